Background: an optimization exercise with open tools, aiming at small area and a short achievable clock period. Do not read the settings as production practice. RTL that was checked went through simulation tests only; none was proved equivalent to the original. Runs are listed by start time; runs that overlapped did not see each other's results, and the first one shown may already differ from the original design. Not every run is shown, and edits may drop behaviour that the tests do not exercise. Only the layout flow was run in runs 1 and 2; the RTL was not checked for function there. Power and IR drop assume default switching activity.

$ cat config.mk
export PLATFORM = sky130hd
export DESIGN_NAME = QRCODE_FINDER
export DESIGN_NICKNAME = QRCODE_FINDER
export VERILOG_FILES = /design/flow/design.v
export SDC_FILE = /design/flow/constraint.sdc
export NUM_CORES = 4
export LEC_CHECK = 0
export CAP_MARGIN = 20
export CORE_MARGIN = 2
export CORE_UTILIZATION = 45
export SLEW_MARGIN = 20
$ cat constraint.sdc
create_clock -name core_clock -period 9.0 [get_ports {iCLOCK}]
set_input_delay 1.8000 -clock core_clock [delete_from_list [all_inputs] [get_ports {iCLOCK}]]
set_output_delay 1.8000 -clock core_clock [all_outputs]
set_load 0.01 [all_outputs]
$ cat design.v
module QRCODE_FINDER (
input             iCLOCK,
input             iRESET,
input [23:0]      iVID_DATA,
input             iVID_START,
input             iVID_DATA_VALID,
input [10:0]      iADDRESS,
input [31:0]      iWRITE_DATA,
input             iWRITE,
input             iREAD,
output  [31:0]    oREAD_DATA,
output reg [23:0] oVID_DATA,
output            oVID_START,
output            oVID_DATA_VALID
);
parameter pHRES=128;
parameter pVRES=480;
parameter pTHRESHOLD=60;
parameter pRESULTS=32;
localparam cPIPE_DEPTH=4;
localparam cHBITS=$clog2(pHRES);
localparam cRBITS=$clog2(pRESULTS);
reg [9:0] rHCNT;
reg [9:0] rVCNT ;
reg [cPIPE_DEPTH-1:0] rVALID_PIPE;
reg [cPIPE_DEPTH-1:0] rSTART_PIPE;
reg [cPIPE_DEPTH-1:0] rDSTART_PIPE;
reg [cPIPE_DEPTH-1:0][23:0] rDATA_PIPE;
reg [cPIPE_DEPTH-1:0][9:0] rHCNT_PIPE;
reg rDSTART;
reg [9:0] rLUM;
wire [9:0] wLUM;
wire [9:0] wLUM_NORM;
reg [cPIPE_DEPTH-1:0][9:0] rLUM_HIST;
reg [1:0] rSTATE;
reg [9:0] rPREV_CHANGE;
reg [1:0] rPREV_STATE;
reg [9:0] rPREV_HSTART;
reg [9:0] rPREV_CENT_HSTART;
reg [9:0] rPREV_CENT_HEND;
reg [9:0] rPREV_DUR;
reg [3:0] rDECODE_STATE;
reg [9:0] rREFBIT_DUR_MAX;
reg [9:0] rREFBIT_DUR_MIN;
reg [9:0] rREFBIT_3DUR_MAX;
reg [9:0] rREFBIT_3DUR_MIN;
reg [9:0] rREFBIT_HSTART;
reg rFOUND;
reg rCHANGE;
reg [9:0] rHSTART;
reg rUPDATE, rREFRESH;
wire signed [11:0] wLUM_DIFF;
reg signed [10:0] rLUM_DIFF;
reg signed [12:0] rTHRESHOLD;
wire [19:0] wLB_RAM_DATA;
reg [10:0] rAVL_ADDRESS;
reg [31:0] rREAD_DATA;
localparam stNONE  = 2'd0;
localparam stWHITE = 2'd1;
localparam stBLACK = 2'd2;
localparam dsIDLE   = 4'd0;
localparam dsFIRST  = 4'd1;
localparam dsSECOND = 4'd2;
localparam dsCENTER = 4'd3;
localparam dsTHIRD  = 4'd4;
localparam dsFOURTH = 4'd5;
assign wLUM = {2'b0,iVID_DATA[7:0]}+
              {2'b0,iVID_DATA[15:8]}+
              {2'b0,iVID_DATA[23:16]};
assign wLUM_NORM = rLUM+rLUM[9:2]+rLUM[9:4]+rLUM[9:6]+rLUM[9:8];
assign oVID_START=rSTART_PIPE[2];
assign oVID_DATA_VALID=rVALID_PIPE[2];
reg [19:0] rLINE_BUF [0:pHRES-1];
always @(posedge iCLOCK)
begin
  if (rVALID_PIPE[1])
    rLINE_BUF[rHCNT_PIPE[1][cHBITS-1:0]] <= {wLB_RAM_DATA[9:0],rLUM_DIFF[10:1]};
end
assign wLB_RAM_DATA = rLINE_BUF[rHCNT_PIPE[1][cHBITS-1:0]];
reg [1:0] rOUTMODE;
reg [cRBITS-1:0] rDETECT_ADDR;
wire [31:0] wDETECT_DATA;
reg         rDETECT_WRITE;
reg [31:0] rRESULTS [0:pRESULTS-1];
reg [cRBITS-1:0] rRESULTS_RADDR;
always @(posedge iCLOCK)
begin
  if (rDETECT_WRITE)
    rRESULTS[rDETECT_ADDR] <= rUPDATE? {32{1'b1}} : {2'b0,rVCNT,rPREV_CENT_HSTART,rPREV_CENT_HEND};
  rRESULTS_RADDR <= iADDRESS[cRBITS-1:0];
end
assign wDETECT_DATA = rRESULTS[rRESULTS_RADDR];
always @(posedge iCLOCK)
begin
  if (iRESET) begin
    rTHRESHOLD<= pTHRESHOLD;
    rOUTMODE <= 0;
    rREFRESH <= 0;
  end
  if (iWRITE) begin
    case (iADDRESS)
      0: {rOUTMODE,rREFRESH}<= iWRITE_DATA;
      1: rTHRESHOLD <= iWRITE_DATA;
    endcase
  end
  rAVL_ADDRESS <= iADDRESS;
  if (iREAD) begin
    case (iADDRESS)
      0 : rREAD_DATA<= {rOUTMODE,rUPDATE};  
      default: rREAD_DATA<=0;
    endcase
  end
  if (rREFRESH&!rUPDATE)
    rREFRESH<=0;
end
assign oREAD_DATA = rAVL_ADDRESS[10] ? wDETECT_DATA : rREAD_DATA;
assign wLUM_DIFF = { {2{rLUM_DIFF[10]}},rLUM_DIFF[10:1]} + { {1{wLB_RAM_DATA[9]}},wLB_RAM_DATA[9:0],1'b0} + {{2{wLB_RAM_DATA[19]}},wLB_RAM_DATA[19:10]};
always @(posedge iCLOCK)
begin
  rDETECT_WRITE<=0;
  if (rDETECT_WRITE)
    rDETECT_ADDR<=rDETECT_ADDR+1;
  rDATA_PIPE  <= {rDATA_PIPE,iVID_DATA};
  rVALID_PIPE <= {rVALID_PIPE,iVID_DATA_VALID};
  rSTART_PIPE <= {rSTART_PIPE,iVID_START};
  rDSTART_PIPE <= {rDSTART_PIPE,rDSTART};
  rHCNT_PIPE <= {rHCNT_PIPE,rHCNT};
  if (iVID_DATA_VALID) begin
    rDSTART <= iVID_START;
    rLUM    <= wLUM;
    rHCNT   <= rHCNT+1;
    if (rHCNT==pHRES-1) begin
      rHCNT<=0;
      rSTATE<=stNONE;
      rVCNT<=rVCNT+1;
      rDSTART_PIPE[0]<=1;
    end
    if (rDSTART) begin
      rHCNT<=0;
      rVCNT<=0;
      if (rUPDATE&&rREFRESH) begin
        rUPDATE<=0;
        rDETECT_ADDR<=0;
      end
      if (!rUPDATE) begin
        rUPDATE <=1;
        rDETECT_WRITE<=1;
      end
      rSTATE<=stNONE;
    end
  end
  if (rVALID_PIPE[0]) begin
    rLUM_DIFF <= {1'b0,rLUM_HIST[0]}-{1'b0,rLUM_HIST[2]};
    rLUM_HIST <= {rLUM_HIST,wLUM_NORM};
    if (rDSTART_PIPE[0]) begin
      rLUM_HIST<={cPIPE_DEPTH-1{wLUM_NORM}};
      rLUM_DIFF<=0;
    end
  end
  if (rVALID_PIPE[1]) begin
    rCHANGE<=0;
    oVID_DATA<= rOUTMODE==0 ? rDATA_PIPE[1] :
                rOUTMODE==1 ? {3{rLUM_HIST[0][9:2]}} :
                rOUTMODE==2 ? (rSTATE==stNONE) ? {3{8'h80}} :
                              (rSTATE==stBLACK) ? {3{8'h0}} : {3{8'hFF}}  :
                              0;
    if ((wLUM_DIFF>0) && (wLUM_DIFF > rTHRESHOLD ) ) begin
      if ((rSTATE==stWHITE && rPREV_CHANGE<wLUM_DIFF) ||
          (rSTATE!=stWHITE) ) begin
        rHSTART<= rHCNT_PIPE[1];
        rPREV_CHANGE<= wLUM_DIFF;
        if (rSTATE!=stWHITE) begin
          rSTATE <= stWHITE;
          rPREV_STATE <= rSTATE;
          rPREV_HSTART <= rHSTART;
          rCHANGE<=1;
          if (rOUTMODE!=0) oVID_DATA<= 24'hff0000;
          rPREV_DUR<=rHCNT_PIPE[0]-rHSTART;
        end
      end
    end
    if ((wLUM_DIFF<0) && ((-wLUM_DIFF) > rTHRESHOLD ) ) begin
      if ((rSTATE==stBLACK && rPREV_CHANGE<(-wLUM_DIFF)) ||
          (rSTATE!=stBLACK) ) begin
        rHSTART<= rHCNT_PIPE[1];
        rPREV_CHANGE<= -wLUM_DIFF;
        if (rSTATE!=stBLACK) begin
          rSTATE <= stBLACK;
          rPREV_STATE <= rSTATE;
          rPREV_HSTART <= rHSTART;
          rCHANGE<=1;
          if (rOUTMODE!=0) oVID_DATA<= 24'h0000ff;
          rPREV_DUR<=rHCNT_PIPE[0]-rHSTART;
        end
      end
    end
    if (rDSTART_PIPE[1]) begin
      rPREV_STATE<=stNONE;
      rHSTART <=0;
      rCHANGE<=0;
    end
    rFOUND<=0;
    if (rFOUND && rOUTMODE!=0)
      oVID_DATA<= 24'h00FF00;
  end
  if (rVALID_PIPE[2]) begin
    if (rDSTART_PIPE[2])
      rDECODE_STATE<=dsIDLE;
    else if (rCHANGE) begin
      case (rDECODE_STATE)
        dsIDLE: begin
          if (rPREV_STATE==stBLACK) begin
            rREFBIT_DUR_MAX <=rPREV_DUR+(rPREV_DUR>>3)+1;
            rREFBIT_DUR_MIN <=rPREV_DUR-(rPREV_DUR>>3)-1;
            rREFBIT_3DUR_MAX <=(rPREV_DUR<<1)+rPREV_DUR+(rPREV_DUR>>2)+(rPREV_DUR>>3)+3;
            rREFBIT_3DUR_MIN <=(rPREV_DUR<<1)+rPREV_DUR-(rPREV_DUR>>2)-(rPREV_DUR>>3)-3;
            rDECODE_STATE<=dsFIRST;
            rREFBIT_HSTART<= rPREV_HSTART;
          end
        end
        dsFIRST: begin
          if ((rREFBIT_DUR_MAX>=rPREV_DUR) &&
              (rREFBIT_DUR_MIN<=rPREV_DUR)  ) begin
            rDECODE_STATE<= dsCENTER;
          end
          else
            rDECODE_STATE<= dsIDLE;
        end
        dsCENTER: begin
          if ((rREFBIT_3DUR_MAX>=rPREV_DUR) &&
              (rREFBIT_3DUR_MIN<=rPREV_DUR)  ) begin
            rDECODE_STATE<= dsTHIRD;
            rPREV_CENT_HSTART<= rPREV_HSTART;
          end
          else begin
            rREFBIT_DUR_MAX <=rPREV_DUR+(rPREV_DUR>>3)+1;
            rREFBIT_DUR_MIN <=rPREV_DUR-(rPREV_DUR>>3)-1;
            rREFBIT_3DUR_MAX <=(rPREV_DUR<<1)+rPREV_DUR+(rPREV_DUR>>2)+(rPREV_DUR>>3)+3;
            rREFBIT_3DUR_MIN <=(rPREV_DUR<<1)+rPREV_DUR-(rPREV_DUR>>2)-(rPREV_DUR>>3)-3;
            rDECODE_STATE<=dsFIRST;
            rREFBIT_HSTART<= rPREV_HSTART;
          end
        end
        dsTHIRD: begin
          if ((rREFBIT_DUR_MAX>=rPREV_DUR) &&
              (rREFBIT_DUR_MIN<=rPREV_DUR)  ) begin
            rDECODE_STATE<= dsFOURTH;
            rPREV_CENT_HEND<= rPREV_HSTART;
          end
          else
            rDECODE_STATE<= dsIDLE;
        end
        dsFOURTH: begin
          if ((rREFBIT_DUR_MAX>=rPREV_DUR) &&
              (rREFBIT_DUR_MIN<=rPREV_DUR)  ) begin
            rDECODE_STATE<= dsIDLE;
            rFOUND<=1;
            rDETECT_WRITE<=!rUPDATE;
          end
          else begin
            rREFBIT_DUR_MAX <=rPREV_DUR+(rPREV_DUR>>3)+1;
            rREFBIT_DUR_MIN <=rPREV_DUR-(rPREV_DUR>>3)-1;
            rREFBIT_3DUR_MAX <=(rPREV_DUR<<1)+rPREV_DUR+(rPREV_DUR>>2)+(rPREV_DUR>>3)+3;
            rREFBIT_3DUR_MIN <=(rPREV_DUR<<1)+rPREV_DUR-(rPREV_DUR>>2)-(rPREV_DUR>>3)-3;
            rDECODE_STATE<=dsFIRST;
            rREFBIT_HSTART<= rPREV_HSTART;
          end
        end
      endcase
    end
  end
  if (iRESET) begin
    rHCNT <= 0;
    rVCNT <= 0;
    rVALID_PIPE <= 0;
    rSTART_PIPE <= 0;
    rDSTART_PIPE <= 0;
    rHCNT_PIPE <= 0;
    rDSTART <= 0;
    rLUM <= 0;
    rLUM_HIST <= 0;
    rLUM_DIFF <= 0;
    rSTATE <= stNONE;
    rPREV_CHANGE <= 0;
    rPREV_STATE <= stNONE;
    rPREV_HSTART <= 0;
    rPREV_DUR <= 0;
    rHSTART <= 0;
    rCHANGE <= 0;
    rFOUND <= 0;
    rDECODE_STATE <= dsIDLE;
    rREFBIT_DUR_MAX <= 0;
    rREFBIT_DUR_MIN <= 0;
    rREFBIT_3DUR_MAX <= 0;
    rREFBIT_3DUR_MIN <= 0;
    rPREV_CENT_HSTART <= 0;
    rPREV_CENT_HEND <= 0;
    rUPDATE <= 0;
    rDETECT_ADDR <= 0;
    rDETECT_WRITE <= 0;
    oVID_DATA <= 0;
  end
end
endmodule
$ cat run.sh
#!/bin/bash
# synth_recipe.tcl (not shown) runs the flow's synth.tcl, then flattens the netlist and writes it again
# the make line also repeats each setting of config.mk as NAME=value (left out here)
make -C /OpenROAD-flow-scripts/flow DESIGN_CONFIG=/design/flow/config.mk WORK_HOME=/design/flow/orfs CLKGATE_MAP_FILE= SYNTH_SCRIPT=/design/flow/synth_recipe.tcl finish
==> reports/results.ini, run 1 <==
[run_status]
outcome = complete, no violations

[clocking]
clkSinkCount = 3864
clock_latency_ps = 970
cts-resized-gates = 0
cts_tree = done
root_buffer = clkbuf_16
path_clk_slew_ps = 60
cts.path.max_buffers = 4
cts_buffers = 386
h-tree-depth = 5
hold_buffers = 0
postCtsSetupBuffers = 0

[sta]
fin_setup_tns_ps = 0
min_period_over_period_pct = 96.2
fin_skew_ps = 106
setup_violations = 0
max_freq_ghz = 0.116
hold-worst-slack_ps = 309
slew_violations = 0
worst_slew_pin_slew_ps = 1330
rsz0062_at_grt = false
hold_viol = 0
period_needed_ps = 8650
max_slew_margin_pct = 10.9

[setup_path]
worstSetupEndpointType = flop
critPathSlowestCell = nor2_1
worstPathRequired_ps = 9840
reg2regPathDepth = 26
cp_slowest_stage_delay_ps = 1030
r2r-end = rPREV_DUR[4]$_SDFFE_PP0P_
critPathLaunchType = flop
path_class = reg2reg
startpoint = rHCNT_PIPE[13]$_SDFF_PP0_
r2r_slack_ps = 350
crit_fanout = 16
cp.arrival_ps = 9490
r2r-start = rHCNT_PIPE[13]$_SDFF_PP0_

[finish]
stdcell_area_sq_um = 171000
final_layout_size_suffix_gt1_share_pct = 18.2
final_common_cell = edfxtp_1
nNetsFinal = 9247
mostFrequentLayoutCells = 3555 x edfxtp_1, 999 x a22oi_1, 466 x buf_4, 400 x clkbuf_16, 311 x mux4_2
final_cells = 13600
area_growth_pct = 15.1
fillers = 26200

[pwr]
p_int_mw = 30.1
leakagePower_nw = 55.2
p_total_mw = 39.0
seq_power_share_pct = 51.8
ir_worst_vdd_v = 0.000170
switching_share_pct = 22.7
power_density_nw_per_um2 = 227
clock_power_share_pct = 40.6
power_switching_mw = 8.86
pwr-share-comb_pct = 7.6

[grt]
grt_pass1_wl_mm = 605
overflow = 0
grt_pass1_vias = 83300
antenna_found_initial = 20
grt_usage_pct = 24.9
grt_max_degree = 141

[worst_hold_path]
min_from = rDATA_PIPE[1]$_DFF_P_
min_path_type = reg2reg
whs_path_depth = 0
hold_path_end = rDATA_PIPE[25]$_DFF_P_

[synth]
ys_ff_latch = 3864
yosysWarnings = 1
synth_cell_type_count = 95
syn_nets = 8746
avgSynthCellArea_sq_um = 17.7
synth.yosys.seq_area_share_pct = 75.8
async_reset_ff_share_pct = 0
synth_edf_count = 3555
syn_area_sq_um = 149000
synthCells = 8424
yosys_most_used_dff = edfxtp_1

[floorplanning]
initial_core_util_pct = 45.1
die_y_um = 579
dieArea_sq_um = 336000
boundaryPins = 131
std_cell_rows = 211
die_w_um = 579
core_area_sq_um = 330000

[placed_design]
port_buffers = 111
dp_cells = 12900
place.detailed.hpwl_mm = 252
dpl_cell_area_sq_um = 159000
gp_congestion = 0.870

[drt]
drt-total-wl_mm = 425
vias_per_cell = 6.24
drt_first_iter_violations = 10300
vias = 85000
drtPass1Iterations = 7
drc_errors = 0
postRouteAntennaNets = 0
wl_per_cell_um = 31.2

[flow_run]
cap_violations = 0

## flip-flops by register name, indices dropped and copies added (netlist names), 6 cells and up
signal and count:
rRESULTS 992, rLUM_HIST 30, rREFBIT_DUR_MIN 9, rLUM 10, rPREV_HSTART 10, rHCNT 10
rHSTART 10, rREFBIT_3DUR_MIN 10, rLINE_BUF 2560, rAVL_ADDRESS 6, rVCNT 10, rREFBIT_3DUR_MAX 10
rPREV_CENT_HSTART 10, rREFBIT_DUR_MAX 10, oVID_DATA 24, rPREV_CENT_HEND 10, rTHRESHOLD 13, rHCNT_PIPE 20
rPREV_DUR 10, rPREV_CHANGE 10, rDATA_PIPE 48, rLUM_DIFF 10
## worst max-delay path by stage
| stage | slack [ps] | endpoint | cells past startpoint |
|---|---|---|---|
| 3_5_place_dp | 490 | rPREV_DUR[1]$_SDFFE_PP0P_ | 30 |
| 5_1_grt | 80 | rPREV_DUR[1]$_SDFFE_PP0P_ | 28 |
| 2_1_floorplan | -350 | rPREV_CHANGE[0]$_SDFFE_PP0P_ | 30 |
| 3_3_place_gp | 300 | rPREV_DUR[4]$_SDFFE_PP0P_ | 28 |
| 6_report | 350 | rPREV_DUR[4]$_SDFFE_PP0P_ | 26 |
| 4_1_cts | 450 | rPREV_DUR[1]$_SDFFE_PP0P_ | 30 |
## cell usage after synthesis (16+ instances only)
library cell / count / area, sq um
edfxtp_1: 3555 / 107000
a22oi_1: 1003 / 7530
nor2_1: 325 / 1220
mux4_2: 311 / 7000
dfxtp_1: 309 / 6190
clkbuf_1: 263 / 987
ha_1: 196 / 2450
inv_1: 174 / 653
a21oi_1: 167 / 836
nand4_1: 166 / 1040
a22o_1: 153 / 1340
a221oi_1: 147 / 1290
nand2_1: 143 / 537
buf_2: 138 / 691
buf_1: 122 / 458
a41oi_1: 115 / 1010
o21ai_0: 108 / 541
a31oi_1: 77 / 482
mux2i_1: 74 / 741
nand3_1: 74 / 370
nor2b_1: 74 / 463
xnor2_1: 66 / 578
nor3_1: 54 / 270
fa_1: 53 / 1060
o31ai_1: 49 / 368
o211ai_1: 48 / 360
nand2b_1: 32 / 200
nor4_1: 32 / 200
or2_2: 31 / 194
a211oi_1: 29 / 218
a21o_1: 24 / 180
xor2_1: 21 / 184
and3_1: 20 / 125
o2111ai_1: 17 / 149
or4_1: 17 / 128
o21bai_1: 16 / 120
## critical path, delay by kind of cell, from the launching register on
family / cells / cell delay, ps
simple gates: 10 / 3670
compound gates: 8 / 2400
fa+ha+maj: 4 / 1600
flops: 1 / 430
buf+inv: 4 / 400
## final cells by class
cell class / count / area (sq um) / share of cell area [%]
Sequential cell: 3864 / 113000 / 65.9
Multi-Input combinational cell: 3853 / 34000 / 19.8
Clock buffer: 491 / 10400 / 6.07
Timing Repair Buffer: 642 / 5870 / 3.43
Tap cell: 4366 / 5460 / 3.19
Clock inverter: 217 / 2000 / 1.17
Inverter: 178 / 671 / 0.391
Antenna cell: 13 / 32.5 / 0.0190
## metrics by stage
step                setup slack (ps)  util [%]
global placement                 298      48.2
finish                           346      52.0
floorplan                       -350         -
global route                    76.1      52.0
CTS                              447      51.9
detailed placement               490      48.2
## kinds of logic (layout without fill, tap and decap cells)
| logic type | after synthesis | in the layout | share of synthesized area [%] |
|---|---|---|---|
| flip-flops | 3864 | 3864 | 75.8 |
| AO/OA/AOI/OAI | 2113 | 2113 | 10.7 |
| AND/OR/NAND/NOR | 1012 | 1012 | 3.45 |
| buffers and inverters | 707 | 1528 | 1.92 |
| multiplexers | 389 | 389 | 5.23 |
| adder cells (fa/ha/maj) | 250 | 250 | 2.37 |
| XOR/XNOR | 89 | 89 | 0.537 |
| other | 0 | 13 | 0 |
## routing by layer
metal | vias up | global-route usage (%) | part of all wire [%]
met5 | - | 0 | 0.013
met4 | 10 | 9.32 | 4.0
met3 | 717 | 3.53 | 8.0
met2 | 4038 | 40.8 | 48
met1 | 44300 | 33.9 | 40
li1 | 35900 | - | -
## power groups by stage
stage | Combinational, mW | Clock (mW) | Sequential, mW
4_1_cts | 2.95 | 16.0 | 20.2
6_report | 2.94 | 15.8 | 20.2
3_3_place_gp | 2.88 | 0 | 20.6
2_1_floorplan | 1.77 | 0 | 20.6
3_5_place_dp | 2.93 | 0 | 20.6
5_1_grt | 3.21 | 16.7 | 20.2
==> run 2: changes to the inputs <==
==> design.v (replaced) <==
module QRCODE_FINDER (
input             iCLOCK,
input             iRESET,
input [23:0]      iVID_DATA,
input             iVID_START,
input             iVID_DATA_VALID,
input [10:0]      iADDRESS,
input [31:0]      iWRITE_DATA,
input             iWRITE,
input             iREAD,
output reg [31:0] oREAD_DATA,
output reg [23:0] oVID_DATA,
output            oVID_START,
output            oVID_DATA_VALID
);
localparam pTHRESHOLD = 60;
localparam stNONE  = 2'd0;
localparam stWHITE = 2'd1;
localparam stBLACK = 2'd2;
localparam dsIDLE   = 3'd0;
localparam dsFIRST  = 3'd1;
localparam dsCENTER = 3'd3;
localparam dsTHIRD  = 3'd4;
localparam dsFOURTH = 3'd5;
reg [6:0]  rHCNT;
reg [9:0]  rVCNT;
reg        rDSTART;
reg [2:0]  rVALID_PIPE;
reg [2:0]  rSTART_PIPE;
reg [2:0]  rDSTART_PIPE;
reg [23:0] rDATA0, rDATA1;
reg [6:0]  rHCNT_P0, rHCNT_P1;
reg [9:0]  rLUM;
reg [9:0]  rH0, rH1, rH2;
reg [19:0] rLBQ;
reg [11:0] rMAG;
reg        rPOS, rNEG;
reg [1:0]  rSTATE;
reg [9:0]  rPREV_CHANGE;
reg [1:0]  rPREV_STATE;
reg [6:0]  rHSTART;
reg [6:0]  rPREV_HSTART;
reg [7:0]  rPREV_DUR;
reg        rCHANGE;
reg        rFOUND;
reg [2:0]  rDECODE_STATE;
reg [9:0]  rREFBIT_DUR_MAX;
reg [9:0]  rREFBIT_DUR_MIN;
reg [9:0]  rREFBIT_3DUR_MAX;
reg [9:0]  rREFBIT_3DUR_MIN;
reg [6:0]  rPREV_CENT_HSTART;
reg [6:0]  rPREV_CENT_HEND;
reg        rUPDATE, rREFRESH;
reg signed [12:0] rTHRESHOLD;
reg [1:0]  rOUTMODE;
reg [4:0]  rDETECT_ADDR;
reg        rDETECT_WRITE;
reg [4:0]  rEND_ADDR;
assign oVID_START      = rSTART_PIPE[2];
assign oVID_DATA_VALID = rVALID_PIPE[2];
wire [9:0] wLUM      = {2'b0,iVID_DATA[7:0]} + {2'b0,iVID_DATA[15:8]} + {2'b0,iVID_DATA[23:16]};
wire [9:0] wLUM_NORM = rLUM + rLUM[9:2] + rLUM[9:4] + rLUM[9:6] + rLUM[9:8];
wire        wFLAG1   = rDSTART_PIPE[0];
wire [10:0] wLUM_DIFF = wFLAG1 ? 11'd0 : {1'b0,rH0} - {1'b0,rH2};
reg [19:0] rLINE_BUF [0:127];
wire [19:0] wLB_WDATA = {rLBQ[9:0], wLUM_DIFF[10:1]};
always @(posedge iCLOCK) begin
  if (rVALID_PIPE[0])
    rLINE_BUF[rHCNT_P0] <= wLB_WDATA;
  rLBQ <= (rVALID_PIPE[0] && rHCNT_P0 == rHCNT) ? wLB_WDATA : rLINE_BUF[rHCNT];
end
wire [13:0] wA  = wFLAG1 ? 14'd0 : {4'b0, rH0};
wire [13:0] wB  = wFLAG1 ? 14'd0 : {4'b0, rH2};
wire [13:0] wL1 = {{2{rLBQ[9]}},  rLBQ[9:0],   2'b0};
wire [13:0] wL2 = {{3{rLBQ[19]}}, rLBQ[19:10], 1'b0};
wire [13:0] wS  = wA - wB + wL1 + wL2;
wire [13:0] wSN = wB - wA - wL1 - wL2 + 14'd1;
always @(posedge iCLOCK) begin
  rMAG <= wS[13] ? wSN[12:1] : wS[12:1];
  rPOS <= !wS[13] && (wS[12:1] != 0);
  rNEG <= wS[13];
end
wire wGT_TH = $signed({1'b0, rMAG}) > rTHRESHOLD;
wire wRISE  = rPOS && wGT_TH;
wire wFALL  = rNEG && wGT_TH;
wire wPC_LT = {2'b0, rPREV_CHANGE} < rMAG;
wire [9:0] wDUR = {{2{rPREV_DUR[7]}}, rPREV_DUR};
wire [9:0] wDUR_MAX  = wDUR + (wDUR>>3) + 10'd1;
wire [9:0] wDUR_MIN  = wDUR - (wDUR>>3) - 10'd1;
wire [9:0] w3DUR_MAX = (wDUR<<1) + wDUR + (wDUR>>2) + (wDUR>>3) + 10'd3;
wire [9:0] w3DUR_MIN = (wDUR<<1) + wDUR - (wDUR>>2) - (wDUR>>3) - 10'd3;
wire wIN1 = (rREFBIT_DUR_MAX  >= wDUR) && (rREFBIT_DUR_MIN  <= wDUR);
wire wIN3 = (rREFBIT_3DUR_MAX >= wDUR) && (rREFBIT_3DUR_MIN <= wDUR);
reg [23:0] rRESULTS [0:31];
always @(posedge iCLOCK) begin
  if (rDETECT_WRITE) begin
    if (rUPDATE)
      rEND_ADDR <= rDETECT_ADDR;
    else
      rRESULTS[rDETECT_ADDR] <= {rVCNT, rPREV_CENT_HSTART, rPREV_CENT_HEND};
  end
end
wire [23:0] wRES = rRESULTS[iADDRESS[4:0]];
wire [2:0]  wCTRL = (iADDRESS == 11'd0) ? {rOUTMODE, rUPDATE} : 3'd0;
reg  [2:0]  rCTRL;
always @(posedge iCLOCK) begin
  if (iADDRESS[10])
    oREAD_DATA <= (iADDRESS[4:0] == rEND_ADDR) ? 32'hFFFFFFFF :
                  {2'b0, wRES[23:14], 3'b0, wRES[13:7], 3'b0, wRES[6:0]};
  else
    oREAD_DATA <= iREAD ? {29'b0, wCTRL} : {29'b0, rCTRL};
  if (iREAD)
    rCTRL <= wCTRL;
end
always @(posedge iCLOCK) begin
  if (iRESET) begin
    rTHRESHOLD <= pTHRESHOLD;
    rOUTMODE <= 0;
    rREFRESH <= 0;
  end
  if (iWRITE) begin
    case (iADDRESS)
      0: {rOUTMODE,rREFRESH} <= iWRITE_DATA[2:0];
      1: rTHRESHOLD <= iWRITE_DATA[12:0];
    endcase
  end
  if (rREFRESH & !rUPDATE)
    rREFRESH <= 0;
end
always @(posedge iCLOCK) begin
  rDETECT_WRITE <= 0;
  if (rDETECT_WRITE)
    rDETECT_ADDR <= rDETECT_ADDR + 1'b1;
  rDATA0 <= iVID_DATA;
  rDATA1 <= rDATA0;
  rVALID_PIPE  <= {rVALID_PIPE[1:0], iVID_DATA_VALID};
  rSTART_PIPE  <= {rSTART_PIPE[1:0], iVID_START};
  rDSTART_PIPE <= {rDSTART_PIPE[1:0], rDSTART};
  rHCNT_P0 <= rHCNT;
  rHCNT_P1 <= rHCNT_P0;
  rLUM <= wLUM;
  if (iVID_DATA_VALID) begin
    rDSTART <= iVID_START;
    rHCNT   <= rHCNT + 1'b1;
    if (rHCNT == 7'd127) begin
      rSTATE <= stNONE;
      rVCNT <= rVCNT + 1'b1;
      rDSTART_PIPE[0] <= 1'b1;
    end
    if (rDSTART) begin
      rHCNT <= 0;
      rVCNT <= 0;
      if (rUPDATE && rREFRESH) begin
        rUPDATE <= 0;
        rDETECT_ADDR <= 0;
      end
      if (!rUPDATE) begin
        rUPDATE <= 1;
        rDETECT_WRITE <= 1;
      end
      rSTATE <= stNONE;
    end
  end
  if (rVALID_PIPE[0]) begin
    if (wFLAG1) begin
      rH0 <= wLUM_NORM;
      rH1 <= wLUM_NORM;
      rH2 <= wLUM_NORM;
    end else begin
      rH0 <= wLUM_NORM;
      rH1 <= rH0;
      rH2 <= rH1;
    end
  end
  if (rVALID_PIPE[1]) begin
    rCHANGE <= 0;
    oVID_DATA <= rOUTMODE == 0 ? rDATA1 :
                 rOUTMODE == 1 ? {3{rH0[9:2]}} :
                 rOUTMODE == 2 ? ((rSTATE == stNONE)  ? {3{8'h80}} :
                                  (rSTATE == stBLACK) ? {3{8'h00}} : {3{8'hFF}}) :
                 24'd0;
    if (wRISE && (rSTATE != stWHITE || wPC_LT)) begin
      rHSTART <= rHCNT_P1;
      rPREV_CHANGE <= rMAG[9:0];
      if (rSTATE != stWHITE) begin
        rSTATE <= stWHITE;
        rPREV_STATE <= rSTATE;
        rPREV_HSTART <= rHSTART;
        rCHANGE <= 1;
        if (rOUTMODE != 0) oVID_DATA <= 24'hff0000;
        rPREV_DUR <= rHCNT_P0 - rHSTART;
      end
    end
    if (wFALL && (rSTATE != stBLACK || wPC_LT)) begin
      rHSTART <= rHCNT_P1;
      rPREV_CHANGE <= rMAG[9:0];
      if (rSTATE != stBLACK) begin
        rSTATE <= stBLACK;
        rPREV_STATE <= rSTATE;
        rPREV_HSTART <= rHSTART;
        rCHANGE <= 1;
        if (rOUTMODE != 0) oVID_DATA <= 24'h0000ff;
        rPREV_DUR <= rHCNT_P0 - rHSTART;
      end
    end
    if (rDSTART_PIPE[1]) begin
      rPREV_STATE <= stNONE;
      rHSTART <= 0;
      rCHANGE <= 0;
    end
    rFOUND <= 0;
    if (rFOUND && rOUTMODE != 0)
      oVID_DATA <= 24'h00FF00;
  end
  if (rVALID_PIPE[2]) begin
    if (rDSTART_PIPE[2])
      rDECODE_STATE <= dsIDLE;
    else if (rCHANGE) begin
      case (rDECODE_STATE)
        dsIDLE: begin
          if (rPREV_STATE == stBLACK) begin
            rREFBIT_DUR_MAX  <= wDUR_MAX;
            rREFBIT_DUR_MIN  <= wDUR_MIN;
            rREFBIT_3DUR_MAX <= w3DUR_MAX;
            rREFBIT_3DUR_MIN <= w3DUR_MIN;
            rDECODE_STATE <= dsFIRST;
          end
        end
        dsFIRST: begin
          if (wIN1)
            rDECODE_STATE <= dsCENTER;
          else
            rDECODE_STATE <= dsIDLE;
        end
        dsCENTER: begin
          if (wIN3) begin
            rDECODE_STATE <= dsTHIRD;
            rPREV_CENT_HSTART <= rPREV_HSTART;
          end else begin
            rREFBIT_DUR_MAX  <= wDUR_MAX;
            rREFBIT_DUR_MIN  <= wDUR_MIN;
            rREFBIT_3DUR_MAX <= w3DUR_MAX;
            rREFBIT_3DUR_MIN <= w3DUR_MIN;
            rDECODE_STATE <= dsFIRST;
          end
        end
        dsTHIRD: begin
          if (wIN1) begin
            rDECODE_STATE <= dsFOURTH;
            rPREV_CENT_HEND <= rPREV_HSTART;
          end else
            rDECODE_STATE <= dsIDLE;
        end
        dsFOURTH: begin
          if (wIN1) begin
            rDECODE_STATE <= dsIDLE;
            rFOUND <= 1;
            rDETECT_WRITE <= !rUPDATE;
          end else begin
            rREFBIT_DUR_MAX  <= wDUR_MAX;
            rREFBIT_DUR_MIN  <= wDUR_MIN;
            rREFBIT_3DUR_MAX <= w3DUR_MAX;
            rREFBIT_3DUR_MIN <= w3DUR_MIN;
            rDECODE_STATE <= dsFIRST;
          end
        end
        default: ;
      endcase
    end
  end
  if (iRESET) begin
    rHCNT <= 0;
    rVCNT <= 0;
    rVALID_PIPE <= 0;
    rSTART_PIPE <= 0;
    rDSTART_PIPE <= 0;
    rDSTART <= 0;
    rH0 <= 0;
    rH1 <= 0;
    rH2 <= 0;
    rSTATE <= stNONE;
    rPREV_STATE <= stNONE;
    rHSTART <= 0;
    rCHANGE <= 0;
    rFOUND <= 0;
    rDECODE_STATE <= dsIDLE;
    rUPDATE <= 0;
    rDETECT_ADDR <= 0;
    rDETECT_WRITE <= 0;
  end
end
endmodule
==> reports/results.ini, run 2 <==
[synth]
netlist.area_leader.share_pct = 73.3
async_reset_ff_share_pct = 0
avgSynthCellArea_sq_um = 18.0
yosysWarnings = 1
syn_area_sq_um = 141000
netlist_top_cells_area = edfxtp_1 73%, a22oi_1 4.1%, mux4_2 4.0%, dfxtp_1 2.9%, ha_1 1.9%
ys_ff_latch = 3645
synthCells = 7837
syn_nets = 8182
synth_cell_type_count = 88
synth.yosys.seq_area_share_pct = 76.3
yosys_most_used_dff = edfxtp_1
yosysTopAreaCell = edfxtp_1
yosys.cell_count.top_type = edfxtp_1
synth_edf_count = 3438
yosys-top-cells-count = 3438 x edfxtp_1, 773 x a22oi_1, 318 x nor2_1

[clocking]
cts_buffers = 376
path_clk_slew_ps = 60
clock_latency_ps = 970
cts_tree = done
root_buffer = clkbuf_16
clkSinkCount = 3645
cts.path.max_buffers = 4
h-tree-depth = 5
cts-resized-gates = 0
postCtsSetupBuffers = 0
hold_buffers = 0

[finish]
final_cells = 12700
mostFrequentLayoutCells = 3438 x edfxtp_1, 773 x a22oi_1, 381 x clkbuf_16, 314 x buf_4, 252 x mux4_2
area_growth_pct = 14.4
finish.utilization_pct = 51.7
final_layout_size_suffix_gt1_share_pct = 16.8
final_common_cell = edfxtp_1
nNetsFinal = 8538
largest_reg_flops = 2560
stdcell_area_sq_um = 161000
fillers = 24800

[sta]
min_period_over_period_pct = 82.7
period_needed_ps = 7440
max_slew_margin_pct = 11.7
rsz0062_at_grt = false
fin_setup_tns_ps = 0
setup_violations = 0
worst_slew_pin_slew_ps = 1290
hold_viol = 0
hold-worst-slack_ps = 298
fin_skew_ps = 88.8
max_freq_ghz = 0.134
slew_violations = 0
setup_ws_ps = 1560

[setup_path]
path_class = reg2reg
worstPathRequired_ps = 9770
worstSetupEndpointType = flop
critPathLaunchType = flop
critPathSlowestCell = and3b_4
cp.arrival_ps = 8210
worstPathCellList = buf_4 > and3b_4 > buf_4 > a22oi_1 > nand4_1 > mux4_2 > nand2_1 > nand4_1 > a31o_4 > fa_1 > ha_1 > o21ai_0 > nor2_1 > o31a_1 > o22ai_1 > o21ai_0 > o221a_2 > inv_1 > mux2_2
cp_top_family = compound AO/OA/AOI/OAI gates
cp_slowest_stage_delay_ps = 900
crit_buf_inv = 3
crit_fanout = 44

[floorplanning]
initial_core_util_pct = 45.2
std_cell_rows = 205
dieArea_sq_um = 317000
die_y_um = 563
die_w_um = 563
core_area_sq_um = 312000
boundaryPins = 131

[pwr]
ir_worst_vdd_v = 0.000341
leakagePower_nw = 50.8
power_density_nw_per_um2 = 272
p_total_mw = 43.8

[placed_design]
dp_cells = 12000
place.detailed.hpwl_mm = 242
dp_slack_ps = 1710
port_buffers = 111
dpl_cell_area_sq_um = 149000
gp_congestion = 0.929

[drt]
vias = 79400
postRouteAntennaNets = 0
drc_errors = 0
wl_per_cell_um = 32.5
drt_first_iter_violations = 11200
vias_per_cell = 6.28
drtPass1Iterations = 6
drt-total-wl_mm = 411

[grt]
grt_usage_pct = 25.3
grt_pass1_wl_mm = 576
grt_pass1_vias = 77100
antenna_found_initial = 25
grt_max_degree = 107
overflow = 0

[flow_run]
cap_violations = 0

[run_status]
outcome = complete, no violations

[worst_hold_path]
min_path_type = reg2reg

[run 2: cell count changes after synthesis, moves of 59 or more]
cell / delta
a221oi_1: +88
dfxtp_1: -102
edfxtp_1: -117
mux4_2: -59
a22oi_1: -230
clkbuf_1: -71
a41oi_1: -94
a31oi_1: +82
[run 2: metal layers]
metal / wire (um) / track usage [%]
met1: 159000 / 34.3
met5: 97 / 0
met2: 196000 / 41.2
met4: 16600 / 9.38
met3: 39000 / 4.48
[run 2: final timing paths]
kind                                           from            endpoint  slack, ps  depth (start not counted)
worst max-delay path            rHCNT_P0[1]$_DFF_P_     rMAG[6]$_DFF_P_       1560                         19
worst min-delay path             rDATA0[19]$_DFF_P_  rDATA1[19]$_DFF_P_        300                          0
worst max register to register  rHCNT_P0[1]$_DFF_P_     rMAG[6]$_DFF_P_       1560                         19
worst min register to register   rDATA0[19]$_DFF_P_  rDATA1[19]$_DFF_P_        300                          0
[run 2: logic make-up (layout without fill, tap and decap cells)]
| group | Yosys count | count (layout) | synth area share [%] |
|---|---|---|---|
| adders and majority gates | 272 | 272 | 2.74 |
| AOI/OAI and AO/OA | 1948 | 1948 | 10.4 |
| DFF | 3645 | 3645 | 76.3 |
| other | 0 | 16 | 0 |
| xor gates and xnor gates | 110 | 110 | 0.684 |
| and+or+nand+nor | 842 | 842 | 2.96 |
| muxes | 378 | 378 | 4.97 |
| buffers and inverters | 642 | 1305 | 1.95 |
[run 2: worst reg2reg max path, stage by stage (launching register included)]
cell,delay [ps]
dfxtp_4,760
buf_4,420
and3b_4,900
buf_4,620
a22oi_1,140
nand4_1,240
mux4_2,360
nand2_1,240
nand4_1,200
a31o_4,620
fa_1,540
ha_1,340
o21ai_0,90
nor2_1,70
o31a_1,260
o22ai_1,250
o21ai_0,160
o221a_2,330
inv_1,380
mux2_2,400
[run 2: cell type report]
| type | count | area, sq um | area share, % |
|---|---|---|---|
| Antenna cell | 16 | 40.0 | 0.0249 |
| Clock inverter | 222 | 2320 | 1.44 |
| Sequential cell | 3645 | 107000 | 66.7 |
| Timing Repair Buffer | 450 | 3960 | 2.46 |
| Inverter | 170 | 643 | 0.399 |
| Multi-Input combinational cell | 3550 | 31600 | 19.6 |
| Clock buffer | 463 | 9920 | 6.16 |
| Tap cell | 4140 | 5180 | 3.22 |
[run 2: where the power goes]
part | leakage [nW] | internal, mW | total [mW] | switching (mW)
combinational | 12.3 | 2.39 | 7.56 | 5.17
sequential | 32.6 | 20.6 | 20.7 | 0.149
clock | 5.92 | 8.86 | 15.4 | 6.59
total | 50.8 | 31.8 | 43.8 | 11.9
==> run 3: changes to the inputs <==
--- a/design.v
+++ b/design.v
@@ -31,7 +31,7 @@
 reg [23:0] rDATA0, rDATA1;
 reg [6:0]  rHCNT_P0, rHCNT_P1;
 reg [9:0]  rLUM;
-reg [9:0]  rH0, rH1, rH2;
+reg [9:0]  rH0, rH1;
 reg [19:0] rLBQ;
 reg [11:0] rMAG;
 reg        rPOS, rNEG;
@@ -40,14 +40,14 @@
 reg [1:0]  rPREV_STATE;
 reg [6:0]  rHSTART;
 reg [6:0]  rPREV_HSTART;
-reg [7:0]  rPREV_DUR;
+reg [6:0]  rPREV_DUR;
 reg        rCHANGE;
 reg        rFOUND;
 reg [2:0]  rDECODE_STATE;
-reg [9:0]  rREFBIT_DUR_MAX;
-reg [9:0]  rREFBIT_DUR_MIN;
-reg [9:0]  rREFBIT_3DUR_MAX;
-reg [9:0]  rREFBIT_3DUR_MIN;
+reg [7:0]  rREFBIT_DUR_MAX;
+reg [6:0]  rREFBIT_DUR_MIN;
+reg [8:0]  rREFBIT_3DUR_MAX;
+reg [8:0]  rREFBIT_3DUR_MIN;
 reg [6:0]  rPREV_CENT_HSTART;
 reg [6:0]  rPREV_CENT_HEND;
 reg        rUPDATE, rREFRESH;
@@ -61,46 +61,80 @@
 wire [9:0] wLUM      = {2'b0,iVID_DATA[7:0]} + {2'b0,iVID_DATA[15:8]} + {2'b0,iVID_DATA[23:16]};
 wire [9:0] wLUM_NORM = rLUM + rLUM[9:2] + rLUM[9:4] + rLUM[9:6] + rLUM[9:8];
 wire        wFLAG1   = rDSTART_PIPE[0];
-wire [10:0] wLUM_DIFF = wFLAG1 ? 11'd0 : {1'b0,rH0} - {1'b0,rH2};
-reg [19:0] rLINE_BUF [0:127];
+reg  [10:0] rHDIFF;
+wire [10:0] wLUM_DIFF = wFLAG1 ? 11'd0 : rHDIFF;
+reg  [20*128-1:0] rLINE_BUF;
+reg  [7:0]  rCOL_HI, rCOLW_HI;
+reg  [15:0] rCOL_LO, rCOLW_LO;
+wire [6:0]  wHCNT_NEXT = iRESET ? 7'd0 :
+                         !iVID_DATA_VALID ? rHCNT :
+                         rDSTART ? 7'd0 : rHCNT + 1'b1;
 wire [19:0] wLB_WDATA = {rLBQ[9:0], wLUM_DIFF[10:1]};
+integer k;
 always @(posedge iCLOCK) begin
-  if (rVALID_PIPE[0])
-    rLINE_BUF[rHCNT_P0] <= wLB_WDATA;
-  rLBQ <= (rVALID_PIPE[0] && rHCNT_P0 == rHCNT) ? wLB_WDATA : rLINE_BUF[rHCNT];
+  rCOL_HI  <= 8'd1 << wHCNT_NEXT[6:4];
+  rCOL_LO  <= 16'd1 << wHCNT_NEXT[3:0];
+  rCOLW_HI <= rCOL_HI;
+  rCOLW_LO <= rCOL_LO;
+  for (k = 1; k < 127; k = k + 1)
+    if (rVALID_PIPE[0] && rCOLW_HI[k/16] && rCOLW_LO[k%16])
+      rLINE_BUF[k*20 +: 20] <= wLB_WDATA;
+  rLBQ <= wLB_RD;
 end
-wire [13:0] wA  = wFLAG1 ? 14'd0 : {4'b0, rH0};
-wire [13:0] wB  = wFLAG1 ? 14'd0 : {4'b0, rH2};
+reg [19:0] wLB_RD;
+reg [19:0] wLB_GRP;
+integer g;
+always @* begin
+  wLB_RD = 20'd0;
+  for (g = 0; g < 8; g = g + 1) begin
+    wLB_GRP = 20'd0;
+    for (k = 16*g; k < 16*g + 16; k = k + 1)
+      if (k != 0 && k != 127)
+        wLB_GRP = wLB_GRP | ({20{rCOL_LO[k%16]}} & rLINE_BUF[k*20 +: 20]);
+    wLB_RD = wLB_RD | ({20{rCOL_HI[g]}} & wLB_GRP);
+  end
+end
+wire [13:0] wD  = {{3{wLUM_DIFF[10]}}, wLUM_DIFF};
 wire [13:0] wL1 = {{2{rLBQ[9]}},  rLBQ[9:0],   2'b0};
 wire [13:0] wL2 = {{3{rLBQ[19]}}, rLBQ[19:10], 1'b0};
-wire [13:0] wS  = wA - wB + wL1 + wL2;
-wire [13:0] wSN = wB - wA - wL1 - wL2 + 14'd1;
+wire [13:0] wS  = wD + wL1 + wL2;
+wire [13:0] wSN = 14'd1 - wD - wL1 - wL2;
 always @(posedge iCLOCK) begin
   rMAG <= wS[13] ? wSN[12:1] : wS[12:1];
   rPOS <= !wS[13] && (wS[12:1] != 0);
   rNEG <= wS[13];
 end
-wire wGT_TH = $signed({1'b0, rMAG}) > rTHRESHOLD;
+wire wGT_TH = rTHRESHOLD[12] | (rMAG > rTHRESHOLD[11:0]);
 wire wRISE  = rPOS && wGT_TH;
 wire wFALL  = rNEG && wGT_TH;
 wire wPC_LT = {2'b0, rPREV_CHANGE} < rMAG;
-wire [9:0] wDUR = {{2{rPREV_DUR[7]}}, rPREV_DUR};
-wire [9:0] wDUR_MAX  = wDUR + (wDUR>>3) + 10'd1;
-wire [9:0] wDUR_MIN  = wDUR - (wDUR>>3) - 10'd1;
-wire [9:0] w3DUR_MAX = (wDUR<<1) + wDUR + (wDUR>>2) + (wDUR>>3) + 10'd3;
-wire [9:0] w3DUR_MIN = (wDUR<<1) + wDUR - (wDUR>>2) - (wDUR>>3) - 10'd3;
-wire wIN1 = (rREFBIT_DUR_MAX  >= wDUR) && (rREFBIT_DUR_MIN  <= wDUR);
-wire wIN3 = (rREFBIT_3DUR_MAX >= wDUR) && (rREFBIT_3DUR_MIN <= wDUR);
-reg [23:0] rRESULTS [0:31];
+wire [6:0] wDUR      = rPREV_DUR;
+wire [4:0] wDUR_T1   = {1'b0, wDUR[6:3]} + 5'd1;
+wire [5:0] wDUR_T3   = {1'b0, wDUR[6:2]} + {2'b0, wDUR[6:3]} + 6'd3;
+wire [8:0] wDUR_X3   = {1'b0, wDUR, 1'b0} + {2'b0, wDUR};
+wire [7:0] wDUR_MAX  = {1'b0, wDUR} + {3'b0, wDUR_T1};
+wire [6:0] wDUR_MIN  = wDUR - wDUR_T1[4:0];
+wire [8:0] w3DUR_MAX = wDUR_X3 + {3'b0, wDUR_T3};
+wire [8:0] w3DUR_MIN = wDUR_X3 - {3'b0, wDUR_T3};
+wire wIN1 = (rREFBIT_DUR_MAX  >= {1'b0, wDUR}) && (rREFBIT_DUR_MIN  <= wDUR);
+wire wIN3 = (rREFBIT_3DUR_MAX >= {2'b0, wDUR}) && (rREFBIT_3DUR_MIN <= {2'b0, wDUR});
+reg [24*32-1:0] rRESULTS;
+integer j;
 always @(posedge iCLOCK) begin
   if (rDETECT_WRITE) begin
     if (rUPDATE)
       rEND_ADDR <= rDETECT_ADDR;
-    else
-      rRESULTS[rDETECT_ADDR] <= {rVCNT, rPREV_CENT_HSTART, rPREV_CENT_HEND};
+    for (j = 0; j < 32; j = j + 1)
+      if (!rUPDATE && rDETECT_ADDR == j)
+        rRESULTS[j*24 +: 24] <= {rVCNT, rPREV_CENT_HSTART, rPREV_CENT_HEND};
   end
 end
-wire [23:0] wRES = rRESULTS[iADDRESS[4:0]];
+reg [23:0] wRES;
+always @* begin
+  wRES = 24'd0;
+  for (j = 0; j < 32; j = j + 1)
+    wRES = wRES | ({24{iADDRESS[4:0] == j}} & rRESULTS[j*24 +: 24]);
+end
 wire [2:0]  wCTRL = (iADDRESS == 11'd0) ? {rOUTMODE, rUPDATE} : 3'd0;
 reg  [2:0]  rCTRL;
 always @(posedge iCLOCK) begin
@@ -165,20 +199,29 @@
     if (wFLAG1) begin
       rH0 <= wLUM_NORM;
       rH1 <= wLUM_NORM;
-      rH2 <= wLUM_NORM;
+      rHDIFF <= 0;
     end else begin
       rH0 <= wLUM_NORM;
       rH1 <= rH0;
-      rH2 <= rH1;
+      rHDIFF <= {1'b0,rLUM} + {3'b0,rLUM[9:2]} + {5'b0,rLUM[9:4]} +
+                {7'b0,rLUM[9:6]} + {9'b0,rLUM[9:8]} - {1'b0,rH1};
     end
   end
-  if (rVALID_PIPE[1]) begin
-    rCHANGE <= 0;
-    oVID_DATA <= rOUTMODE == 0 ? rDATA1 :
+  oVID_DATA <= rOUTMODE == 0 ? rDATA1 :
                  rOUTMODE == 1 ? {3{rH0[9:2]}} :
                  rOUTMODE == 2 ? ((rSTATE == stNONE)  ? {3{8'h80}} :
                                   (rSTATE == stBLACK) ? {3{8'h00}} : {3{8'hFF}}) :
                  24'd0;
+  if (rVALID_PIPE[1] && rOUTMODE != 0) begin
+    if (rFOUND)
+      oVID_DATA <= 24'h00FF00;
+    else if (wRISE && rSTATE != stWHITE)
+      oVID_DATA <= 24'hff0000;
+    else if (wFALL && rSTATE != stBLACK)
+      oVID_DATA <= 24'h0000ff;
+  end
+  if (rVALID_PIPE[1]) begin
+    rCHANGE <= 0;
     if (wRISE && (rSTATE != stWHITE || wPC_LT)) begin
       rHSTART <= rHCNT_P1;
       rPREV_CHANGE <= rMAG[9:0];
@@ -187,7 +230,6 @@
         rPREV_STATE <= rSTATE;
         rPREV_HSTART <= rHSTART;
         rCHANGE <= 1;
-        if (rOUTMODE != 0) oVID_DATA <= 24'hff0000;
         rPREV_DUR <= rHCNT_P0 - rHSTART;
       end
     end
@@ -199,7 +241,6 @@
         rPREV_STATE <= rSTATE;
         rPREV_HSTART <= rHSTART;
         rCHANGE <= 1;
-        if (rOUTMODE != 0) oVID_DATA <= 24'h0000ff;
         rPREV_DUR <= rHCNT_P0 - rHSTART;
       end
     end
@@ -209,8 +250,6 @@
       rCHANGE <= 0;
     end
     rFOUND <= 0;
-    if (rFOUND && rOUTMODE != 0)
-      oVID_DATA <= 24'h00FF00;
   end
   if (rVALID_PIPE[2]) begin
     if (rDSTART_PIPE[2])
@@ -270,19 +309,14 @@
   end
   if (iRESET) begin
     rHCNT <= 0;
-    rVCNT <= 0;
     rVALID_PIPE <= 0;
     rSTART_PIPE <= 0;
-    rDSTART_PIPE <= 0;
     rDSTART <= 0;
     rH0 <= 0;
     rH1 <= 0;
-    rH2 <= 0;
+    rHDIFF <= 0;
     rSTATE <= stNONE;
-    rPREV_STATE <= stNONE;
     rHSTART <= 0;
-    rCHANGE <= 0;
-    rFOUND <= 0;
     rDECODE_STATE <= dsIDLE;
     rUPDATE <= 0;
     rDETECT_ADDR <= 0;
--- a/config.mk
+++ b/config.mk
@@ -8,4 +8,7 @@
 export CAP_MARGIN = 20
 export CORE_MARGIN = 2
 export CORE_UTILIZATION = 45
+export CTS_CLUSTER_DIAMETER = 100
+export CTS_CLUSTER_SIZE = 30
+export SETUP_SLACK_MARGIN = 5
 export SLEW_MARGIN = 20
==> reports/results.ini, run 3 <==
[drt]
wl_per_cell_um = 35.1
vias_per_cell = 6.59
drt-total-wl_mm = 421
vias = 78900
drtPass1Iterations = 8
drt_first_iter_violations = 12400
postRouteAntennaNets = 0
drc_errors = 0

[worst_hold_path]
min_from = rDATA0[5]$_DFF_P_
hold_path_end = rDATA1[5]$_DFF_P_
min_path_type = reg2reg
whs_path_depth = 0

[setup_path]
r2r-start = rCOL_LO[1]$_SDFF_PP0_
cp.arrival_ps = 4680
r2r_slack_ps = 4960
worstSetupEndpointType = flop
cp_slowest_stage_delay_ps = 790
worstPathCellList = buf_4 > buf_12 > a22o_1 > a221oi_1 > nand4_1 > a22o_1 > a221oi_2 > nand4_1
critPathSlowestCell = a221oi_2
crit_fanout = 61
path_class = reg2reg
r2r-end = rLBQ[11]$_DFF_P_
critPathLaunchType = flop
worstPathRequired_ps = 9640
reg2regPathDepth = 8

[synth]
synth_edf_count = 3378
yosys-top-cells-count = 3378 x edfxtp_1, 767 x a22oi_1, 443 x a221oi_1
synth_top_family_by_area = compound AO/OA/AOI/OAI gates
synthMuxAreaShare_pct = 0.227
synth-xor-area-share_pct = 0.638
yosysTopAreaCell = edfxtp_1
netlist_top_cells_area = edfxtp_1 75%, a22oi_1 4.2%, dfxtp_1 4.2%, a221oi_1 2.9%, a22o_1 2.8%
synthCells = 7768
syn_area_sq_um = 136000
yosys_most_used_dff = edfxtp_1
yosysWarnings = 1
netlist.area_leader.share_pct = 74.6
synth.yosys.seq_area_share_pct = 78.8
yosys.cell_count.top_type = edfxtp_1
synth_compound_area_share_pct = 11.9
avgSynthCellArea_sq_um = 17.5
syn_nets = 8074
synthAdderAreaFrac_pct = 2.48
async_reset_ff_share_pct = 0
synthSimpleGateAreaFrac_pct = 4.15
synth_cell_type_count = 77
ys_ff_latch = 3664

[floorplanning]
std_cell_rows = 201
die_w_um = 554
core_area_sq_um = 300000
die_y_um = 554
dieArea_sq_um = 307000
boundaryPins = 131
initial_core_util_pct = 45.3

[sta]
period_needed_ps = 4040
fin_skew_ps = 70.1
fin_setup_tns_ps = 0
max_freq_ghz = 0.248
setup_violations = 0
max_slew_margin_pct = 19.9
slew_violations = 0
rsz0062_at_grt = true
worst_slew_pin_slew_ps = 1190
hold-worst-slack_ps = 339
hold_viol = 0
min_period_over_period_pct = 44.9

[finish]
fillers = 24600
area_growth_pct = 8.87
nNetsFinal = 8229
final_layout_size_suffix_gt1_share_pct = 8.44
mostFrequentLayoutCells = 3378 x edfxtp_1, 767 x a22oi_1, 442 x a22o_1, 439 x a221oi_1, 296 x buf_4
final_cells = 12000
finish.utilization_pct = 49.3
largest_reg_flops = 2520
final_common_cell = edfxtp_1

[pwr]
ir_worst_vdd_v = 0.000234
p_total_mw = 32.1
power_density_nw_per_um2 = 217
leakagePower_nw = 47.1

[clocking]
clock_latency_ps = 910
cts.path.max_buffers = 4
h-tree-depth = 4
root_buffer = clkbuf_16
cts_tree = done
cts_buffers = 152
hold_buffers = 0
path_clk_slew_ps = 110
clkSinkCount = 3664

[placed_design]
dp_cells = 11700
port_buffers = 111
gp_congestion = 0.827
place.detailed.hpwl_mm = 225

[grt]
grt_pass1_vias = 75000
grt_max_degree = 114
grt-busiest-layer = met2
grt_pass1_wl_mm = 578
antenna_found_initial = 22
met2_usage_pct = 43.1
overflow = 0
grtUsageMet1_pct = 36.4
met3_usage_pct = 4.45
grt_usage_pct = 26.5

[run_status]
outcome = complete, no violations

[flow_run]
cap_violations = 0

-- run 3: worst max-delay path, delay by kind of cell, from the launching register on --
kind                   cells  cell delay (ps)
DFF                        1              460
buffers and inverters      2              760
and+or+nand+nor            2              620
AOI/OAI and AO/OA          4             1810
-- run 3: cells by family after synthesis --
| family | after synthesis |
|---|---|
| AO/OA/AOI/OAI | 2049 |
| XOR/XNOR | 99 |
| adder cells (fa/ha/maj) | 233 |
| buffers and inverters | 621 |
| flip-flops | 3664 |
| multiplexers | 30 |
| AND/OR/NAND/NOR | 1072 |
-- run 3: metal layers --
metal	share of wire, %	wire length, um
met1	38	162000
met2	47	198000
met3	11	45100
met4	3.7	15700
met5	0.0038	16
-- run 3: repair_timing --
item | CTS | global route
pin swaps | 0 | 2
buffers inserted | 8 | 13
endpoints found under the setup margin | 22 | 40
gates resized for setup | 10 | 16
-- run 3: worst max-delay path by stage --
stage,start,to,slack [ps],cells past startpoint
floorplan,rDSTART_PIPE[0]$_DFF_P_,rPOS$_DFF_P_,4600,14
global placement,iADDRESS[1],oREAD_DATA[2]$_DFF_P_,3940,9
detailed placement,iADDRESS[1],oREAD_DATA[2]$_DFF_P_,3970,9
CTS,rDSTART_PIPE[0]$_DFF_P_,rPOS$_DFF_P_,4980,14
global route,rLUM[2]$_DFF_P_,rHDIFF[10]$_SDFFE_PP0P_,4960,14
finish,rCOL_LO[1]$_SDFF_PP0_,rLBQ[11]$_DFF_P_,4960,8
-- run 3: report_power, final --
part           internal, mW  switching, mW
Sequential             19.0          0.234
Clock                  3.31           5.09
Combinational          1.74           2.71
Total                  24.0           8.03
-- run 3: area by class of cell --
cell class / count / area (sq um) / share of cell area [%]
Tap cell: 3958 / 4950 / 3.35
Clock inverter: 15 / 216 / 0.146
Antenna cell: 20 / 50.0 / 0.0338
Timing Repair Buffer: 440 / 3930 / 2.66
Sequential cell: 3664 / 107000 / 72.5
Inverter: 182 / 707 / 0.478
Multi-Input combinational cell: 3483 / 26800 / 18.1
Clock buffer: 218 / 4120 / 2.78
-- run 3: per-stage QoR --
step	setup slack, ps	cell area [sq um]
floorplan	4600	136000
CTS	4980	148000
global route	4960	148000
detailed placement	3970	143000
global placement	3940	143000
finish	4960	148000
==> run 4: changes to the inputs <==
==> flow/run.sh (new file) <==
#!/bin/bash
set -euo pipefail
MARGIN=$(cat flow/setup_margin)
sed "s|\"\${@:-finish}\"|SETUP_SLACK_MARGIN=${MARGIN} \"\${@:-finish}\"|" standard.sh > own_standard.sh
grep -q "SETUP_SLACK_MARGIN=${MARGIN}" own_standard.sh
bash own_standard.sh > make_finish.log 2>&1
==> flow/setup_margin (new file) <==
5.5
==> standard.sh (new file) <==
#!/bin/bash
# synth_recipe.tcl (not shown) runs the flow's synth.tcl, then flattens the netlist and writes it again
# the make line also repeats each setting of config.mk as NAME=value (left out here)
make -C /OpenROAD-flow-scripts/flow DESIGN_CONFIG=/design/flow/config.mk WORK_HOME=/design/flow/orfs CLKGATE_MAP_FILE= SYNTH_SCRIPT=/design/flow/synth_recipe.tcl "${@:-finish}"
--- a/config.mk
+++ b/config.mk
@@ -9,6 +9,5 @@
 export CORE_MARGIN = 2
 export CORE_UTILIZATION = 45
 export CTS_CLUSTER_DIAMETER = 100
-export CTS_CLUSTER_SIZE = 30
-export SETUP_SLACK_MARGIN = 5
+export CTS_CLUSTER_SIZE = 24
 export SLEW_MARGIN = 20
removed: run.sh
==> reports/results.ini, run 4 <==
[setup_path]
critPathLaunchType = flop
r2r_slack_ps = 5330
cp.arrival_ps = 4430
worstPathRequired_ps = 9770
r2r-end = rH1[8]$_SDFFE_PP0P_
crit_fanout = 3
r2r-start = rLUM[2]$_DFF_P_
path_class = reg2reg
reg2regPathDepth = 14
worstSetupEndpointType = flop

[grt]
antenna_found_initial = 25
grt_pass1_vias = 75400
grt_pass1_wl_mm = 583
grt_max_degree = 127
grt_usage_pct = 26.7
overflow = 0

[sta]
fin_skew_ps = 88.0
max_freq_ghz = 0.273
max_slew_margin_pct = 19.7
slew_violations = 0
hold-worst-slack_ps = 330
worst_slew_pin_slew_ps = 1200
rsz0062_at_grt = true
period_needed_ps = 3670
setup_ws_ps = 5330
fin_setup_tns_ps = 0
setup_violations = 0
min_period_over_period_pct = 40.7
hold_viol = 0

[finish]
mostFrequentLayoutCells = 3378 x edfxtp_1, 766 x a22oi_1, 442 x a22o_1, 440 x a221oi_1, 341 x buf_4
nNetsFinal = 8319
area_growth_pct = 10.2
final_layout_size_suffix_gt1_share_pct = 10.4
finish.utilization_pct = 49.9
final_common_cell = edfxtp_1
final_cells = 12100
fillers = 24400
largest_reg_flops = 2520

[clocking]
cts_tree = done
cts_buffers = 181
hold_buffers = 0
clkSinkCount = 3664
clock_latency_ps = 920
cts.path.max_buffers = 4
path_clk_slew_ps = 100
h-tree-depth = 4
root_buffer = clkbuf_16

[synth]
yosys.cell_count.top_type = edfxtp_1
syn_area_sq_um = 136000
yosysTopAreaCell = edfxtp_1
synth_edf_count = 3378
yosysWarnings = 1
netlist_top_cells_area = edfxtp_1 75%, a22oi_1 4.2%, dfxtp_1 4.2%, a221oi_1 2.9%, a22o_1 2.8%
netlist.area_leader.share_pct = 74.6
yosys-top-cells-count = 3378 x edfxtp_1, 767 x a22oi_1, 443 x a221oi_1
avgSynthCellArea_sq_um = 17.5
async_reset_ff_share_pct = 0
ys_ff_latch = 3664
synth_cell_type_count = 77
synthCells = 7768
yosys_most_used_dff = edfxtp_1
synth.yosys.seq_area_share_pct = 78.8
syn_nets = 8074

[worst_hold_path]
min_path_type = reg2reg
min_from = rDATA0[21]$_DFF_P_
hold_path_end = rDATA1[21]$_DFF_P_
whs_path_depth = 0

[pwr]
leakagePower_nw = 48.0
ir_worst_vdd_v = 0.000291
power_density_nw_per_um2 = 224

[drt]
drtPass1Iterations = 8
wl_per_cell_um = 34.9
postRouteAntennaNets = 0
drt-total-wl_mm = 422
vias_per_cell = 6.54
vias = 79200
drt_first_iter_violations = 12000
drc_errors = 0

[floorplanning]
dieArea_sq_um = 307000
initial_core_util_pct = 45.3
die_w_um = 554
die_y_um = 554
core_area_sq_um = 300000
std_cell_rows = 201
boundaryPins = 131

[placed_design]
port_buffers = 111
dp_slack_ps = 4030
gp_congestion = 0.814
dp_cells = 11700
place.detailed.hpwl_mm = 217

[flow_run]
cap_violations = 0

[run_status]
outcome = complete, no violations

[run 4: cells by family after synthesis]
group / share of synthesized area, %
XOR/XNOR: 0.638
AND/OR/NAND/NOR: 4.15
buffers and inverters: 1.77
flip-flops: 78.8
AO/OA/AOI/OAI: 11.9
multiplexers: 0.227
adder cells (fa/ha/maj): 2.48
[run 4: what timing repair did]
item | 4_1_cts | 5_1_grt
endpoints found under the hold margin | 0 | 0
setup endpoints to repair | 145 | 36
setup buffers | 55 | 32
pin swaps | 26 | 30
cloned | 3 | 0
gates resized for setup | 176 | 53
[run 4: worst max-delay path by stage]
| stage | from | end | slack (ps) | cells after the start |
|---|---|---|---|---|
| 2_1_floorplan | rDSTART_PIPE[0]$_DFF_P_ | rPOS$_DFF_P_ | 4650 | 14 |
| 3_3_place_gp | iADDRESS[1] | oREAD_DATA[5]$_SDFF_PN0_ | 4100 | 8 |
| 3_5_place_dp | iADDRESS[1] | oREAD_DATA[5]$_SDFF_PN0_ | 4030 | 8 |
| 4_1_cts | rLUM[2]$_DFF_P_ | rH1[8]$_SDFFE_PP0P_ | 5380 | 14 |
| 5_1_grt | rLUM[2]$_DFF_P_ | rH0[8]$_SDFFE_PP0P_ | 5170 | 15 |
| 6_report | rLUM[2]$_DFF_P_ | rH1[8]$_SDFFE_PP0P_ | 5330 | 14 |
[run 4: stage by stage]
stage / instance area (sq um) / power [mW]
after floorplan: 136000 / 22.6
after global placement: 143000 / 23.9
after detailed placement: 143000 / 23.9
after CTS: 149000 / 33.1
after global routing: 150000 / 34.7
final: 150000 / 33.5
[run 4: worst max-delay path: stages, from the launching register on]
cell and delay, ps:
dfxtp_4 360, buf_6 110, fa_1 510, inv_1 50, fa_1 480, inv_1 50
fa_2 350, fa_2 400, a21o_1 180, a21oi_2 180, o21ai_2 100, o41ai_2 240
xnor2_1 190, mux2i_1 110, a211oi_1 240
[run 4: layout make-up]
class	count	area (sq um)	share of cell area, %
clock buffers	286	4990	3.33
flip-flops and latches	3664	107000	71.6
diodes	17	42.5	0.0284
well taps	3958	4950	3.31
multi-input cells	3483	27200	18.1
inverters	182	721	0.481
repair buffers	501	4480	2.99
clock inverters	12	154	0.103
[run 4: metal layers]
layer  global-route usage, %  share of wire (%)
met2                    43.0                 47
met4                    8.83                3.9
met1                    36.9                 39
met3                    4.76                 11
met5                       0              0.016
[run 4: report_power, final]
| part | switching [mW] | internal [mW] | total [mW] |
|---|---|---|---|
| logic | 3.01 | 2.17 | 5.17 |
| clock network | 5.22 | 3.89 | 9.11 |
| registers | 0.223 | 19.0 | 19.2 |
| total | 8.45 | 25.0 | 33.5 |
==> run 5: changes to the inputs <==
--- a/design.v
+++ b/design.v
@@ -32,6 +32,8 @@
 reg [6:0]  rHCNT_P0, rHCNT_P1;
 reg [9:0]  rLUM;
 reg [9:0]  rH0, rH1;
+reg        rH1_IS_H0;
+wire [9:0] wH1 = rH1_IS_H0 ? rH0 : rH1;
 reg [19:0] rLBQ;
 reg [11:0] rMAG;
 reg        rPOS, rNEG;
@@ -59,23 +61,39 @@
 assign oVID_START      = rSTART_PIPE[2];
 assign oVID_DATA_VALID = rVALID_PIPE[2];
 wire [9:0] wLUM      = {2'b0,iVID_DATA[7:0]} + {2'b0,iVID_DATA[15:8]} + {2'b0,iVID_DATA[23:16]};
-wire [9:0] wLUM_NORM = rLUM + rLUM[9:2] + rLUM[9:4] + rLUM[9:6] + rLUM[9:8];
+wire [10:0] wN_A0 = {1'b0, rLUM};
+wire [10:0] wN_A1 = {3'b0, rLUM[9:2]};
+wire [10:0] wN_A2 = {5'b0, rLUM[9:4]};
+wire [10:0] wN_A34 = {7'b0, rLUM[9:6]} + {9'b0, rLUM[9:8]};
+wire [10:0] wN_S1 = wN_A0 ^ wN_A1 ^ wN_A2;
+wire [10:0] wN_C1 = {(wN_A0[9:0] & wN_A1[9:0]) | (wN_A0[9:0] & wN_A2[9:0]) | (wN_A1[9:0] & wN_A2[9:0]), 1'b0};
+wire [10:0] wN_S2 = wN_S1 ^ wN_C1 ^ wN_A34;
+wire [10:0] wN_C2 = {(wN_S1[9:0] & wN_C1[9:0]) | (wN_S1[9:0] & wN_A34[9:0]) | (wN_C1[9:0] & wN_A34[9:0]), 1'b0};
+wire [10:0] wN_SUB = ~{1'b0, wH1};
+wire [10:0] wN_S3 = wN_S2 ^ wN_C2 ^ wN_SUB;
+wire [10:0] wN_C3 = {(wN_S2[9:0] & wN_C2[9:0]) | (wN_S2[9:0] & wN_SUB[9:0]) | (wN_C2[9:0] & wN_SUB[9:0]), 1'b1};
+wire [10:0] wLUM_NORM11 = wN_S2 + wN_C2;
+wire [9:0]  wLUM_NORM = wLUM_NORM11[9:0];
+wire [10:0] wNORM_MINUS_H1 = wN_S3 + wN_C3;
 wire        wFLAG1   = rDSTART_PIPE[0];
 reg  [10:0] rHDIFF;
-wire [10:0] wLUM_DIFF = wFLAG1 ? 11'd0 : rHDIFF;
+wire        wFLAGN   = rHCNT == 7'd127 || rDSTART;
+wire [10:0] wLUM_DIFF = rHDIFF;
 reg  [20*128-1:0] rLINE_BUF;
-reg  [7:0]  rCOL_HI, rCOLW_HI;
-reg  [15:0] rCOL_LO, rCOLW_LO;
+reg  [3:0]  rCOL_HI;
+reg  [31:0] rCOL_LO;
+reg  [7:0]  rCOLW_HI;
+reg  [15:0] rCOLW_LO;
 wire [6:0]  wHCNT_NEXT = iRESET ? 7'd0 :
                          !iVID_DATA_VALID ? rHCNT :
                          rDSTART ? 7'd0 : rHCNT + 1'b1;
 wire [19:0] wLB_WDATA = {rLBQ[9:0], wLUM_DIFF[10:1]};
 integer k;
 always @(posedge iCLOCK) begin
-  rCOL_HI  <= 8'd1 << wHCNT_NEXT[6:4];
-  rCOL_LO  <= 16'd1 << wHCNT_NEXT[3:0];
-  rCOLW_HI <= rCOL_HI;
-  rCOLW_LO <= rCOL_LO;
+  rCOL_HI  <= 4'd1 << wHCNT_NEXT[5:4];
+  rCOL_LO  <= 32'd1 << {wHCNT_NEXT[6], wHCNT_NEXT[3:0]};
+  rCOLW_HI <= 8'd1 << rHCNT[6:4];
+  rCOLW_LO <= 16'd1 << rHCNT[3:0];
   for (k = 1; k < 127; k = k + 1)
     if (rVALID_PIPE[0] && rCOLW_HI[k/16] && rCOLW_LO[k%16])
       rLINE_BUF[k*20 +: 20] <= wLB_WDATA;
@@ -90,8 +108,8 @@
     wLB_GRP = 20'd0;
     for (k = 16*g; k < 16*g + 16; k = k + 1)
       if (k != 0 && k != 127)
-        wLB_GRP = wLB_GRP | ({20{rCOL_LO[k%16]}} & rLINE_BUF[k*20 +: 20]);
-    wLB_RD = wLB_RD | ({20{rCOL_HI[g]}} & wLB_GRP);
+        wLB_GRP = wLB_GRP | ({20{rCOL_LO[(k/64)*16 + k%16]}} & rLINE_BUF[k*20 +: 20]);
+    wLB_RD = wLB_RD | ({20{rCOL_HI[g%4]}} & wLB_GRP);
   end
 end
 wire [13:0] wD  = {{3{wLUM_DIFF[10]}}, wLUM_DIFF};
@@ -172,9 +190,9 @@
   rDSTART_PIPE <= {rDSTART_PIPE[1:0], rDSTART};
   rHCNT_P0 <= rHCNT;
   rHCNT_P1 <= rHCNT_P0;
-  rLUM <= wLUM;
   if (iVID_DATA_VALID) begin
     rDSTART <= iVID_START;
+    rLUM    <= wLUM;
     rHCNT   <= rHCNT + 1'b1;
     if (rHCNT == 7'd127) begin
       rSTATE <= stNONE;
@@ -195,16 +213,16 @@
       rSTATE <= stNONE;
     end
   end
+  rH0 <= wLUM_NORM;
   if (rVALID_PIPE[0]) begin
-    if (wFLAG1) begin
-      rH0 <= wLUM_NORM;
-      rH1 <= wLUM_NORM;
+    rH1_IS_H0 <= wFLAG1;
+    if (wFLAG1 || wFLAGN) begin
       rHDIFF <= 0;
     end else begin
-      rH0 <= wLUM_NORM;
+      rHDIFF <= wNORM_MINUS_H1;
+    end
+    if (!wFLAG1) begin
       rH1 <= rH0;
-      rHDIFF <= {1'b0,rLUM} + {3'b0,rLUM[9:2]} + {5'b0,rLUM[9:4]} +
-                {7'b0,rLUM[9:6]} + {9'b0,rLUM[9:8]} - {1'b0,rH1};
     end
   end
   oVID_DATA <= rOUTMODE == 0 ? rDATA1 :
@@ -312,9 +330,6 @@
     rVALID_PIPE <= 0;
     rSTART_PIPE <= 0;
     rDSTART <= 0;
-    rH0 <= 0;
-    rH1 <= 0;
-    rHDIFF <= 0;
     rSTATE <= stNONE;
     rHSTART <= 0;
     rDECODE_STATE <= dsIDLE;
==> reports/results.ini, run 5 <==
[setup_path]
r2r_slack_ps = 5210
crit_top_cell = fa_2
critPathSlowestCell = fa_1
worstPathCellList = ha_4 > fa_2 > fa_2 > fa_1 > inv_2 > fa_2 > nor2b_4 > o2111ai_2 > a31oi_2 > a31oi_1 > xnor2_1 > nor2_1
reg2regPathDepth = 12
critPathLaunchType = flop
r2r-end = rHDIFF[10]$_SDFFCE_PP0P_
r2r-start = rLUM[6]$_DFFE_PP_
cp_slowest_stage_delay_ps = 580
worstPathRequired_ps = 9620
startpoint = rLUM[6]$_DFFE_PP_
crit_fanout = 2
path_class = reg2reg
worstSetupEndpointType = flop
crit_path_end = rHDIFF[10]$_SDFFCE_PP0P_
cp.arrival_ps = 4410

[synth]
avgSynthCellArea_sq_um = 17.5
syn_nets = 8060
synth.yosys.seq_area_share_pct = 79.1
yosys_most_used_dff = edfxtp_1
yosysTopAreaCell = edfxtp_1
synth_cell_type_count = 78
yosys-top-cells-count = 3409 x edfxtp_1, 1009 x a22oi_1, 369 x clkbuf_1
synth_edf_count = 3409
yosysWarnings = 1
ys_ff_latch = 3677
async_reset_ff_share_pct = 0
yosys.cell_count.top_type = edfxtp_1
netlist.area_leader.share_pct = 75.2
synthCells = 7766
syn_area_sq_um = 136000
netlist_top_cells_area = edfxtp_1 75%, a22oi_1 5.6%, dfxtp_1 3.9%, a221oi_1 1.9%, a22o_1 1.8%

[drt]
drtPass1Iterations = 6
wl_per_cell_um = 38.3
drc_errors = 0
vias_per_cell = 6.78
drt_first_iter_violations = 14200
postRouteAntennaNets = 0
vias = 81900
drt-total-wl_mm = 462

[sta]
rsz0062_at_grt = true
period_needed_ps = 3790
hold_viol = 0
slew_violations = 0
fin_skew_ps = 76.9
max_freq_ghz = 0.264
setup_violations = 0
min_period_over_period_pct = 42.1
fin_setup_tns_ps = 0
worst_slew_pin_slew_ps = 1300
max_slew_margin_pct = 12.3

[clocking]
cts.path.max_buffers = 4
h-tree-depth = 4
hold_buffers = 0
path_clk_slew_ps = 100
clock_latency_ps = 920
root_buffer = clkbuf_16
cts_tree = done
cts_buffers = 182
clkSinkCount = 3677

[floorplanning]
initial_core_util_pct = 45.3
std_cell_rows = 201
dieArea_sq_um = 307000
core_area_sq_um = 301000
boundaryPins = 131
die_w_um = 554
die_y_um = 554

[finish]
fillers = 24400
mostFrequentLayoutCells = 3409 x edfxtp_1, 1009 x a22oi_1, 340 x buf_4, 310 x nand4_1, 287 x a221oi_1
nNetsFinal = 8304
stdcell_area_sq_um = 150000
area_growth_pct = 10.4
final_layout_size_suffix_gt1_share_pct = 10.6
finish.utilization_pct = 50.0
largest_reg_flops = 2520
final_common_cell = edfxtp_1

[grt]
grt_pass1_vias = 76900
grt_pass1_wl_mm = 623
grt_max_degree = 126
antenna_found_initial = 22
overflow = 0
grt_usage_pct = 29.1

[placed_design]
place.detailed.hpwl_mm = 240
dpl_cell_area_sq_um = 144000
port_buffers = 111
gp_congestion = 0.845

[pwr]
power_density_nw_per_um2 = 232
leakagePower_nw = 48.3
ir_worst_vdd_v = 0.000316

[flow_run]
cap_violations = 0

[run_status]
outcome = complete, no violations

[worst_hold_path]
min_path_type = reg2reg

## run 5: critical path, delay by kind of cell (launching register included)
kind                     cells  cell delay (ps)
buffers and inverters        1               50
AND/OR/NAND/NOR              2              180
flip-flops                   1              460
AO/OA/AOI/OAI                3              450
XOR/XNOR                     1              180
adder cells (fa/ha/maj)      5             2210
## run 5: cell families after synthesis
| group | share of synthesized area (%) |
|---|---|
| flip-flops | 79.1 |
| AND/OR/NAND/NOR | 4.31 |
| XOR/XNOR | 0.547 |
| multiplexers | 0.316 |
| buffers and inverters | 1.78 |
| adder cells (fa/ha/maj) | 2.32 |
| AO/OA/AOI/OAI | 11.6 |
## run 5: where the power goes
group,internal [mW],switching [mW]
Sequential,19.8,0.243
Combinational,2.13,3.48
Clock,3.94,5.29
Total,25.9,9.01
## run 5: worst min path at each step
| stage | from | end | slack [ps] | depth (start not counted) |
|---|---|---|---|---|
| global placement | rDATA0[8]$_DFF_P_ | rDATA1[8]$_DFF_P_ | 310 | 0 |
| global route | rDATA0[23]$_DFF_P_ | rDATA1[23]$_DFF_P_ | 340 | 0 |
| floorplan | rDATA0[0]$_DFF_P_ | rDATA1[0]$_DFF_P_ | 310 | 0 |
| finish | rDATA0[14]$_DFF_P_ | rDATA1[14]$_DFF_P_ | 330 | 0 |
| detailed placement | rDATA0[14]$_DFF_P_ | rDATA1[14]$_DFF_P_ | 310 | 0 |
| CTS | rDATA0[14]$_DFF_P_ | rDATA1[14]$_DFF_P_ | 330 | 0 |
## run 5: metal layers
| layer | vias to the layer above | global-route usage [%] | wire (um) | part of all wire (%) |
|---|---|---|---|---|
| met2 | 5968 | 47.0 | 216000 | 47 |
| met4 | 20 | 11.0 | 21200 | 4.6 |
| met3 | 1032 | 5.66 | 57100 | 12 |
| met5 | - | 0 | 139 | 0.030 |
| li1 | 32300 | - | - | - |
| met1 | 42600 | 39.1 | 168000 | 36 |
## run 5: cell type report
| class | instances | area (sq um) | share of cell area (%) |
|---|---|---|---|
| well taps | 3958 | 4950 | 3.30 |
| diodes | 3 | 7.51 | 0.00500 |
| multi-input cells | 3466 | 27000 | 18.0 |
| clock inverters | 11 | 159 | 0.106 |
| repair buffers | 503 | 4480 | 2.98 |
| flip-flops and latches | 3677 | 108000 | 71.8 |
| inverters | 180 | 688 | 0.458 |
| clock buffers | 293 | 5060 | 3.36 |
## run 5: repair_timing
action                     CTS  global route
pin swaps                   40            27
resized for setup          151            76
buffers inserted            52            27
setup endpoints to repair  206            97
cloned                       1             1
## run 5: metrics by stage
stage	cells	worst slack [ps]	hold WS (ps)	power [mW]
after CTS	12100	5210	329	34.7
after global placement	11700	3610	310	25.3
after floorplan	7766	4710	310	23.8
after detailed placement	11700	3460	312	25.4
after global routing	12100	5070	340	36.0
final	12100	5210	328	34.9
==> run 6: changes to the inputs <==
==> flow/setup_margin (replaced) <==
5.8
==> reports/results.ini, run 6 <==
[sta]
hold_viol = 0
setup_ws_ps = 5220
worst_slew_pin_slew_ps = 1200
min_period_over_period_pct = 42.0
setup_violations = 0
slew_violations = 0
max_freq_ghz = 0.265
hold-worst-slack_ps = 331
fin_setup_tns_ps = 0
fin_skew_ps = 64.8
period_needed_ps = 3780
max_slew_margin_pct = 19.3
rsz0062_at_grt = true

[grt]
overflow = 0
antenna_found_initial = 23
grt_usage_pct = 29.5
grt_max_degree = 127
grt_pass1_wl_mm = 628
grt_pass1_vias = 77300

[setup_path]
critPathLaunchType = flop
r2r-start = rLUM[8]$_DFFE_PP_
critPathSlowestCell = fa_2
worstPathCellList = ha_4 > fa_2 > fa_2 > fa_1 > inv_1 > fa_2 > nor2b_4 > o2111ai_4 > a31oi_2 > buf_4 > xnor2_1 > nor2_1
cp_slowest_stage_delay_ps = 560
crit_top_cell = fa_2
path_class = reg2reg
cp_top_family = adder cells
startpoint = rLUM[8]$_DFFE_PP_
worstSetupEndpointType = flop
worstPathRequired_ps = 9610
crit_buf_inv = 2
cp.arrival_ps = 4390
crit_fanout = 2

[synth]
async_reset_ff_share_pct = 0
netlist.area_leader.share_pct = 75.2
synthSimpleGateAreaFrac_pct = 4.31
avgSynthCellArea_sq_um = 17.5
synth_compound_area_share_pct = 11.6
yosys-top-cells-count = 3409 x edfxtp_1, 1009 x a22oi_1, 369 x clkbuf_1
synthCells = 7766
synth-xor-area-share_pct = 0.547
synthMuxAreaShare_pct = 0.316
syn_nets = 8060
netlist_top_cells_area = edfxtp_1 75%, a22oi_1 5.6%, dfxtp_1 3.9%, a221oi_1 1.9%, a22o_1 1.8%
yosysWarnings = 1
synth_top_family_by_area = compound AO/OA/AOI/OAI gates
synthAdderAreaFrac_pct = 2.32
synth.yosys.seq_area_share_pct = 79.1
synth_cell_type_count = 78
yosys_most_used_dff = edfxtp_1
yosys.cell_count.top_type = edfxtp_1
synth_edf_count = 3409
ys_ff_latch = 3677
yosysTopAreaCell = edfxtp_1
syn_area_sq_um = 136000

[floorplanning]
dieArea_sq_um = 307000
die_y_um = 554
boundaryPins = 131
std_cell_rows = 201
die_w_um = 554
initial_core_util_pct = 45.3
core_area_sq_um = 301000

[clocking]
h-tree-depth = 4
cts_buffers = 182
root_buffer = clkbuf_16
clkSinkCount = 3677
cts_tree = done
clock_latency_ps = 920
path_clk_slew_ps = 90
hold_buffers = 0
cts.path.max_buffers = 4

[finish]
fillers = 24300
nNetsFinal = 8407
largest_reg_flops = 2520
area_growth_pct = 11.4
finish.utilization_pct = 50.5
final_layout_size_suffix_gt1_share_pct = 13.4
final_common_cell = edfxtp_1
mostFrequentLayoutCells = 3409 x edfxtp_1, 1009 x a22oi_1, 401 x buf_4, 310 x nand4_1, 287 x a221oi_1

[pwr]
p_total_mw = 35.9
ir_worst_vdd_v = 0.000374
power_density_nw_per_um2 = 237
leakagePower_nw = 48.8

[flow_run]
cap_violations = 0

[placed_design]
place.detailed.hpwl_mm = 241
gp_congestion = 0.852
dp_slack_ps = 3790
port_buffers = 111

[drt]
drtPass1Iterations = 7
drt-total-wl_mm = 470
postRouteAntennaNets = 0
vias = 82400
wl_per_cell_um = 38.6
drc_errors = 0
drt_first_iter_violations = 14400
vias_per_cell = 6.77

[worst_hold_path]
min_path_type = reg2reg
min_from = rDATA0[3]$_DFF_P_

[run_status]
outcome = complete, no violations

[run 6: final timing paths]
kind,end,slack (ps),cells past startpoint
worst max-delay path,rHDIFF[8]$_SDFFCE_PP0P_,5220,12
worst min-delay path,rDATA1[3]$_DFF_P_,330,0
worst max register to register,rHDIFF[8]$_SDFFCE_PP0P_,5220,12
worst min register to register,rDATA1[3]$_DFF_P_,330,0
[run 6: area by class of cell]
class / instances / area [sq um] / share of cell area (%)
multi-input combinational: 3468 / 27400 / 18.1
timing repair buffer: 604 / 5560 / 3.67
sequential: 3677 / 108000 / 71.2
clock buffer: 266 / 4900 / 3.23
inverter: 180 / 693 / 0.457
antenna: 5 / 12.5 / 0.00825
clock inverter: 12 / 174 / 0.115
tap: 3958 / 4950 / 3.26
[run 6: what timing repair did]
action | 4_1_cts | 5_1_grt
endpoints found under the hold margin | 0 | 0
setup endpoints to repair | 219 | 121
pin swaps | 58 | 77
gates resized for setup | 486 | 119
cloned | 8 | 8
buffers inserted | 82 | 67
[run 6: through the flow]
stage	instances	instance area [sq um]
3_3_place_gp	11700	144000
4_1_cts	12100	150000
2_1_floorplan	7766	137000
5_1_grt	12200	152000
3_5_place_dp	11700	144000
6_report	12200	152000
[run 6: report_power, final]
group | switching, mW | internal (mW) | total [mW]
sequential | 0.228 | 19.8 | 20.1
combinational | 3.96 | 2.79 | 6.74
clock | 5.26 | 3.83 | 9.09
total | 9.45 | 26.5 | 35.9
[run 6: cell families after synthesis]
| family | after synthesis |
|---|---|
| muxes | 41 |
| AOI/OAI and AO/OA | 2035 |
| DFF | 3677 |
| buffers and inverters | 624 |
| xor gates and xnor gates | 85 |
| and+or+nand+nor | 1083 |
| adders and majority gates | 221 |
[run 6: routing by layer]
metal	share of wire, %	global-route usage (%)
met1	36	39.2
met2	47	47.5
met3	12	6.11
met4	4.8	11.8
met5	0.017	0
==> run 7: changes to the inputs <==
==> design.v: back to that of run 3 <==
==> flow/setup_margin (replaced) <==
5.5
--- a/config.mk
+++ b/config.mk
@@ -7,7 +7,7 @@
 export LEC_CHECK = 0
 export CAP_MARGIN = 20
 export CORE_MARGIN = 2
-export CORE_UTILIZATION = 45
+export CORE_UTILIZATION = 55
 export CTS_CLUSTER_DIAMETER = 100
 export CTS_CLUSTER_SIZE = 24
 export SLEW_MARGIN = 20
==> reports/results.ini, run 7 <==
[run_status]
outcome = complete, no violations

[grt]
grt_max_degree = 100
grt_pass1_vias = 74600
antenna_found_initial = 10
overflow = 0
grtUsageMet1_pct = 45.7
grt-busiest-layer = met2
met2_usage_pct = 53.2
met3_usage_pct = 4.75
grt_pass1_wl_mm = 578
grt_usage_pct = 32.8

[finish]
final_common_cell = edfxtp_1
final_cells = 11400
largest_reg_flops = 2520
fillers = 18100
multi_input_area_sq_um = 27200
stdcell_area_sq_um = 149000
area_growth_pct = 9.65
nNetsFinal = 8318
seqCellArea_sq_um = 107000
mostFrequentLayoutCells = 3378 x edfxtp_1, 762 x a22oi_1, 441 x a22o_1, 437 x a221oi_1, 345 x buf_4
finish.utilization_pct = 60.6
final_layout_size_suffix_gt1_share_pct = 10.4

[drt]
drt-total-wl_mm = 419
drt_first_iter_violations = 12300
drtPass1Iterations = 7
vias = 78800
vias_per_cell = 6.93
drc_errors = 0
wl_per_cell_um = 36.8
postRouteAntennaNets = 0

[synth]
netlist.area_leader.share_pct = 74.6
ys_ff_latch = 3664
syn_nets = 8074
avgSynthCellArea_sq_um = 17.5
synth_cell_type_count = 77
yosys-top-cells-count = 3378 x edfxtp_1, 767 x a22oi_1, 443 x a221oi_1
syn_area_sq_um = 136000
yosysWarnings = 1
async_reset_ff_share_pct = 0
netlist_top_cells_area = edfxtp_1 75%, a22oi_1 4.2%, dfxtp_1 4.2%, a221oi_1 2.9%, a22o_1 2.8%
yosys.cell_count.top_type = edfxtp_1
synth_edf_count = 3378
synth.yosys.seq_area_share_pct = 78.8
yosysTopAreaCell = edfxtp_1
yosys_most_used_dff = edfxtp_1
synthCells = 7768

[pwr]
leakagePower_nw = 48.1
ir_worst_vdd_v = 0.000224
power_density_nw_per_um2 = 223

[setup_path]
path_class = reg2reg
cp_slowest_stage_delay_ps = 890
critPathSlowestCell = o21ai_0
crit_buf_inv = 2
crit_top_cell = buf_4
cp_top_family = compound AO/OA/AOI/OAI gates
critPathLaunchType = flop
worstPathCellList = buf_4 > buf_4 > a221oi_1 > nand3_1 > o21ai_0 > nand4_1
worstSetupEndpointType = flop
crit_fanout = 35
cp.arrival_ps = 4130
worstPathRequired_ps = 9560

[sta]
max_freq_ghz = 0.280
hold_viol = 0
period_needed_ps = 3570
worst_slew_pin_slew_ps = 1150
slew_violations = 0
fin_setup_tns_ps = 0
max_slew_margin_pct = 23.6
hold-worst-slack_ps = 333
setup_violations = 0
rsz0062_at_grt = true
fin_skew_ps = 35.6
min_period_over_period_pct = 39.7

[placed_design]
dp_cells = 11000
port_buffers = 111
dpl_cell_area_sq_um = 142000
place.detailed.hpwl_mm = 219
gp_congestion = 0.823

[floorplanning]
std_cell_rows = 182
die_y_um = 501
die_w_um = 501
core_area_sq_um = 246000
dieArea_sq_um = 251000
boundaryPins = 131
initial_core_util_pct = 55.3

[flow_run]
cap_violations = 0

[clocking]
clock_latency_ps = 870
cts.path.max_buffers = 3
clkSinkCount = 3664
cts_tree = done
root_buffer = clkbuf_16
path_clk_slew_ps = 100
h-tree-depth = 4
cts_buffers = 172
hold_buffers = 0

[worst_hold_path]
min_path_type = reg2reg

## run 7: cell types whose count changed after synthesis, sizes merged, moves of 18 or more
cell	delta
edfxtp	-31
nor3	+24
clkbuf	-63
o21ai	+31
nand2	+25
nand3	+68
a22o	+156
buf	+58
nand4	-91
o41ai	-41
dfxtp	+18
a22oi	-242
a221oi	+154
## run 7: path summary, 6_finish.rpt
kind	start	end	slack [ps]	depth (start not counted)
min reg2reg	rDATA0[14]$_DFF_P_	rDATA1[14]$_DFF_P_	330	0
max	rCOL_LO[3]$_SDFF_PP0_	rLBQ[16]$_DFF_P_	5430	6
min	rDATA0[14]$_DFF_P_	rDATA1[14]$_DFF_P_	330	0
max reg2reg	rCOL_LO[3]$_SDFF_PP0_	rLBQ[16]$_DFF_P_	5430	6
## run 7: cell families (layout without fill, tap and decap cells)
logic type	count (synthesis)	count (layout)	synth area share (%)
mux	30	30	0.227
compound gates	2049	2049	11.9
buf+inv	621	1006	1.77
other cells	0	9	0
flops	3664	3664	78.8
fa+ha+maj	233	233	2.48
simple gates	1072	1073	4.15
xor+xnor	99	99	0.638
## run 7: area by class of cell
type,count,area share (%)
clock buffers,299,3.30
inverters,182,0.493
clock inverters,17,0.158
well taps,3220,2.70
diodes,9,0.0151
flip-flops and latches,3664,72.0
multi-input cells,3484,18.3
repair buffers,508,3.07
## run 7: metal layers
| layer | share of wire [%] | routed length [um] |
|---|---|---|
| met1 | 38 | 160000 |
| met2 | 48 | 200000 |
| met3 | 9.9 | 41500 |
| met4 | 4.1 | 17200 |
| met5 | 0.0055 | 23 |
## run 7: stage by stage
stage	setup WS [ps]	total power [mW]
after detailed placement	3800	23.9
after floorplan	4650	22.6
after global placement	3840	23.8
final	5430	33.2
after CTS	5460	33.2
after global routing	5350	34.5
## run 7: timing repair
action,in CTS,in global routing
buffers inserted,55,28
setup endpoints to repair,121,69
pin swaps,28,20
hold endpoints to repair,0,0
gates cloned,3,1
gates resized for setup,188,53
## run 7: report_power, final
group | internal, mW | leakage (nW) | switching [mW]
clock | 3.80 | 2.45 | 5.21
sequential | 19.0 | 32.8 | 0.218
combinational | 2.10 | 12.8 | 2.91
total | 24.9 | 48.1 | 8.34
==> run 8: changes to the inputs <==
--- a/design.v
+++ b/design.v
@@ -64,18 +64,20 @@
 reg  [10:0] rHDIFF;
 wire [10:0] wLUM_DIFF = wFLAG1 ? 11'd0 : rHDIFF;
 reg  [20*128-1:0] rLINE_BUF;
-reg  [7:0]  rCOL_HI, rCOLW_HI;
-reg  [15:0] rCOL_LO, rCOLW_LO;
+reg  [3:0]  rCOL_HI;
+reg  [31:0] rCOL_LO;
+reg  [7:0]  rCOLW_HI;
+reg  [15:0] rCOLW_LO;
 wire [6:0]  wHCNT_NEXT = iRESET ? 7'd0 :
                          !iVID_DATA_VALID ? rHCNT :
                          rDSTART ? 7'd0 : rHCNT + 1'b1;
 wire [19:0] wLB_WDATA = {rLBQ[9:0], wLUM_DIFF[10:1]};
 integer k;
 always @(posedge iCLOCK) begin
-  rCOL_HI  <= 8'd1 << wHCNT_NEXT[6:4];
-  rCOL_LO  <= 16'd1 << wHCNT_NEXT[3:0];
-  rCOLW_HI <= rCOL_HI;
-  rCOLW_LO <= rCOL_LO;
+  rCOL_HI  <= 4'd1 << wHCNT_NEXT[5:4];
+  rCOL_LO  <= 32'd1 << {wHCNT_NEXT[6], wHCNT_NEXT[3:0]};
+  rCOLW_HI <= 8'd1 << rHCNT[6:4];
+  rCOLW_LO <= 16'd1 << rHCNT[3:0];
   for (k = 1; k < 127; k = k + 1)
     if (rVALID_PIPE[0] && rCOLW_HI[k/16] && rCOLW_LO[k%16])
       rLINE_BUF[k*20 +: 20] <= wLB_WDATA;
@@ -90,8 +92,8 @@
     wLB_GRP = 20'd0;
     for (k = 16*g; k < 16*g + 16; k = k + 1)
       if (k != 0 && k != 127)
-        wLB_GRP = wLB_GRP | ({20{rCOL_LO[k%16]}} & rLINE_BUF[k*20 +: 20]);
-    wLB_RD = wLB_RD | ({20{rCOL_HI[g]}} & wLB_GRP);
+        wLB_GRP = wLB_GRP | ({20{rCOL_LO[(k/64)*16 + k%16]}} & rLINE_BUF[k*20 +: 20]);
+    wLB_RD = wLB_RD | ({20{rCOL_HI[g%4]}} & wLB_GRP);
   end
 end
 wire [13:0] wD  = {{3{wLUM_DIFF[10]}}, wLUM_DIFF};
--- a/config.mk
+++ b/config.mk
@@ -7,7 +7,7 @@
 export LEC_CHECK = 0
 export CAP_MARGIN = 20
 export CORE_MARGIN = 2
-export CORE_UTILIZATION = 55
+export CORE_UTILIZATION = 45
 export CTS_CLUSTER_DIAMETER = 100
 export CTS_CLUSTER_SIZE = 24
 export SLEW_MARGIN = 20
==> reports/results.ini, run 8 <==
[synth]
yosysTopAreaCell = edfxtp_1
netlist.area_leader.share_pct = 74.5
synth.yosys.seq_area_share_pct = 78.9
synth_cell_type_count = 79
yosys-top-cells-count = 3378 x edfxtp_1, 835 x a22oi_1, 380 x a22o_1
yosys.cell_count.top_type = edfxtp_1
synth_edf_count = 3378
synthCells = 7783
async_reset_ff_share_pct = 0
syn_nets = 8094
netlist_top_cells_area = edfxtp_1 75%, a22oi_1 4.6%, dfxtp_1 4.4%, a22o_1 2.4%, a221oi_1 2.4%
syn_area_sq_um = 136000
ys_ff_latch = 3676
yosysWarnings = 1
avgSynthCellArea_sq_um = 17.5
yosys_most_used_dff = edfxtp_1

[setup_path]
path_class = reg2reg
reg2regPathDepth = 14
r2r_slack_ps = 5360
cp.arrival_ps = 4400
crit_fanout = 2
worstPathRequired_ps = 9750
critPathLaunchType = flop
worstSetupEndpointType = flop
r2r-end = rH1[8]$_SDFFE_PP0P_
startpoint = rLUM[2]$_DFF_P_
r2r-start = rLUM[2]$_DFF_P_

[placed_design]
port_buffers = 111
place.detailed.hpwl_mm = 236
dp_slack_ps = 3700
dp_cells = 11700
gp_congestion = 0.825

[grt]
grt_pass1_vias = 77000
grt_pass1_wl_mm = 622
antenna_found_initial = 14
overflow = 0
grt_max_degree = 127
grt_usage_pct = 29.1

[floorplanning]
initial_core_util_pct = 45.3
die_w_um = 554
dieArea_sq_um = 307000
std_cell_rows = 201
core_area_sq_um = 301000
boundaryPins = 131
die_y_um = 554

[clocking]
cts_buffers = 181
h-tree-depth = 4
clock_latency_ps = 920
path_clk_slew_ps = 100
hold_buffers = 0
clkSinkCount = 3676
root_buffer = clkbuf_16
cts_tree = done
cts.path.max_buffers = 4

[worst_hold_path]
hold_path_end = rDATA1[23]$_DFF_P_
min_from = rDATA0[23]$_DFF_P_
min_path_type = reg2reg
whs_path_depth = 0

[sta]
setup_ws_ps = 5360
hold_viol = 0
max_freq_ghz = 0.274
worst_slew_pin_slew_ps = 1260
fin_setup_tns_ps = 0
rsz0062_at_grt = true
period_needed_ps = 3640
fin_skew_ps = 74.6
setup_violations = 0
slew_violations = 0
min_period_over_period_pct = 40.5
max_slew_margin_pct = 15.4

[finish]
final_layout_size_suffix_gt1_share_pct = 11.2
largest_reg_flops = 2520
area_growth_pct = 10.6
final_cells = 12100
nNetsFinal = 8374
finish.utilization_pct = 50.1
final_common_cell = edfxtp_1
mostFrequentLayoutCells = 3378 x edfxtp_1, 835 x a22oi_1, 380 x a22o_1, 373 x a221oi_1, 373 x buf_4

[drt]
drt_first_iter_violations = 14800
vias_per_cell = 6.82
vias = 82700
drt-total-wl_mm = 464
drc_errors = 0
drtPass1Iterations = 9
postRouteAntennaNets = 0
wl_per_cell_um = 38.2

[flow_run]
cap_violations = 0

[run_status]
outcome = complete, no violations

[pwr]
ir_worst_vdd_v = 0.000289
power_density_nw_per_um2 = 225
leakagePower_nw = 49.1

run 8: routing by layer:
layer	up-vias	track usage [%]	wire length, um
met2	6358	45.3	210000
met4	12	10.8	20800
met5	-	0	58
met3	1023	6.46	61700
li1	32400	-	-
met1	42900	40.2	171000
run 8: logic make-up after synthesis:
| logic type | Yosys count | synth area share [%] |
|---|---|---|
| AO/OA/AOI/OAI | 2035 | 11.7 |
| XOR/XNOR | 98 | 0.631 |
| adder cells (fa/ha/maj) | 238 | 2.52 |
| buffers and inverters | 623 | 1.79 |
| flip-flops | 3676 | 78.9 |
| multiplexers | 34 | 0.256 |
| AND/OR/NAND/NOR | 1079 | 4.17 |
run 8: where the power goes:
part	internal, mW	switching, mW
logic	2.20	3.10
registers	19.1	0.260
clock network	3.86	5.26
total	25.2	8.61
run 8: metrics by stage:
stage	area, sq um	power [mW]	hold slack, ps
after global routing	151000	34.9	339
after global placement	144000	24.2	311
after CTS	149000	33.3	320
final	151000	33.8	320
after floorplan	136000	23.0	310
after detailed placement	144000	24.3	312
run 8: cell type report:
type / instances / area, sq um
inverters: 179 / 704
flip-flops and latches: 3676 / 108000
repair buffers: 539 / 4770
clock inverters: 14 / 163
well taps: 3958 / 4950
multi-input cells: 3486 / 27400
fillers: 24300 / 150000
diodes: 6 / 15.0
clock buffers: 268 / 4920
run 8: timing repair:
action | CTS | global route
pin swaps | 21 | 46
buffers inserted | 29 | 61
gates cloned | 4 | 6
setup endpoints to repair | 161 | 92
resized for setup | 182 | 73
run 8: worst max-delay path by stage:
stage,cells after the start,slack (ps),endpoint
3_3_place_gp,8,3840,oREAD_DATA[28]$_SDFF_PN0_
5_1_grt,14,5230,rH1[8]$_SDFFE_PP0P_
6_report,14,5360,rH1[8]$_SDFFE_PP0P_
2_1_floorplan,16,4800,rMAG[11]$_DFF_P_
3_5_place_dp,8,3700,oREAD_DATA[28]$_SDFF_PN0_
4_1_cts,14,5340,rH1[8]$_SDFFE_PP0P_
run 8: critical path: stages (launching register included):
cell,delay [ps]
dfxtp_4,350
buf_6,110
fa_1,490
inv_1,50
fa_1,500
inv_2,40
fa_2,360
fa_2,370
a21o_1,190
a21oi_2,180
o21ai_2,100
o41ai_2,280
xnor2_1,150
mux2i_1,240
a211oi_2,100
==> run 9: changes to the inputs <==
--- a/design.v
+++ b/design.v
@@ -64,20 +64,18 @@
 reg  [10:0] rHDIFF;
 wire [10:0] wLUM_DIFF = wFLAG1 ? 11'd0 : rHDIFF;
 reg  [20*128-1:0] rLINE_BUF;
-reg  [3:0]  rCOL_HI;
-reg  [31:0] rCOL_LO;
-reg  [7:0]  rCOLW_HI;
-reg  [15:0] rCOLW_LO;
+reg  [7:0]  rCOL_HI, rCOLW_HI;
+reg  [15:0] rCOL_LO, rCOLW_LO;
 wire [6:0]  wHCNT_NEXT = iRESET ? 7'd0 :
                          !iVID_DATA_VALID ? rHCNT :
                          rDSTART ? 7'd0 : rHCNT + 1'b1;
 wire [19:0] wLB_WDATA = {rLBQ[9:0], wLUM_DIFF[10:1]};
 integer k;
 always @(posedge iCLOCK) begin
-  rCOL_HI  <= 4'd1 << wHCNT_NEXT[5:4];
-  rCOL_LO  <= 32'd1 << {wHCNT_NEXT[6], wHCNT_NEXT[3:0]};
-  rCOLW_HI <= 8'd1 << rHCNT[6:4];
-  rCOLW_LO <= 16'd1 << rHCNT[3:0];
+  rCOL_HI  <= 8'd1 << wHCNT_NEXT[6:4];
+  rCOL_LO  <= 16'd1 << wHCNT_NEXT[3:0];
+  rCOLW_HI <= rCOL_HI;
+  rCOLW_LO <= rCOL_LO;
   for (k = 1; k < 127; k = k + 1)
     if (rVALID_PIPE[0] && rCOLW_HI[k/16] && rCOLW_LO[k%16])
       rLINE_BUF[k*20 +: 20] <= wLB_WDATA;
@@ -92,8 +90,8 @@
     wLB_GRP = 20'd0;
     for (k = 16*g; k < 16*g + 16; k = k + 1)
       if (k != 0 && k != 127)
-        wLB_GRP = wLB_GRP | ({20{rCOL_LO[(k/64)*16 + k%16]}} & rLINE_BUF[k*20 +: 20]);
-    wLB_RD = wLB_RD | ({20{rCOL_HI[g%4]}} & wLB_GRP);
+        wLB_GRP = wLB_GRP | ({20{rCOL_LO[k%16]}} & rLINE_BUF[k*20 +: 20]);
+    wLB_RD = wLB_RD | ({20{rCOL_HI[g]}} & wLB_GRP);
   end
 end
 wire [13:0] wD  = {{3{wLUM_DIFF[10]}}, wLUM_DIFF};
--- a/config.mk
+++ b/config.mk
@@ -7,7 +7,7 @@
 export LEC_CHECK = 0
 export CAP_MARGIN = 20
 export CORE_MARGIN = 2
-export CORE_UTILIZATION = 45
+export CORE_UTILIZATION = 65
 export CTS_CLUSTER_DIAMETER = 100
 export CTS_CLUSTER_SIZE = 24
 export SLEW_MARGIN = 20
==> reports/results.ini, run 9 <==
[drt]
drc_errors = 0
wl_per_cell_um = 37.1
drt-total-wl_mm = 405
vias_per_cell = 7.28
postRouteAntennaNets = 0
drt_first_iter_violations = 13500
drtPass1Iterations = 11
vias = 79500

[clocking]
root_buffer = clkbuf_16
h-tree-depth = 4
cts_tree = done
cts.path.max_buffers = 3
cts_buffers = 171
path_clk_slew_ps = 100
clkSinkCount = 3664
clock_latency_ps = 890

[synth]
syn_nets = 8074
syn_area_sq_um = 136000
yosys-top-cells-count = 3378 x edfxtp_1, 767 x a22oi_1, 443 x a221oi_1
synth_cell_type_count = 77
netlist_top_cells_area = edfxtp_1 75%, a22oi_1 4.2%, dfxtp_1 4.2%, a221oi_1 2.9%, a22o_1 2.8%
synth.yosys.seq_area_share_pct = 78.8
yosys.cell_count.top_type = edfxtp_1
ys_ff_latch = 3664
avgSynthCellArea_sq_um = 17.5
synth_edf_count = 3378
synthCells = 7768
netlist.area_leader.share_pct = 74.6
yosysWarnings = 1
yosys_most_used_dff = edfxtp_1
yosysTopAreaCell = edfxtp_1
async_reset_ff_share_pct = 0

[sta]
period_needed_ps = 3580
slew_violations = 0
fin_skew_ps = 42.7
max_freq_ghz = 0.279
fin_setup_tns_ps = 0
hold_viol = 0
rsz0062_at_grt = true
setup_violations = 0
max_slew_margin_pct = 14.6
worst_slew_pin_slew_ps = 1280
min_period_over_period_pct = 39.8
hold-worst-slack_ps = 326

[grt]
grt_pass1_vias = 74800
overflow = 0
grt_max_degree = 100
antenna_found_initial = 12
grt_usage_pct = 37.9
grt_pass1_wl_mm = 561

[pwr]
p_total_mw = 33.3
leakagePower_nw = 47.9
power_density_nw_per_um2 = 225
ir_worst_vdd_v = 0.000334

[floorplanning]
dieArea_sq_um = 213000
core_area_sq_um = 207000
die_w_um = 461
die_y_um = 461
std_cell_rows = 167
initial_core_util_pct = 65.5
boundaryPins = 131

[finish]
area_growth_pct = 8.96
largest_reg_flops = 2520
final_common_cell = edfxtp_1
fillers = 13200
nNetsFinal = 8308
finish.utilization_pct = 71.4
final_layout_size_suffix_gt1_share_pct = 10.3
seqCellArea_sq_um = 107000
final_cells = 10900
multi_input_area_sq_um = 27200
mostFrequentLayoutCells = 3378 x edfxtp_1, 765 x a22oi_1, 440 x a22o_1, 439 x a221oi_1, 342 x buf_4

[placed_design]
place.detailed.hpwl_mm = 213
gp_congestion = 0.836
port_buffers = 111
dp_cells = 10500

[setup_path]
r2r-start = rCOL_LO[2]$_SDFF_PP0_
worstSetupEndpointType = flop
cp.arrival_ps = 4200
critPathSlowestCell = a22oi_1
cp_slowest_stage_delay_ps = 880
reg2regPathDepth = 7
worstPathRequired_ps = 9620
worstPathCellList = buf_4 > buf_4 > a22oi_1 > and3_1 > nand4_1 > a22oi_1 > nand4_1
path_class = reg2reg
critPathLaunchType = flop
r2r-end = rLBQ[18]$_DFF_P_
r2r_slack_ps = 5420
crit_fanout = 29

[worst_hold_path]
min_from = rDATA0[7]$_DFF_P_
hold_path_end = rDATA1[7]$_DFF_P_
whs_path_depth = 0
min_path_type = reg2reg

[run_status]
outcome = complete, no violations

[flow_run]
cap_violations = 0

run 9: cell types whose count changed after synthesis, sizes merged, moves of 39 or more:
cell    previous run  this run
a221oi           373       443
a22oi            835       767
a22o             380       442
nor2             233       189
nand2            139       179
clkbuf           345       306
run 9: power breakdown:
part | internal (mW) | switching, mW
logic | 2.17 | 3.00
clock network | 3.72 | 5.15
registers | 19.0 | 0.238
run 9: critical path, delay by kind of cell, from the launching register on:
kind	cells	cell delay [ps]
DFF	1	510
AOI/OAI and AO/OA	2	1100
buffers and inverters	2	750
and+or+nand+nor	3	890
run 9: cells by family after synthesis:
group                      count (synthesis)  share of synthesized area [%]
DFF                                     3664                           78.8
AOI/OAI and AO/OA                       2049                           11.9
and+or+nand+nor                         1072                           4.15
buffers and inverters                    621                           1.77
adders and majority gates                233                           2.48
xor gates and xnor gates                  99                          0.638
muxes                                     30                          0.227
run 9: per-stage QoR:
step	instance area (sq um)	worst slack [ps]
2_1_floorplan	136000	4650
5_1_grt	148000	5260
3_5_place_dp	142000	3990
6_report	148000	5420
3_3_place_gp	142000	4010
4_1_cts	148000	5430
run 9: layout make-up:
type	count	share of cell area [%]
repair buffers	498	2.95
inverters	182	0.491
flip-flops and latches	3664	72.4
multi-input cells	3485	18.4
well taps	2788	2.36
clock inverters	17	0.159
clock buffers	291	3.22
diodes	7	0.0118
run 9: worst max path at each step:
| stage | depth (start not counted) | from | slack, ps | to |
|---|---|---|---|---|
| 6_report | 7 | rCOL_LO[2]$_SDFF_PP0_ | 5420 | rLBQ[18]$_DFF_P_ |
| 3_5_place_dp | 8 | iADDRESS[3] | 3990 | oREAD_DATA[3]$_SDFF_PN0_ |
| 3_3_place_gp | 8 | iADDRESS[3] | 4010 | oREAD_DATA[3]$_SDFF_PN0_ |
| 2_1_floorplan | 14 | rDSTART_PIPE[0]$_DFF_P_ | 4650 | rPOS$_DFF_P_ |
| 4_1_cts | 13 | rLUM[2]$_DFF_P_ | 5430 | rHDIFF[8]$_SDFFE_PP0P_ |
| 5_1_grt | 14 | rLUM[1]$_DFF_P_ | 5260 | rHDIFF[8]$_SDFFE_PP0P_ |
run 9: routing by layer:
metal | up-vias | wire (um) | GRT usage [%]
met3 | 828 | 51000 | 7.10
met1 | 40500 | 145000 | 53.0
met5 | - | 72 | 0
li1 | 32300 | - | -
met2 | 5899 | 189000 | 59.3
met4 | 10 | 20100 | 15.7
run 9: timing repair:
| action | CTS | global route |
|---|---|---|
| cloned | 3 | 0 |
| hold buffers | 0 | 0 |
| gates resized for setup | 171 | 57 |
| setup endpoints to repair | 118 | 82 |
| pin swaps | 30 | 37 |
| buffers inserted | 48 | 33 |
==> run 10: changes to the inputs <==
--- a/design.v
+++ b/design.v
@@ -64,18 +64,20 @@
 reg  [10:0] rHDIFF;
 wire [10:0] wLUM_DIFF = wFLAG1 ? 11'd0 : rHDIFF;
 reg  [20*128-1:0] rLINE_BUF;
-reg  [7:0]  rCOL_HI, rCOLW_HI;
-reg  [15:0] rCOL_LO, rCOLW_LO;
+reg  [3:0]  rCOL_HI;
+reg  [31:0] rCOL_LO;
+reg  [7:0]  rCOLW_HI;
+reg  [15:0] rCOLW_LO;
 wire [6:0]  wHCNT_NEXT = iRESET ? 7'd0 :
                          !iVID_DATA_VALID ? rHCNT :
                          rDSTART ? 7'd0 : rHCNT + 1'b1;
 wire [19:0] wLB_WDATA = {rLBQ[9:0], wLUM_DIFF[10:1]};
 integer k;
 always @(posedge iCLOCK) begin
-  rCOL_HI  <= 8'd1 << wHCNT_NEXT[6:4];
-  rCOL_LO  <= 16'd1 << wHCNT_NEXT[3:0];
-  rCOLW_HI <= rCOL_HI;
-  rCOLW_LO <= rCOL_LO;
+  rCOL_HI  <= 4'd1 << wHCNT_NEXT[5:4];
+  rCOL_LO  <= 32'd1 << {wHCNT_NEXT[6], wHCNT_NEXT[3:0]};
+  rCOLW_HI <= 8'd1 << rHCNT[6:4];
+  rCOLW_LO <= 16'd1 << rHCNT[3:0];
   for (k = 1; k < 127; k = k + 1)
     if (rVALID_PIPE[0] && rCOLW_HI[k/16] && rCOLW_LO[k%16])
       rLINE_BUF[k*20 +: 20] <= wLB_WDATA;
@@ -90,8 +92,8 @@
     wLB_GRP = 20'd0;
     for (k = 16*g; k < 16*g + 16; k = k + 1)
       if (k != 0 && k != 127)
-        wLB_GRP = wLB_GRP | ({20{rCOL_LO[k%16]}} & rLINE_BUF[k*20 +: 20]);
-    wLB_RD = wLB_RD | ({20{rCOL_HI[g]}} & wLB_GRP);
+        wLB_GRP = wLB_GRP | ({20{rCOL_LO[(k/64)*16 + k%16]}} & rLINE_BUF[k*20 +: 20]);
+    wLB_RD = wLB_RD | ({20{rCOL_HI[g%4]}} & wLB_GRP);
   end
 end
 wire [13:0] wD  = {{3{wLUM_DIFF[10]}}, wLUM_DIFF};
--- a/config.mk
+++ b/config.mk
@@ -7,7 +7,7 @@
 export LEC_CHECK = 0
 export CAP_MARGIN = 20
 export CORE_MARGIN = 2
-export CORE_UTILIZATION = 65
+export CORE_UTILIZATION = 60
 export CTS_CLUSTER_DIAMETER = 100
 export CTS_CLUSTER_SIZE = 24
 export SLEW_MARGIN = 20
==> reports/results.ini, run 10 <==
[run_status]
outcome = complete, no violations

[floorplanning]
std_cell_rows = 174
initial_core_util_pct = 60.5
die_y_um = 480
die_w_um = 480
core_area_sq_um = 225000
dieArea_sq_um = 231000
boundaryPins = 131

[synth]
netlist_top_cells_area = edfxtp_1 75%, a22oi_1 4.6%, dfxtp_1 4.4%, a22o_1 2.4%, a221oi_1 2.4%
ys_ff_latch = 3676
yosysTopAreaCell = edfxtp_1
yosys.cell_count.top_type = edfxtp_1
synth.yosys.seq_area_share_pct = 78.9
netlist.area_leader.share_pct = 74.5
avgSynthCellArea_sq_um = 17.5
yosysWarnings = 1
synth_edf_count = 3378
syn_area_sq_um = 136000
yosys_most_used_dff = edfxtp_1
syn_nets = 8094
async_reset_ff_share_pct = 0
yosys-top-cells-count = 3378 x edfxtp_1, 835 x a22oi_1, 380 x a22o_1
synth_cell_type_count = 79
synthCells = 7783

[clocking]
clock_latency_ps = 890
path_clk_slew_ps = 100
h-tree-depth = 4
root_buffer = clkbuf_16
cts.path.max_buffers = 3
clkSinkCount = 3676
cts_tree = done
cts_buffers = 173
hold_buffers = 0

[pwr]
pwr-share-comb_pct = 15.9
power_switching_mw = 8.59
power_density_nw_per_um2 = 227
p_int_mw = 25.1
leakagePower_nw = 48.7
switching_share_pct = 25.5
seq_power_share_pct = 57.5
clock_power_share_pct = 26.6
ir_worst_vdd_v = 0.000331

[setup_path]
worstPathRequired_ps = 9690
path_class = reg2reg
worstSetupEndpointType = flop
crit_fanout = 41
startpoint = rCOL_LO[9]$_SDFF_PP0_
reg2regPathDepth = 7
r2r_slack_ps = 5300
critPathLaunchType = flop
r2r-end = rLBQ[1]$_DFF_P_
r2r-start = rCOL_LO[9]$_SDFF_PP0_
crit_path_end = rLBQ[1]$_DFF_P_
cp.arrival_ps = 4390

[drt]
vias_per_cell = 7.35
drt-total-wl_mm = 454
wl_per_cell_um = 40.9
vias = 81700
drc_errors = 0
drtPass1Iterations = 6
drt_first_iter_violations = 14000
postRouteAntennaNets = 0

[grt]
grt_pass1_vias = 75700
grt_max_degree = 126
grt_usage_pct = 38.6
grt_pass1_wl_mm = 610
antenna_found_initial = 19
overflow = 0

[finish]
final_layout_size_suffix_gt1_share_pct = 10.3
mostFrequentLayoutCells = 3378 x edfxtp_1, 835 x a22oi_1, 380 x a22o_1, 373 x a221oi_1, 334 x buf_4
largest_reg_flops = 2520
fillers = 15500
final_common_cell = edfxtp_1
area_growth_pct = 9.12
seqCellArea_sq_um = 108000
nNetsFinal = 8310
multi_input_area_sq_um = 27300
stdcell_area_sq_um = 149000

[sta]
worst_slew_pin_slew_ps = 1220
slew_violations = 0
min_period_over_period_pct = 41.1
setup_violations = 0
rsz0062_at_grt = true
fin_setup_tns_ps = 0
max_slew_margin_pct = 18.1
max_freq_ghz = 0.270
period_needed_ps = 3700
hold_viol = 0
fin_skew_ps = 49.7

[placed_design]
place.detailed.hpwl_mm = 227
dpl_cell_area_sq_um = 142000
gp_congestion = 0.843
port_buffers = 111

[worst_hold_path]
min_path_type = reg2reg

[flow_run]
cap_violations = 0

run 10: cell types whose count changed in the layout (fill, tap and decap cells not counted), sizes merged, moves of 38 or more:
cell	change
nor2	+44
a221oi	-70
a22oi	+68
o41ai	+38
nand2	-40
a22o	-62
run 10: routing by layer:
layer | track usage (%) | vias to the layer above | routed length (um)
li1 | - | 32300 | -
met1 | 52.6 | 42100 | 162000
met2 | 61.1 | 6158 | 211000
met3 | 8.04 | 1161 | 57400
met4 | 16.3 | 16 | 23400
met5 | 0 | - | 103
run 10: per-stage QoR:
stage                     power, mW  worst slack (ps)  hold slack, ps  instances  util [%]
after floorplan                23.0              4800             310       7783         -
after global placement         24.1              4010             310      10700      63.2
after detailed placement       24.2              4140             312      10700      63.2
after CTS                      33.1              5320             334      11100      65.7
after global routing           34.8              5270             342      11100      66.0
final                          33.7              5300             335      11100      66.0
run 10: logic make-up (layout without fill, tap and decap cells):
kind of cell / count (synthesis) / in the layout / share of synthesized area [%]
XOR/XNOR: 98 / 98 / 0.631
AO/OA/AOI/OAI: 2035 / 2035 / 11.7
other: 0 / 5 / 0
multiplexers: 34 / 34 / 0.256
flip-flops: 3676 / 3676 / 78.9
AND/OR/NAND/NOR: 1079 / 1079 / 4.17
adder cells (fa/ha/maj): 238 / 238 / 2.52
buffers and inverters: 623 / 949 / 1.79
run 10: worst min-delay path by stage:
stage	startpoint	end	slack [ps]	depth (start not counted)
floorplan	rDATA0[0]$_DFF_P_	rDATA1[0]$_DFF_P_	310	0
global placement	rDATA0[18]$_DFF_P_	rDATA1[18]$_DFF_P_	310	0
detailed placement	rDATA0[12]$_DFF_P_	rDATA1[12]$_DFF_P_	310	0
CTS	rDATA0[7]$_DFF_P_	rDATA1[7]$_DFF_P_	330	0
global route	rDATA0[20]$_DFF_P_	rDATA1[20]$_DFF_P_	340	0
finish	rDATA0[7]$_DFF_P_	rDATA1[7]$_DFF_P_	330	0
run 10: worst max-delay path, stage by stage, from the launching register on:
cell and delay [ps]:
dfxtp_4 470, buf_4 420, buf_4 540, a22o_1 360, a221oi_1 220, nand3_1 190
o41ai_2 1060, nand4_1 170
run 10: power by group through the flow:
stage | registers, mW | clock network, mW | logic (mW)
after global placement | 19.8 | 0 | 4.31
after floorplan | 19.7 | 0 | 3.23
after detailed placement | 19.8 | 0 | 4.41
after CTS | 19.4 | 8.98 | 4.76
final | 19.4 | 8.98 | 5.35
after global routing | 19.4 | 9.55 | 5.90
run 10: repair_timing:
item	4_1_cts	5_1_grt
hold endpoints to repair	0	0
pin swaps	14	35
buffers inserted	34	32
gates cloned	0	2
resized for setup	143	59
setup endpoints to repair	165	101
run 10: area by class of cell:
cell class	count	area share, %
Clock inverter	18	0.168
Clock buffer	267	3.19
Sequential cell	3676	72.4
Antenna cell	5	0.00842
Inverter	179	0.473
Tap cell	2992	2.52
Multi-Input combinational cell	3484	18.3
Timing Repair Buffer	485	2.85

port drivers added, routing unchanged:
In the flow no input, the clock included, has a driving cell. The finished layouts below were timed again as built, in two steps. Step 1 (the two cells are an assumption about what drives the block):
set clk [get_ports {iCLOCK}]
set_driving_cell -lib_cell sky130_fd_sc_hd__clkbuf_16 $clk
set_driving_cell -lib_cell sky130_fd_sc_hd__buf_2 [delete_from_list [all_inputs] $clk]
Step 2, shift: input delay + t, output delay - t, t = (earliest + latest rising clock arrival at the registers) / 2. This alone moves slack from input paths to output paths. Slacks: ideal ports / drivers / drivers and shift; pairs: ideal ports / drivers.
run	t, ns	slack for setup (ns)	hold WS [ns]	worst register clock-pin slew, ns
run 1	1.026	0.346 / 0.346 / 0.346	0.309 / 0.309 / 0.309	0.07 / 0.07
run 2	1.028	1.560 / 1.560 / 1.560	0.298 / 0.298 / 0.298	0.07 / 0.07
run 3	0.973	4.961 / 4.961 / 4.094	0.339 / 0.339 / 0.339	0.12 / 0.12
run 4	0.968	5.333 / 5.333 / 4.723	0.330 / 0.330 / 0.330	0.10 / 0.10
run 5	0.989	5.207 / 5.207 / 4.635	0.328 / 0.328 / 0.328	0.11 / 0.11
run 6	0.976	5.224 / 5.224 / 4.853	0.331 / 0.331 / 0.331	0.11 / 0.11
run 7	0.941	5.428 / 5.428 / 4.719	0.333 / 0.333 / 0.333	0.10 / 0.10
run 8	0.992	5.357 / 5.357 / 4.568	0.320 / 0.320 / 0.320	0.11 / 0.11
run 9	0.962	5.421 / 5.421 / 4.628	0.326 / 0.326 / 0.326	0.10 / 0.10
run 10	0.954	5.301 / 5.301 / 4.657	0.335 / 0.335 / 0.335	0.10 / 0.10
After both steps every run listed still meets setup and hold. The setup slack of run 3, which loses most, moves by 0.000 ns with the drivers and by -0.867 ns with both steps.
